Source: an optimization exercise on an open RTL-to-GDS flow (aim: small area and a short achievable clock period). Production flows keep margins and buffers that such runs may drop. At most, simulation tests tie the RTL to the original design; equivalence was not proved. Runs are listed by start time; runs that overlapped did not see each other's results, and the first one shown may already differ from the original design. Some runs may be left out. An edit can pass the tests and still lose a function that they never use. No functional check of the RTL was part of runs 1 and 2. Power is estimated from default activity; no workload was simulated.

File: flow/run.sh
#!/bin/bash
# synth_recipe.tcl (not shown) runs the flow's synth.tcl, then flattens the netlist and writes it again
# the make line also repeats each setting of config.mk as NAME=value (left out here)
make -C /OpenROAD-flow-scripts/flow DESIGN_CONFIG=/design/flow/config.mk WORK_HOME=/design/flow/orfs CLKGATE_MAP_FILE= SYNTH_SCRIPT=/design/flow/synth_recipe.tcl finish
File: flow/config.mk
export PLATFORM = sky130hd
export DESIGN_NAME = circle_gen
export DESIGN_NICKNAME = circle_gen
export VERILOG_FILES = /design/flow/design.v
export SDC_FILE = /design/flow/constraint.sdc
export NUM_CORES = 4
export LEC_CHECK = 0
export CAP_MARGIN = 20
export CORE_MARGIN = 2
export CORE_UTILIZATION = 40
export SLEW_MARGIN = 20
File: flow/constraint.sdc
create_clock -name core_clock -period 20.0 [get_ports {clk_d}]
set_input_delay 4.0000 -clock core_clock [delete_from_list [all_inputs] [get_ports {clk_d}]]
set_output_delay 4.0000 -clock core_clock [all_outputs]
set_load 0.01 [all_outputs]
File: flow/design.v
module circle_gen(
  input clk_d,
  input [9:0] pixel_x,
  input [9:0] pixel_y,
  input video_on,
  input [9:0] x, 
  input [9:0] y, 
  input [5:0] r,
  input [9:0] E1x, 
  input [9:0] E1y,
  input [9:0] E2x, 
  input [9:0] E2y,
  input [9:0] E3x, 
  input [9:0] E3y,
  input [9:0] E4x, 
  input [9:0] E4y,
  input [9:0] F1x, 
  input [9:0] F1y,
  input gamemenu,
  input gamerun,
  input gamepause,
  output reg [3:0] red,
  output reg [3:0] green,
  output reg [3:0] blue
  );
  always @(posedge clk_d) 
  begin
          if ((pixel_x<=14 && pixel_x >=0)||(pixel_x >=626 && pixel_x <=640)||(pixel_y<=14&&pixel_y >=0)||(pixel_y>=466 && pixel_y <= 480)) 
        begin
          red <= gamepause?(((pixel_x<=14 && pixel_x >=0)||(pixel_x >=626 && pixel_x <=640)||(pixel_y<=14&&pixel_y >=0)||(pixel_y>=466 && pixel_y <= 480))?(4'hF):(4'h0)):(4'h0);
          green <= gamemenu?(((pixel_x<=14 && pixel_x >=0)||(pixel_x >=626 && pixel_x <=640)||(pixel_y<=14&&pixel_y >=0)||(pixel_y>=466 && pixel_y <= 480))?(4'hF):(4'h0)):(4'h0);
          blue <= gamerun?(((pixel_x<=14 && pixel_x >=0)||(pixel_x >=626 && pixel_x <=640)||(pixel_y<=14&&pixel_y >=0)||(pixel_y>=466 && pixel_y <= 480))?(4'hF):(4'h0)):(4'h0);
          end  
          else
          begin
              if (r == 20)
              begin
                  red <= video_on?((pixel_x - x)*(pixel_x - x) + (pixel_y - y) * (pixel_y - y) <= 20 * 20 ? 4'hF:4'h0):(4'h0);
                  green <= (video_on?((pixel_x - E1x)*(pixel_x - E1x) + (pixel_y - E1y) * (pixel_y - E1y) <= 10 * 10 ? 4'hF:4'h0):(4'h0)) | (video_on?((pixel_x - E2x)*(pixel_x - E2x) + (pixel_y - E2y) * (pixel_y - E2y) <= 10 * 10 ? 4'hF:4'h0):(4'h0))|(video_on?((pixel_x - E3x)*(pixel_x - E3x) + (pixel_y - E3y) * (pixel_y - E3y) <= 10 * 10 ? 4'hF:4'h0) | (video_on?((pixel_x - E4x)*(pixel_x - E4x) + (pixel_y - E4y) * (pixel_y - E4y) <= 10 * 10 ? 4'hF:4'h0):(4'h0)):(4'h0));
                  blue <= video_on?((pixel_x - F1x)*(pixel_x - F1x) + (pixel_y - F1y) * (pixel_y - F1y) <= 10 * 10 ? 4'hF:4'h0):(4'h0);
              end
              else if (r == 18)
              begin 
                  red <= video_on?((pixel_x - x)*(pixel_x - x) + (pixel_y - y) * (pixel_y - y) <= 18 * 18 ? 4'hF:4'h0):(4'h0);
                  green <= (video_on?((pixel_x - E1x)*(pixel_x - E1x) + (pixel_y - E1y) * (pixel_y - E1y) <= 10 * 10 ? 4'hF:4'h0):(4'h0)) | (video_on?((pixel_x - E2x)*(pixel_x - E2x) + (pixel_y - E2y) * (pixel_y - E2y) <= 10 * 10 ? 4'hF:4'h0):(4'h0))|(video_on?((pixel_x - E3x)*(pixel_x - E3x) + (pixel_y - E3y) * (pixel_y - E3y) <= 10 * 10 ? 4'hF:4'h0) | (video_on?((pixel_x - E4x)*(pixel_x - E4x) + (pixel_y - E4y) * (pixel_y - E4y) <= 10 * 10 ? 4'hF:4'h0):(4'h0)):(4'h0));
                  blue <= video_on?((pixel_x - F1x)*(pixel_x - F1x) + (pixel_y - F1y) * (pixel_y - F1y) <= 10 * 10 ? 4'hF:4'h0):(4'h0);
              end
              else if (r == 16)
              begin 
                  red <= video_on?((pixel_x - x)*(pixel_x - x) + (pixel_y - y) * (pixel_y - y) <= 16 * 16 ? 4'hF:4'h0):(4'h0);
                  green <= (video_on?((pixel_x - E1x)*(pixel_x - E1x) + (pixel_y - E1y) * (pixel_y - E1y) <= 10 * 10 ? 4'hF:4'h0):(4'h0)) | (video_on?((pixel_x - E2x)*(pixel_x - E2x) + (pixel_y - E2y) * (pixel_y - E2y) <= 10 * 10 ? 4'hF:4'h0):(4'h0))|(video_on?((pixel_x - E3x)*(pixel_x - E3x) + (pixel_y - E3y) * (pixel_y - E3y) <= 10 * 10 ? 4'hF:4'h0) | (video_on?((pixel_x - E4x)*(pixel_x - E4x) + (pixel_y - E4y) * (pixel_y - E4y) <= 10 * 10 ? 4'hF:4'h0):(4'h0)):(4'h0));
                  blue <= video_on?((pixel_x - F1x)*(pixel_x - F1x) + (pixel_y - F1y) * (pixel_y - F1y) <= 10 * 10 ? 4'hF:4'h0):(4'h0);
              end
              else if (r == 14)
              begin 
                  red <= video_on?((pixel_x - x)*(pixel_x - x) + (pixel_y - y) * (pixel_y - y) <= 14 * 14 ? 4'hF:4'h0):(4'h0);
                  green <= (video_on?((pixel_x - E1x)*(pixel_x - E1x) + (pixel_y - E1y) * (pixel_y - E1y) <= 10 * 10 ? 4'hF:4'h0):(4'h0)) | (video_on?((pixel_x - E2x)*(pixel_x - E2x) + (pixel_y - E2y) * (pixel_y - E2y) <= 10 * 10 ? 4'hF:4'h0):(4'h0))|(video_on?((pixel_x - E3x)*(pixel_x - E3x) + (pixel_y - E3y) * (pixel_y - E3y) <= 10 * 10 ? 4'hF:4'h0) | (video_on?((pixel_x - E4x)*(pixel_x - E4x) + (pixel_y - E4y) * (pixel_y - E4y) <= 10 * 10 ? 4'hF:4'h0):(4'h0)):(4'h0));
                  blue <= video_on?((pixel_x - F1x)*(pixel_x - F1x) + (pixel_y - F1y) * (pixel_y - F1y) <= 10 * 10 ? 4'hF:4'h0):(4'h0);
              end
              else if (r == 12)
              begin 
                  red <= video_on?((pixel_x - x)*(pixel_x - x) + (pixel_y - y) * (pixel_y - y) <= 12 * 12 ? 4'hF:4'h0):(4'h0);
                  green <= (video_on?((pixel_x - E1x)*(pixel_x - E1x) + (pixel_y - E1y) * (pixel_y - E1y) <= 10 * 10 ? 4'hF:4'h0):(4'h0)) | (video_on?((pixel_x - E2x)*(pixel_x - E2x) + (pixel_y - E2y) * (pixel_y - E2y) <= 10 * 10 ? 4'hF:4'h0):(4'h0))|(video_on?((pixel_x - E3x)*(pixel_x - E3x) + (pixel_y - E3y) * (pixel_y - E3y) <= 10 * 10 ? 4'hF:4'h0) | (video_on?((pixel_x - E4x)*(pixel_x - E4x) + (pixel_y - E4y) * (pixel_y - E4y) <= 10 * 10 ? 4'hF:4'h0):(4'h0)):(4'h0));
                  blue <= video_on?((pixel_x - F1x)*(pixel_x - F1x) + (pixel_y - F1y) * (pixel_y - F1y) <= 10 * 10 ? 4'hF:4'h0):(4'h0);
              end
              else if (r == 10)
              begin 
                  red <= 4'h0;
                  green <= (video_on?((pixel_x - E1x)*(pixel_x - E1x) + (pixel_y - E1y) * (pixel_y - E1y) <= 10 * 10 ? 4'hF:4'h0):(4'h0)) | (video_on?((pixel_x - E2x)*(pixel_x - E2x) + (pixel_y - E2y) * (pixel_y - E2y) <= 10 * 10 ? 4'hF:4'h0):(4'h0))|(video_on?((pixel_x - E3x)*(pixel_x - E3x) + (pixel_y - E3y) * (pixel_y - E3y) <= 10 * 10 ? 4'hF:4'h0) | (video_on?((pixel_x - E4x)*(pixel_x - E4x) + (pixel_y - E4y) * (pixel_y - E4y) <= 10 * 10 ? 4'hF:4'h0):(4'h0)):(4'h0));
                  blue <= video_on?((pixel_x - F1x)*(pixel_x - F1x) + (pixel_y - F1y) * (pixel_y - F1y) <= 10 * 10 ? 4'hF:4'h0):(4'h0);
              end
          end
   end
endmodule 
==> impl_metrics.ini, run 1 <==
[run_status]
status = complete, no violations

[floorplan]
fp.dieH_um = 529
die_width_um = 529
ios = 163
core_area_um2 = 274000
die_area_um2 = 280000
floorplan.initialDensity_pct = 40.3
row_count = 192

[route]
ant_nets = 0
vias = 71300
drt_iter0_drc = 4062
wl_per_cell_um = 19.2
first_pass_iters = 6
drc = 0
via_per_inst = 4.76
wl_um = 287000

[sta]
rsz0062_at_grt = no
fin_tns_setup_ns = 0
min_period_over_period_pct = 88.6
setup_violations = 0
fmax_mhz = 56.5
worst_pin_slew_ns = 1.10
finalCriticalPeriod_ns = 17.71
maxSlewViolCount = 0
slew_headroom_pct = 26.5
finalHoldViolCount = 0
fin_ws_ns = 2.29

[worst_setup_path]
crit_path_frequent_cell = fa_1
cp-startpoint = pixel_x[1]
slowest_stage = fa_1
crit_family = adder cells
end_kind = flip-flop
crit_type = input port to flip-flop
slowest_delay_ns = 0.85
worstPathRequired_ns = 20.10
path_max_fanout = 17
worst_ep_arrival_time_ns = 17.82
critical_path.startpoint_type = input port
worst-path-buf-inv = 8

[cells_and_area]
syn_to_final_growth_pct = 5.65
nets = 15900
fill_cells = 26900
final_cells = 15000
layout-drive-gt1-share_pct = 2.31

[clocking]
cts_tree = done
postCtsSetupBuffers = 0
hold_buffers = 0
cts_sinks = 3
root_buffer = clkbuf_16
cts_buffer_depth = 2
htree_levels = 1
clk_pin_slew_worst_paths_ns = 0.06
ctsResizeCount = 0
cts_buffers = 3

[placed_design]
port_buffers = 162
dp_hpwl_um = 265000
dp_slack_ns = 1.96
gp_congestion = 0.931
placedCellCount = 15000

[logic_synthesis]
async_reset_ff_share_pct = 0
syn_inst = 11200
synth_ff_type = edfxtp_1
synth_common_cells = inv_1 (3782), fa_1 (3046), ha_1 (1421)
netlist-cell-type-count = 95
synth_edf_count = 3
yosys_warnings = 1
synth_top_area_share_pct = 55.2
netlist_area_um2 = 110000
synth_nets = 15800
synth.area.top_cells = fa_1 (55%), ha_1 (16%), inv_1 (13%)
ys_ff_latch = 3
yosys.area.top_type = fa_1
synth-seq-area-share_pct = 0.0816
syn_area_per_cell_um2 = 9.88
yosysMostFrequentCell = inv_1

[global_routing]
overflow = 0
grt_pass1_wl_um = 461000
grt_pass1_vias = 79700
grt_max_degree = 30
track_usage_pct = 21.5
antenna_found_initial = 25

[hold_path]
min_from = gamerun
hold_depth = 3
hp-class = input port to flip-flop
holdPathEnd = blue[2]$_DFFE_PP_

[job]
maxCapViolCount = 0
[area by class of cell]
type                    instances  area, um^2  share of cell area (%)
diodes                          3        7.51                 0.00644
clock buffers                   4        78.8                  0.0676
multi-input cells            7222       95400                    81.8
inverters                    3805       14300                    12.2
well taps                    3686        4610                    3.96
repair buffers                238        2100                    1.80
flip-flops and latches          3        90.1                  0.0773
[logic make-up (layout without fill, tap and decap cells)]
family | count (synthesis) | after routing | share of synthesized area, %
compound gates | 818 | 818 | 4.93
xor+xnor | 492 | 492 | 3.94
simple gates | 1419 | 1419 | 5.98
fa+ha+maj | 4467 | 4467 | 71.4
buf+inv | 3947 | 4047 | 13.5
mux | 26 | 26 | 0.243
other cells | 0 | 3 | 0
flops | 3 | 3 | 0.0816
[metal layers]
| metal | wire (um) | vias to the layer above | part of all wire (%) | GRT usage (%) |
|---|---|---|---|---|
| li1 | - | 32800 | - | - |
| met1 | 124000 | 36700 | 43 | 29.3 |
| met5 | 91 | - | 0.032 | 0 |
| met4 | 9030 | 14 | 3.2 | 5.46 |
| met3 | 15000 | 252 | 5.2 | 2.65 |
| met2 | 139000 | 1505 | 48 | 36.1 |
[worst max-delay path by stage]
| stage | slack, ns | depth (start not counted) | to |
|---|---|---|---|
| 2_1_floorplan | 4.47 | 39 | blue[2]$_DFFE_PP_ |
| 3_3_place_gp | 2.11 | 44 | green[2]$_DFFE_PP_ |
| 3_5_place_dp | 1.96 | 41 | green[2]$_DFFE_PP_ |
| 4_1_cts | 2.23 | 41 | green[2]$_DFFE_PP_ |
| 5_1_grt | 1.15 | 41 | green[2]$_DFFE_PP_ |
| 6_report | 2.29 | 39 | green[2]$_DFFE_PP_ |
[registers in the layout, indices dropped and copies added, names as in the netlist]
register,count
green,1
red,1
blue,1
[through the flow]
stage | hold slack [ns] | utilization [%] | instance area (um^2)
floorplan | 4.18 | - | 110000
CTS | 4.58 | 42.5 | 117000
detailed placement | 4.86 | 42.5 | 117000
finish | 4.59 | 42.5 | 117000
global route | 4.59 | 42.5 | 117000
global placement | 4.87 | 42.5 | 117000
[layout by cell type (no fill, tap or decap), types with 37 or more instances in the layout]
cell type        synthesis  routed
nand2b_1               105     105
inv_1                 3782    3781
clkdlybuf4s50_1          0     144
a21o_1                 104     104
xnor2_1                383     383
nor3_1                  69      69
nor2b_1                 60      60
o21ai_0                184     182
or2_2                  107     107
nand3_1                 49      49
a21oi_1                183     183
buf_4                    9      76
ha_1                  1421    1421
nand2_1                308     308
xor2_1                 105     105
nor2_1                 586     583
o21a_1                  37      37
fa_1                  3046    3046
Power of run 1 is left out: the tool's default activity adds up to more than one toggle a clock period on the data nets, which glitch-free logic cannot reach.
==> run 2: changes to the inputs <==
==> flow/design.v (replaced) <==
module circle_gen(
  input clk_d,
  input [9:0] pixel_x,
  input [9:0] pixel_y,
  input video_on,
  input [9:0] x,
  input [9:0] y,
  input [5:0] r,
  input [9:0] E1x,
  input [9:0] E1y,
  input [9:0] E2x,
  input [9:0] E2y,
  input [9:0] E3x,
  input [9:0] E3y,
  input [9:0] E4x,
  input [9:0] E4y,
  input [9:0] F1x,
  input [9:0] F1y,
  input gamemenu,
  input gamerun,
  input gamepause,
  output [3:0] red,
  output [3:0] green,
  output [3:0] blue
  );
  wire bx = (pixel_x <= 10'd14) || (pixel_x >= 10'd626 && pixel_x <= 10'd640);
  wire by = (pixel_y <= 10'd14) || (pixel_y >= 10'd466 && pixel_y <= 10'd480);
  wire border = bx | by;
  wire rok = (r == 6'd10) | (r == 6'd12) | (r == 6'd14) | (r == 6'd16) | (r == 6'd18) | (r == 6'd20);
  wire [10:0] ux16 = {1'b0, pixel_x} + 11'd16;
  wire [10:0] uy16 = {1'b0, pixel_y} + 11'd16;
  wire [10:0] ux32 = {1'b0, pixel_x} + 11'd32;
  wire [10:0] uy32 = {1'b0, pixel_y} + 11'd32;
  wire e1, e2, e3, e4, f1, p1;
  circ10 c_e1(.ux(ux16), .uy(uy16), .cx(E1x), .cy(E1y), .o(e1));
  circ10 c_e2(.ux(ux16), .uy(uy16), .cx(E2x), .cy(E2y), .o(e2));
  circ10 c_e3(.ux(ux16), .uy(uy16), .cx(E3x), .cy(E3y), .o(e3));
  circ10 c_e4(.ux(ux16), .uy(uy16), .cx(E4x), .cy(E4y), .o(e4));
  circ10 c_f1(.ux(ux16), .uy(uy16), .cx(F1x), .cy(F1y), .o(f1));
  circp  c_p1(.ux(ux32), .uy(uy32), .cx(x), .cy(y), .k(r[3:1]), .o(p1));
  reg red_q, green_q, blue_q;
  always @(posedge clk_d) begin
    if (border) begin
      red_q <= gamepause;
      green_q <= gamemenu;
      blue_q <= gamerun;
    end else if (rok) begin
      red_q <= video_on & p1;
      green_q <= video_on & (e1 | e2 | e3 | e4);
      blue_q <= video_on & f1;
    end
  end
  assign red = {4{red_q}};
  assign green = {4{green_q}};
  assign blue = {4{blue_q}};
endmodule
module win #(parameter W = 5) (
  input [10:0] u,
  input [9:0] c,
  output [W-1:0] e,
  output ok
  );
  wire [W:0] lo = {1'b0, u[W-1:0]} - {1'b0, c[W-1:0]};
  wire [10-W:0] uh = u[10:W];
  wire [10-W:0] uhm = uh - 1'b1;
  wire [10-W:0] ch = {1'b0, c[9:W]};
  assign e = {~lo[W-1], lo[W-2:0]};
  assign ok = lo[W] ? (uhm == ch) : (uh == ch);
endmodule
module circ10(
  input [10:0] ux,
  input [10:0] uy,
  input [9:0] cx,
  input [9:0] cy,
  output o
  );
  wire [4:0] ex, ey;
  wire okx, oky;
  win #(.W(5)) wx(.u(ux), .c(cx), .e(ex), .ok(okx));
  win #(.W(5)) wy(.u(uy), .c(cy), .e(ey), .ok(oky));
  reg t;
  always @* begin
    case ({ex, ey})
      10'd0, 10'd1, 10'd2, 10'd3, 10'd4, 10'd5, 10'd6, 10'd7, 10'd8, 10'd9, 10'd10, 10'd22,
      10'd23, 10'd24, 10'd25, 10'd26, 10'd27, 10'd28, 10'd29, 10'd30, 10'd31, 10'd32, 10'd33, 10'd34,
      10'd35, 10'd36, 10'd37, 10'd38, 10'd39, 10'd40, 10'd41, 10'd55, 10'd56, 10'd57, 10'd58, 10'd59,
      10'd60, 10'd61, 10'd62, 10'd63, 10'd64, 10'd65, 10'd66, 10'd67, 10'd68, 10'd69, 10'd70, 10'd71,
      10'd72, 10'd73, 10'd87, 10'd88, 10'd89, 10'd90, 10'd91, 10'd92, 10'd93, 10'd94, 10'd95, 10'd96,
      10'd97, 10'd98, 10'd99, 10'd100, 10'd101, 10'd102, 10'd103, 10'd104, 10'd105, 10'd119, 10'd120, 10'd121,
      10'd122, 10'd123, 10'd124, 10'd125, 10'd126, 10'd127, 10'd128, 10'd129, 10'd130, 10'd131, 10'd132, 10'd133,
      10'd134, 10'd135, 10'd136, 10'd137, 10'd151, 10'd152, 10'd153, 10'd154, 10'd155, 10'd156, 10'd157, 10'd158,
      10'd159, 10'd160, 10'd161, 10'd162, 10'd163, 10'd164, 10'd165, 10'd166, 10'd167, 10'd168, 10'd184, 10'd185,
      10'd186, 10'd187, 10'd188, 10'd189, 10'd190, 10'd191, 10'd192, 10'd193, 10'd194, 10'd195, 10'd196, 10'd197,
      10'd198, 10'd199, 10'd200, 10'd216, 10'd217, 10'd218, 10'd219, 10'd220, 10'd221, 10'd222, 10'd223, 10'd224,
      10'd225, 10'd226, 10'd227, 10'd228, 10'd229, 10'd230, 10'd231, 10'd249, 10'd250, 10'd251, 10'd252, 10'd253,
      10'd254, 10'd255, 10'd256, 10'd257, 10'd258, 10'd259, 10'd260, 10'd261, 10'd262, 10'd282, 10'd283, 10'd284,
      10'd285, 10'd286, 10'd287, 10'd288, 10'd289, 10'd290, 10'd291, 10'd292, 10'd316, 10'd317, 10'd318, 10'd319,
      10'd320, 10'd704, 10'd736, 10'd737, 10'd738, 10'd739, 10'd740, 10'd764, 10'd765, 10'd766, 10'd767, 10'd768,
      10'd769, 10'd770, 10'd771, 10'd772, 10'd773, 10'd774, 10'd794, 10'd795, 10'd796, 10'd797, 10'd798, 10'd799,
      10'd800, 10'd801, 10'd802, 10'd803, 10'd804, 10'd805, 10'd806, 10'd807, 10'd825, 10'd826, 10'd827, 10'd828,
      10'd829, 10'd830, 10'd831, 10'd832, 10'd833, 10'd834, 10'd835, 10'd836, 10'd837, 10'd838, 10'd839, 10'd840,
      10'd856, 10'd857, 10'd858, 10'd859, 10'd860, 10'd861, 10'd862, 10'd863, 10'd864, 10'd865, 10'd866, 10'd867,
      10'd868, 10'd869, 10'd870, 10'd871, 10'd872, 10'd888, 10'd889, 10'd890, 10'd891, 10'd892, 10'd893, 10'd894,
      10'd895, 10'd896, 10'd897, 10'd898, 10'd899, 10'd900, 10'd901, 10'd902, 10'd903, 10'd904, 10'd905, 10'd919,
      10'd920, 10'd921, 10'd922, 10'd923, 10'd924, 10'd925, 10'd926, 10'd927, 10'd928, 10'd929, 10'd930, 10'd931,
      10'd932, 10'd933, 10'd934, 10'd935, 10'd936, 10'd937, 10'd951, 10'd952, 10'd953, 10'd954, 10'd955, 10'd956,
      10'd957, 10'd958, 10'd959, 10'd960, 10'd961, 10'd962, 10'd963, 10'd964, 10'd965, 10'd966, 10'd967, 10'd968,
      10'd969, 10'd983, 10'd984, 10'd985, 10'd986, 10'd987, 10'd988, 10'd989, 10'd990, 10'd991, 10'd992, 10'd993,
      10'd994, 10'd995, 10'd996, 10'd997, 10'd998, 10'd999, 10'd1000, 10'd1001, 10'd1015, 10'd1016, 10'd1017, 10'd1018,
      10'd1019, 10'd1020, 10'd1021, 10'd1022, 10'd1023: t = 1'b1;
      default: t = 1'b0;
    endcase
  end
  assign o = okx & oky & t;
endmodule
module circp(
  input [10:0] ux,
  input [10:0] uy,
  input [9:0] cx,
  input [9:0] cy,
  input [2:0] k,
  output o
  );
  wire [5:0] ex, ey;
  wire okx, oky;
  win #(.W(6)) wx(.u(ux), .c(cx), .e(ex), .ok(okx));
  win #(.W(6)) wy(.u(uy), .c(cy), .e(ey), .ok(oky));
  wire [4:0] ax = ex[5] ? -ex[4:0] : ex[4:0];
  wire [4:0] ay = ey[5] ? -ey[4:0] : ey[4:0];
  reg [4:0] lim;
  reg lv;
  always @* begin
    lv = 1'b1;
    lim = 5'd0;
    case (k)
      3'd0:  
        case (ax)
          5'd0: lim = 5'd16;
          5'd1: lim = 5'd15;
          5'd2: lim = 5'd15;
          5'd3: lim = 5'd15;
          5'd4: lim = 5'd15;
          5'd5: lim = 5'd15;
          5'd6: lim = 5'd14;
          5'd7: lim = 5'd14;
          5'd8: lim = 5'd13;
          5'd9: lim = 5'd13;
          5'd10: lim = 5'd12;
          5'd11: lim = 5'd11;
          5'd12: lim = 5'd10;
          5'd13: lim = 5'd9;
          5'd14: lim = 5'd7;
          5'd15: lim = 5'd5;
          5'd16: lim = 5'd0;
          default: lv = 1'b0;
        endcase
      3'd1:  
        case (ax)
          5'd0: lim = 5'd18;
          5'd1: lim = 5'd17;
          5'd2: lim = 5'd17;
          5'd3: lim = 5'd17;
          5'd4: lim = 5'd17;
          5'd5: lim = 5'd17;
          5'd6: lim = 5'd16;
          5'd7: lim = 5'd16;
          5'd8: lim = 5'd16;
          5'd9: lim = 5'd15;
          5'd10: lim = 5'd14;
          5'd11: lim = 5'd14;
          5'd12: lim = 5'd13;
          5'd13: lim = 5'd12;
          5'd14: lim = 5'd11;
          5'd15: lim = 5'd9;
          5'd16: lim = 5'd8;
          5'd17: lim = 5'd5;
          5'd18: lim = 5'd0;
          default: lv = 1'b0;
        endcase
      3'd2:  
        case (ax)
          5'd0: lim = 5'd20;
          5'd1: lim = 5'd19;
          5'd2: lim = 5'd19;
          5'd3: lim = 5'd19;
          5'd4: lim = 5'd19;
          5'd5: lim = 5'd19;
          5'd6: lim = 5'd19;
          5'd7: lim = 5'd18;
          5'd8: lim = 5'd18;
          5'd9: lim = 5'd17;
          5'd10: lim = 5'd17;
          5'd11: lim = 5'd16;
          5'd12: lim = 5'd16;
          5'd13: lim = 5'd15;
          5'd14: lim = 5'd14;
          5'd15: lim = 5'd13;
          5'd16: lim = 5'd12;
          5'd17: lim = 5'd10;
          5'd18: lim = 5'd8;
          5'd19: lim = 5'd6;
          5'd20: lim = 5'd0;
          default: lv = 1'b0;
        endcase
      3'd6:  
        case (ax)
          5'd0: lim = 5'd12;
          5'd1: lim = 5'd11;
          5'd2: lim = 5'd11;
          5'd3: lim = 5'd11;
          5'd4: lim = 5'd11;
          5'd5: lim = 5'd10;
          5'd6: lim = 5'd10;
          5'd7: lim = 5'd9;
          5'd8: lim = 5'd8;
          5'd9: lim = 5'd7;
          5'd10: lim = 5'd6;
          5'd11: lim = 5'd4;
          5'd12: lim = 5'd0;
          default: lv = 1'b0;
        endcase
      3'd7:  
        case (ax)
          5'd0: lim = 5'd14;
          5'd1: lim = 5'd13;
          5'd2: lim = 5'd13;
          5'd3: lim = 5'd13;
          5'd4: lim = 5'd13;
          5'd5: lim = 5'd13;
          5'd6: lim = 5'd12;
          5'd7: lim = 5'd12;
          5'd8: lim = 5'd11;
          5'd9: lim = 5'd10;
          5'd10: lim = 5'd9;
          5'd11: lim = 5'd8;
          5'd12: lim = 5'd7;
          5'd13: lim = 5'd5;
          5'd14: lim = 5'd0;
          default: lv = 1'b0;
        endcase
      default: lv = 1'b0;
    endcase
  end
  assign o = okx & oky & lv & (ay <= lim) & ~(ex[5] & ex[4:0] == 5'd0) & ~(ey[5] & ey[4:0] == 5'd0);
endmodule
==> impl_metrics.ini, run 2 <==
[placed_design]
dp_slack_ns = 9.53
port_buffers = 162
gp_congestion = 0.901
placed_area_um2 = 9450
dp_hpwl_um = 21200

[worst_setup_path]
worst_ep_arrival_time_ns = 10.27
slowest_delay_ns = 0.58
crit_path_end = red_q$_DFFE_PP_
path_max_fanout = 10
slowest_stage = fa_1
crit_type = input port to flip-flop
critical_path.startpoint_type = input port
cp-startpoint = pixel_x[0]
worstPathRequired_ns = 20.03
end_kind = flip-flop
crit_path_frequent_cell = ha_1

[global_routing]
track_usage_pct = 24.9
grt_pass1_wl_um = 40900
antenna_found_initial = 0
grt_max_degree = 22
overflow = 0
grt_pass1_vias = 7944

[logic_synthesis]
synth_edf_count = 3
syn_inst = 1094
synth_common_cells = inv_1 (104), ha_1 (93), xnor2_1 (86)
synth-simple-area-share_pct = 23.0
synthMuxAreaShare_pct = 3.83
netlist-cell-type-count = 84
synth_ff_type = edfxtp_1
synth.area.top_cells = ha_1 (15%), xnor2_1 (9.7%), xor2_1 (5.9%)
synth_fa_ha_area_share_pct = 18.5
synth_top_family_by_area = compound AO/OA/AOI/OAI gates
synth-seq-area-share_pct = 1.16
yosys.area.top_type = ha_1
syn_area_per_cell_um2 = 7.08
synth_xor_xnor_area_share_pct = 17.2
yosysMostFrequentCell = inv_1
synth_compound_area_share_pct = 27.8
synth_nets = 1350
synth_top_area_share_pct = 15.0
async_reset_ff_share_pct = 0
netlist_area_um2 = 7740
ys_ff_latch = 3
yosys_warnings = 3

[hold_path]
hp-class = input port to flip-flop

[route]
ant_nets = 0
via_per_inst = 5.73
first_pass_iters = 5
wl_per_cell_um = 17.6
vias = 8434
drc = 0
drt_iter0_drc = 642
wl_um = 25900

[cells_and_area]
register_area_um2 = 90.1
layout-drive-gt1-share_pct = 3.55
reg_top3 = blue_q: 1 flops, green_q: 1 flops, red_q: 1 flops
syn_to_final_growth_pct = 23.2
final_common_cell = clkdlybuf4s50_1
nets = 1468
fill_cells = 1879
layout_common_cells = clkdlybuf4s50_1 (162), inv_1 (104), ha_1 (93)
multiInputGateArea_um2 = 6990
design_area_um2 = 9540
postLayoutCoreUtil_pct = 50.6

[floorplan]
row_count = 50
die_width_um = 143
fp.dieH_um = 143
floorplan.initialDensity_pct = 41.1
die_area_um2 = 20500
ios = 163
core_area_um2 = 18800

[pwr]
leakage_nw = 3.87
ir_drop_v = 0.0000258
pwr_density_cell_nw_per_um2 = 45.6
finalPower_w = 0.000435

[sta]
worst_pin_slew_ns = 1.04
min_period_over_period_pct = 51.2
maxSlewViolCount = 0
fmax_mhz = 97.6
setup_violations = 0
finalCriticalPeriod_ns = 10.25
finalHoldViolCount = 0
slew_headroom_pct = 30.4
fin_tns_setup_ns = 0
rsz0062_at_grt = no
fin_ws_ns = 9.75

[clocking]
ctsResizeCount = 0
postCtsSetupBuffers = 0
cts_sinks = 3
hold_buffers = 0
cts_buffers = 3
root_buffer = clkbuf_16
cts_buffer_depth = 2
cts_tree = done
clk_pin_slew_worst_paths_ns = 0.03
htree_levels = 1

[run_status]
status = complete, no violations

[job]
maxCapViolCount = 0
[run 2: cell types whose count changed after synthesis, moves of 53 or more]
cell / delta
fa_1: -3034
ha_1: -1328
xnor2_1: -297
a21o_1: -87
clkbuf_1: -96
nand2_1: -234
or2_2: -98
nand2b_1: -87
xor2_1: -53
o21ai_0: -132
a21oi_1: -111
nor2_1: -521
inv_1: -3678
[run 2: kinds of logic (layout without fill, tap and decap cells)]
logic type / count (synthesis) / after routing
adders and majority gates: 108 / 108
AOI/OAI and AO/OA: 316 / 316
muxes: 29 / 29
DFF: 3 / 3
and+or+nand+nor: 336 / 336
other: 0 / 1
xor gates and xnor gates: 144 / 144
buffers and inverters: 158 / 275
[run 2: cell type report]
type | instances | share of cell area, %
diodes | 1 | 0.0262
clock buffers | 4 | 0.827
inverters | 104 | 4.09
multi-input cells | 933 | 73.3
flip-flops and latches | 3 | 0.945
well taps | 260 | 3.41
repair buffers | 167 | 17.4
[run 2: worst max-delay path: cells and delay by family]
| family | cells | cell delay [ns] |
|---|---|---|
| adder cells (fa/ha/maj) | 5 | 1.93 |
| AO/OA/AOI/OAI | 11 | 2.21 |
| buffers and inverters | 4 | 0.99 |
| multiplexers | 2 | 0.38 |
| AND/OR/NAND/NOR | 3 | 0.72 |
[run 2: per-layer routing]
layer	routed length (um)	global-route usage, %	vias up
met2	12000	42.2	311
li1	-	-	4236
met5	0	0	-
met3	1420	2.21	41
met1	11800	33.9	3846
met4	646	5.84	0
[run 2: per-stage QoR]
stage	hold WS (ns)	instances
2_1_floorplan	4.18	1094
5_1_grt	4.57	1471
3_5_place_dp	4.76	1467
4_1_cts	4.53	1471
6_report	4.52	1472
3_3_place_gp	4.76	1467
[run 2: where the power goes]
group | internal [W] | total, W | switching [W]
clock network | 0.0000264 | 0.0000323 | 0.00000590
registers | 0.00000765 | 0.00000826 | 0.000000609
logic | 0.000172 | 0.000395 | 0.000223
total | 0.000206 | 0.000435 | 0.000229
[run 2: worst min-delay path by stage]
stage / startpoint / endpoint / slack [ns] / depth (start not counted)
final: gamepause / red_q$_DFFE_PP_ / 4.52 / 3
after global routing: gamerun / blue_q$_DFFE_PP_ / 4.57 / 3
after CTS: gamepause / red_q$_DFFE_PP_ / 4.53 / 3
after detailed placement: gamerun / blue_q$_DFFE_PP_ / 4.76 / 3
after global placement: gamerun / blue_q$_DFFE_PP_ / 4.76 / 3
after floorplan: gamepause / red_q$_DFFE_PP_ / 4.18 / 2
==> run 3: changes to the inputs <==
==> flow/design.v (replaced) <==
module circle_gen(
  input clk_d,
  input [9:0] pixel_x,
  input [9:0] pixel_y,
  input video_on,
  input [9:0] x,
  input [9:0] y,
  input [5:0] r,
  input [9:0] E1x,
  input [9:0] E1y,
  input [9:0] E2x,
  input [9:0] E2y,
  input [9:0] E3x,
  input [9:0] E3y,
  input [9:0] E4x,
  input [9:0] E4y,
  input [9:0] F1x,
  input [9:0] F1y,
  input gamemenu,
  input gamerun,
  input gamepause,
  output [3:0] red,
  output [3:0] green,
  output [3:0] blue
  );
  wire bx = (pixel_x <= 10'd14) || (pixel_x >= 10'd626 && pixel_x <= 10'd640);
  wire by = (pixel_y <= 10'd14) || (pixel_y >= 10'd466 && pixel_y <= 10'd480);
  wire border = bx | by;
  wire rok = ~r[0] & ((r[5:1] == 5'd5) | (r[5:1] == 5'd6) | (r[5:1] == 5'd7) |
                      (r[5:1] == 5'd8) | (r[5:1] == 5'd9) | (r[5:1] == 5'd10));
  wire [10:0] vx10 = 11'd20 - {1'b0, pixel_x};
  wire [10:0] vy10 = 11'd20 - {1'b0, pixel_y};
  wire [10:0] vxp = 11'd40 - {1'b0, pixel_x};
  wire [10:0] vyp = 11'd40 - {1'b0, pixel_y};
  wire e1, e2, e3, e4, f1, p1;
  circ10 c_e1(.vx(vx10), .vy(vy10), .cx(E1x), .cy(E1y), .o(e1));
  circ10 c_e2(.vx(vx10), .vy(vy10), .cx(E2x), .cy(E2y), .o(e2));
  circ10 c_e3(.vx(vx10), .vy(vy10), .cx(E3x), .cy(E3y), .o(e3));
  circ10 c_e4(.vx(vx10), .vy(vy10), .cx(E4x), .cy(E4y), .o(e4));
  circ10 c_f1(.vx(vx10), .vy(vy10), .cx(F1x), .cy(F1y), .o(f1));
  circp  c_p1(.vx(vxp), .vy(vyp), .cx(x), .cy(y), .k(r[3:1]), .o(p1));
  reg red_q, green_q, blue_q;
  always @(posedge clk_d) begin
    if (border) begin
      red_q <= gamepause;
      green_q <= gamemenu;
      blue_q <= gamerun;
    end else if (rok) begin
      red_q <= video_on & p1;
      green_q <= video_on & (e1 | e2 | e3 | e4);
      blue_q <= video_on & f1;
    end
  end
  assign red = {4{red_q}};
  assign green = {4{green_q}};
  assign blue = {4{blue_q}};
endmodule
module near #(parameter W = 5) (
  input [10:0] v,
  input [9:0] c,
  output [W-1:0] t,
  output ok
  );
  assign t = v[W-1:0] + c[W-1:0];
  wire k = (v[W-1] & c[W-1]) | ((v[W-1] | c[W-1]) & v[W-2] & c[W-2]);
  wire [10-W:0] a = -v[10:W];
  wire [10-W:0] b = ~v[10:W];
  wire [10-W:0] ch = {1'b0, c[9:W]};
  assign ok = k ? (b == ch) : (a == ch);
endmodule
module circ10(
  input [10:0] vx,
  input [10:0] vy,
  input [9:0] cx,
  input [9:0] cy,
  output o
  );
  wire [4:0] tx, ty;
  wire okx, oky;
  near #(.W(5)) nx(.v(vx), .c(cx), .t(tx), .ok(okx));
  near #(.W(5)) ny(.v(vy), .c(cy), .t(ty), .ok(oky));
  reg in;
  always @* begin
    case ({tx, ty})
      10'd340, 10'd368, 10'd369, 10'd370, 10'd371, 10'd372, 10'd373, 10'd374, 10'd375, 10'd376, 10'd398, 10'd399,
      10'd400, 10'd401, 10'd402, 10'd403, 10'd404, 10'd405, 10'd406, 10'd407, 10'd408, 10'd409, 10'd410, 10'd429,
      10'd430, 10'd431, 10'd432, 10'd433, 10'd434, 10'd435, 10'd436, 10'd437, 10'd438, 10'd439, 10'd440, 10'd441,
      10'd442, 10'd443, 10'd460, 10'd461, 10'd462, 10'd463, 10'd464, 10'd465, 10'd466, 10'd467, 10'd468, 10'd469,
      10'd470, 10'd471, 10'd472, 10'd473, 10'd474, 10'd475, 10'd476, 10'd492, 10'd493, 10'd494, 10'd495, 10'd496,
      10'd497, 10'd498, 10'd499, 10'd500, 10'd501, 10'd502, 10'd503, 10'd504, 10'd505, 10'd506, 10'd507, 10'd508,
      10'd523, 10'd524, 10'd525, 10'd526, 10'd527, 10'd528, 10'd529, 10'd530, 10'd531, 10'd532, 10'd533, 10'd534,
      10'd535, 10'd536, 10'd537, 10'd538, 10'd539, 10'd540, 10'd541, 10'd555, 10'd556, 10'd557, 10'd558, 10'd559,
      10'd560, 10'd561, 10'd562, 10'd563, 10'd564, 10'd565, 10'd566, 10'd567, 10'd568, 10'd569, 10'd570, 10'd571,
      10'd572, 10'd573, 10'd587, 10'd588, 10'd589, 10'd590, 10'd591, 10'd592, 10'd593, 10'd594, 10'd595, 10'd596,
      10'd597, 10'd598, 10'd599, 10'd600, 10'd601, 10'd602, 10'd603, 10'd604, 10'd605, 10'd619, 10'd620, 10'd621,
      10'd622, 10'd623, 10'd624, 10'd625, 10'd626, 10'd627, 10'd628, 10'd629, 10'd630, 10'd631, 10'd632, 10'd633,
      10'd634, 10'd635, 10'd636, 10'd637, 10'd650, 10'd651, 10'd652, 10'd653, 10'd654, 10'd655, 10'd656, 10'd657,
      10'd658, 10'd659, 10'd660, 10'd661, 10'd662, 10'd663, 10'd664, 10'd665, 10'd666, 10'd667, 10'd668, 10'd669,
      10'd670, 10'd683, 10'd684, 10'd685, 10'd686, 10'd687, 10'd688, 10'd689, 10'd690, 10'd691, 10'd692, 10'd693,
      10'd694, 10'd695, 10'd696, 10'd697, 10'd698, 10'd699, 10'd700, 10'd701, 10'd715, 10'd716, 10'd717, 10'd718,
      10'd719, 10'd720, 10'd721, 10'd722, 10'd723, 10'd724, 10'd725, 10'd726, 10'd727, 10'd728, 10'd729, 10'd730,
      10'd731, 10'd732, 10'd733, 10'd747, 10'd748, 10'd749, 10'd750, 10'd751, 10'd752, 10'd753, 10'd754, 10'd755,
      10'd756, 10'd757, 10'd758, 10'd759, 10'd760, 10'd761, 10'd762, 10'd763, 10'd764, 10'd765, 10'd779, 10'd780,
      10'd781, 10'd782, 10'd783, 10'd784, 10'd785, 10'd786, 10'd787, 10'd788, 10'd789, 10'd790, 10'd791, 10'd792,
      10'd793, 10'd794, 10'd795, 10'd796, 10'd797, 10'd812, 10'd813, 10'd814, 10'd815, 10'd816, 10'd817, 10'd818,
      10'd819, 10'd820, 10'd821, 10'd822, 10'd823, 10'd824, 10'd825, 10'd826, 10'd827, 10'd828, 10'd844, 10'd845,
      10'd846, 10'd847, 10'd848, 10'd849, 10'd850, 10'd851, 10'd852, 10'd853, 10'd854, 10'd855, 10'd856, 10'd857,
      10'd858, 10'd859, 10'd860, 10'd877, 10'd878, 10'd879, 10'd880, 10'd881, 10'd882, 10'd883, 10'd884, 10'd885,
      10'd886, 10'd887, 10'd888, 10'd889, 10'd890, 10'd891, 10'd910, 10'd911, 10'd912, 10'd913, 10'd914, 10'd915,
      10'd916, 10'd917, 10'd918, 10'd919, 10'd920, 10'd921, 10'd922, 10'd944, 10'd945, 10'd946, 10'd947, 10'd948,
      10'd949, 10'd950, 10'd951, 10'd952, 10'd980: in = 1'b1;
      default: in = 1'b0;
    endcase
  end
  assign o = okx & oky & in;
endmodule
module circp(
  input [10:0] vx,
  input [10:0] vy,
  input [9:0] cx,
  input [9:0] cy,
  input [2:0] k,
  output o
  );
  wire [5:0] tx, ty;
  wire okx, oky;
  near #(.W(6)) nx(.v(vx), .c(cx), .t(tx), .ok(okx));
  near #(.W(6)) ny(.v(vy), .c(cy), .t(ty), .ok(oky));
  wire [5:0] dx = 6'd40 - tx;
  wire [5:0] dy = 6'd40 - ty;
  wire [5:0] ax = dx[5] ? -dx : dx;
  wire [5:0] ay = dy[5] ? -dy : dy;
  reg [4:0] lim;
  reg lv;
  always @* begin
    lv = 1'b1;
    lim = 5'd0;
    case (k)
      3'd0:  
        case (ax)
          6'd0: lim = 5'd16;
          6'd1: lim = 5'd15;
          6'd2: lim = 5'd15;
          6'd3: lim = 5'd15;
          6'd4: lim = 5'd15;
          6'd5: lim = 5'd15;
          6'd6: lim = 5'd14;
          6'd7: lim = 5'd14;
          6'd8: lim = 5'd13;
          6'd9: lim = 5'd13;
          6'd10: lim = 5'd12;
          6'd11: lim = 5'd11;
          6'd12: lim = 5'd10;
          6'd13: lim = 5'd9;
          6'd14: lim = 5'd7;
          6'd15: lim = 5'd5;
          6'd16: lim = 5'd0;
          default: lv = 1'b0;
        endcase
      3'd1:  
        case (ax)
          6'd0: lim = 5'd18;
          6'd1: lim = 5'd17;
          6'd2: lim = 5'd17;
          6'd3: lim = 5'd17;
          6'd4: lim = 5'd17;
          6'd5: lim = 5'd17;
          6'd6: lim = 5'd16;
          6'd7: lim = 5'd16;
          6'd8: lim = 5'd16;
          6'd9: lim = 5'd15;
          6'd10: lim = 5'd14;
          6'd11: lim = 5'd14;
          6'd12: lim = 5'd13;
          6'd13: lim = 5'd12;
          6'd14: lim = 5'd11;
          6'd15: lim = 5'd9;
          6'd16: lim = 5'd8;
          6'd17: lim = 5'd5;
          6'd18: lim = 5'd0;
          default: lv = 1'b0;
        endcase
      3'd2:  
        case (ax)
          6'd0: lim = 5'd20;
          6'd1: lim = 5'd19;
          6'd2: lim = 5'd19;
          6'd3: lim = 5'd19;
          6'd4: lim = 5'd19;
          6'd5: lim = 5'd19;
          6'd6: lim = 5'd19;
          6'd7: lim = 5'd18;
          6'd8: lim = 5'd18;
          6'd9: lim = 5'd17;
          6'd10: lim = 5'd17;
          6'd11: lim = 5'd16;
          6'd12: lim = 5'd16;
          6'd13: lim = 5'd15;
          6'd14: lim = 5'd14;
          6'd15: lim = 5'd13;
          6'd16: lim = 5'd12;
          6'd17: lim = 5'd10;
          6'd18: lim = 5'd8;
          6'd19: lim = 5'd6;
          6'd20: lim = 5'd0;
          default: lv = 1'b0;
        endcase
      3'd6:  
        case (ax)
          6'd0: lim = 5'd12;
          6'd1: lim = 5'd11;
          6'd2: lim = 5'd11;
          6'd3: lim = 5'd11;
          6'd4: lim = 5'd11;
          6'd5: lim = 5'd10;
          6'd6: lim = 5'd10;
          6'd7: lim = 5'd9;
          6'd8: lim = 5'd8;
          6'd9: lim = 5'd7;
          6'd10: lim = 5'd6;
          6'd11: lim = 5'd4;
          6'd12: lim = 5'd0;
          default: lv = 1'b0;
        endcase
      3'd7:  
        case (ax)
          6'd0: lim = 5'd14;
          6'd1: lim = 5'd13;
          6'd2: lim = 5'd13;
          6'd3: lim = 5'd13;
          6'd4: lim = 5'd13;
          6'd5: lim = 5'd13;
          6'd6: lim = 5'd12;
          6'd7: lim = 5'd12;
          6'd8: lim = 5'd11;
          6'd9: lim = 5'd10;
          6'd10: lim = 5'd9;
          6'd11: lim = 5'd8;
          6'd12: lim = 5'd7;
          6'd13: lim = 5'd5;
          6'd14: lim = 5'd0;
          default: lv = 1'b0;
        endcase
      default: lv = 1'b0;
    endcase
  end
  assign o = okx & oky & lv & (ay <= {1'b0, lim});
endmodule
==> flow/flow/run.sh (new file) <==
#!/bin/bash
# Standard ORFS layout, except:
#  - synthesis maps the logic with flow/abc.script (deep AIG optimisation, then
#    mapping) and without the full/half-adder cell extraction;
#  - the port buffers are sky130_fd_sc_hd__buf_1.
# Each tool's output is in the ORFS logs under orfs/logs; make's output in flow_make.log.
set -euo pipefail
here=$(pwd)
export OWN_ABC_SCRIPT=$here/flow/abc.script
bash standard.sh SYNTH_SCRIPT=$here/flow/synth.tcl ADDER_MAP_FILE= SYNTH_OPERATIONS_ARGS=-noshare \
  "BUFFER_PORTS_ARGS=-buffer_cell sky130_fd_sc_hd__buf_1" finish > flow_make.log 2>&1
==> flow/flow/abc.script (new file) <==
strash
&get -n
&deepsyn -T 60
&put
dch -f
map -D 2000
topo
stime -c
buffer -c
upsize -c
dnsize -c
==> flow/flow/synth.tcl (new file) <==
proc synth {args} { yosys synth -nofsm -noshare {*}$args }
proc abc {args} {
  set out {}
  set skip 0
  foreach a $args {
    if {$skip} { set skip 0; continue }
    if {$a eq "-script" || $a eq "-D"} { set skip 1; continue }
    lappend out $a
  }
  yosys abc -script $::env(OWN_ABC_SCRIPT) {*}$out
}
source $::env(SCRIPTS_DIR)/synth.tcl
# left out here: clear keep_hierarchy, flatten, clean up, hide names made inside functions, write 1_2_yosys.v
==> flow/standard.sh (new file) <==
#!/bin/bash
# synth_recipe.tcl (not shown) runs the flow's synth.tcl, then flattens the netlist and writes it again
# the make line also repeats each setting of config.mk as NAME=value (left out here)
make -C /OpenROAD-flow-scripts/flow DESIGN_CONFIG=/design/flow/config.mk WORK_HOME=/design/flow/orfs CLKGATE_MAP_FILE= SYNTH_SCRIPT=/design/flow/synth_recipe.tcl "${@:-finish}"
--- a/flow/config.mk
+++ b/flow/config.mk
@@ -9,3 +9,4 @@
 export CORE_MARGIN = 2
-export CORE_UTILIZATION = 40
-export SLEW_MARGIN = 20
+export CORE_UTILIZATION = 60
+export CTS_BUF_LIST = sky130_fd_sc_hd__clkbuf_4
+export SLEW_MARGIN = 60
removed: flow/run.sh
==> impl_metrics.ini, run 3 <==
[run_status]
status = complete, no violations

[logic_synthesis]
yosys_warnings = 3
yosysMostFrequentCell = nand2_1
netlist_area_um2 = 6020
synth_ff_type = edfxtp_1
synth.area.top_cells = nand2_1 (16%), inv_1 (11%), nor2_1 (11%)
synth_edf_count = 3
synth-seq-area-share_pct = 1.50
yosys.area.top_type = nand2_1
synth_top_area_share_pct = 16.3
syn_inst = 1157
netlist-cell-type-count = 64
ys_ff_latch = 3
synth_common_cells = nand2_1 (262), inv_1 (178), nor2_1 (171)
synth_nets = 1308
async_reset_ff_share_pct = 0
syn_area_per_cell_um2 = 5.21

[sta]
fmax_mhz = 140
worst_pin_slew_ns = 0.534
rsz0062_at_grt = no
whs_ns = 4.10
min_period_over_period_pct = 35.7
slew_headroom_pct = 64.4
finalHoldViolCount = 0
fin_tns_setup_ns = 0
finalCriticalPeriod_ns = 7.13
setup_violations = 0
maxSlewViolCount = 0

[route]
wl_um = 20000
vias = 8057
via_per_inst = 5.60
drc = 0
ant_nets = 0
drt_iter0_drc = 731
first_pass_iters = 5
wl_per_cell_um = 13.9

[clocking]
cts_tree = done
root_buffer = clkbuf_4
ctsResizeCount = 0
clk_pin_slew_worst_paths_ns = 0.05
postCtsSetupBuffers = 0
hold_buffers = 0
htree_levels = 1
cts_buffers = 3
cts_sinks = 3
cts_buffer_depth = 2

[worst_setup_path]
worst_ep_arrival_time_ns = 7.25
worstPathRequired_ns = 20.12
crit_type = input port to flip-flop
end_kind = flip-flop
critical_path.startpoint_type = input port
path_max_fanout = 8

[global_routing]
track_usage_pct = 35.5
antenna_found_initial = 0
grt_pass1_wl_um = 32300
grt_pass1_vias = 6989
grt_max_degree = 17
overflow = 0

[cells_and_area]
reg_top3 = blue_q: 1 flops, green_q: 1 flops, red_q: 1 flops
design_area_um2 = 6740
nets = 1457
final_common_cell = nand2_1
antennaDiodeCount = 0
layout_common_cells = nand2_1 (262), inv_1 (178), nor2_1 (171)
syn_to_final_growth_pct = 11.8
postLayoutCoreUtil_pct = 68.9
layout-drive-gt1-share_pct = 5.98

[floorplan]
die_width_um = 104
fp.dieH_um = 104
ios = 163
row_count = 36
core_area_um2 = 9770
die_area_um2 = 10900
floorplan.initialDensity_pct = 61.6

[pwr]
leakage_nw = 3.31
pwr_density_cell_nw_per_um2 = 38.6
ir_drop_v = 0.0000188

[hold_path]
holdPathEnd = red_q$_DFFE_PP_
hold_depth = 3
min_from = gamepause
hp-class = input port to flip-flop

[placed_design]
port_buffers = 162
gp_congestion = 1.07
placed_area_um2 = 6700
dp_hpwl_um = 17000

[job]
maxCapViolCount = 0
-- run 3: changes by cell type after synthesis, moves of 24 or more --
cell,delta
inv_1,+74
mux2i_1,-24
nand3_1,+29
nor2_1,+106
o21ai_0,+30
ha_1,-93
nand2_1,+188
xnor2_1,-48
-- run 3: metrics by stage --
step | power, W | instances | setup WS, ns
2_1_floorplan | 0.000183 | 1157 | 13.62
3_3_place_gp | 0.000238 | 1433 | 12.36
3_5_place_dp | 0.000239 | 1434 | 12.75
4_1_cts | 0.000254 | 1438 | 13.00
5_1_grt | 0.000287 | 1438 | 12.64
6_report | 0.000260 | 1438 | 12.87
-- run 3: worst max-delay path: stages --
cell and delay [ns]:
buf_1 0.34, nor2_4 0.09, nor2_1 0.43, inv_1 0.25, nor2_1 0.21, o21ai_0 0.11, nand2_1 0.17, inv_1 0.12
nand2_1 0.09, o22ai_1 0.09, a31oi_1 0.16, o2111ai_1 0.12, nor4_1 0.43, nand4_1 0.15, o21bai_1 0.21, o2111ai_1 0.12
nand2_1 0.08, nand2_1 0.06
-- run 3: kinds of logic after synthesis --
family	Yosys count	share of synthesized area, %
flops	3	1.50
compound gates	258	26.4
xor+xnor	98	14.7
buf+inv	209	14.2
simple gates	589	43.2
-- run 3: final cells by class --
type / instances / area, um^2
Multi-Input combinational cell: 945 / 5110
Inverter: 189 / 717
Tap cell: 133 / 166
Sequential cell: 3 / 90.1
Timing Repair Buffer: 164 / 624
Fill cell: 999 / 3040
Clock buffer: 4 / 30.0
-- run 3: power breakdown --
part / switching [W] / total, W / internal (W)
clock network: 0.00000466 / 0.0000136 / 0.00000893
logic: 0.000156 / 0.000238 / 0.0000820
registers: 0.000000698 / 0.00000842 / 0.00000772
total: 0.000162 / 0.000260 / 0.0000986
-- run 3: worst max path at each step --
stage	startpoint	end	cells after the start
floorplan	pixel_x[2]	red_q$_DFFE_PP_	19
global placement	pixel_x[2]	green_q$_DFFE_PP_	17
detailed placement	pixel_x[3]	green_q$_DFFE_PP_	18
CTS	pixel_x[3]	green_q$_DFFE_PP_	18
global route	pixel_x[3]	green_q$_DFFE_PP_	18
finish	pixel_x[3]	green_q$_DFFE_PP_	18
-- run 3: metal layers --
| layer | vias up | part of all wire, % | GRT usage, % |
|---|---|---|---|
| li1 | 4095 | - | - |
| met1 | 3483 | 43 | 47.1 |
| met2 | 439 | 45 | 61.2 |
| met3 | 40 | 9.4 | 4.51 |
| met4 | 0 | 2.4 | 8.01 |
| met5 | - | 0 | 0 |
==> run 4: changes to the inputs <==
==> flow/flow/run.sh (replaced) <==
#!/bin/bash
# Standard ORFS layout, except:
#  - synthesis maps the logic with flow/abc.script (deep AIG optimisation with
#    several seeds, keeping the smallest, then mapping) and without the
#    full/half-adder cell extraction (see flow/synth.tcl);
#  - the port buffers are sky130_fd_sc_hd__buf_1.
# Each tool's log is under orfs/logs; make's output is in flow_make.log.
set -euo pipefail
here=$(pwd)
mkdir -p $here/abc_tmp
export OWN_ABC_SCRIPT=$here/flow/abc.script OWN_ABC_DIR=$here/abc_tmp OWN_ABC_SEEDS="1 2 3 4 5 6"
bash standard.sh SYNTH_SCRIPT=$here/flow/synth.tcl ADDER_MAP_FILE= SYNTH_OPERATIONS_ARGS=-noshare \
  "BUFFER_PORTS_ARGS=-buffer_cell sky130_fd_sc_hd__buf_1" finish > flow_make.log 2>&1
==> flow/flow/abc.script (replaced) <==
strash
&get -n
&deepsyn -T 40 -S @SEED@
&put
dch -f
map -D 2000
topo
stime -c
buffer -c
upsize -c
dnsize -c
--- a/flow/flow/synth.tcl
+++ b/flow/flow/synth.tcl
@@ -9,3 +9,24 @@
   }
-  yosys abc -script $::env(OWN_ABC_SCRIPT) {*}$out
+  set f [open $::env(OWN_ABC_SCRIPT) r]
+  set template [read $f]
+  close $f
+  yosys design -save own_pre
+  set best_area 1e30
+  foreach seed $::env(OWN_ABC_SEEDS) {
+    yosys design -load own_pre
+    set script $::env(OWN_ABC_DIR)/abc_$seed.script
+    set f [open $script w]
+    puts $f [string map [list @SEED@ $seed] $template]
+    close $f
+    yosys abc -script $script {*}$out
+    set st [tee -q -s result.string stat {*}$::lib_args]
+    regexp {Chip area for module[^:]*: *([0-9.]+)} $st -> area
+    puts "own abc seed $seed: area $area"
+    if {$area < $best_area} {
+      set best_area $area
+      yosys design -save own_best
+    }
+  }
+  yosys design -load own_best
+  puts "own abc: kept area $best_area"
 }
==> impl_metrics.ini, run 4 <==
[run_status]
status = complete, no violations

[pwr]
power_frac_seq_pct = 3.5
swShare_pct = 60.7
p_clk_share_pct = 5.6
leakage_nw = 3.05
finalPower_w = 0.000222
power.switching_w = 0.000135
combinationalPowerShare_pct = 90.9
internal-power_w = 0.0000872
ir_drop_v = 0.0000191
pwr_density_cell_nw_per_um2 = 34.4

[sta]
fmax_mhz = 136
fin_ws_ns = 12.64
worst_pin_slew_ns = 0.577
whs_ns = 4.08
finalHoldViolCount = 0
finalCriticalPeriod_ns = 7.36
fin_tns_setup_ns = 0
min_period_over_period_pct = 36.8
setup_violations = 0
slew_headroom_pct = 61.5
maxSlewViolCount = 0
rsz0062_at_grt = no

[route]
first_pass_iters = 7
wl_per_cell_um = 13.6
drc = 0
drt_iter0_drc = 562
ant_nets = 0
vias = 8045
wl_um = 19200
via_per_inst = 5.68

[logic_synthesis]
syn_inst = 1143
synth_top_area_share_pct = 14.9
synth_edf_count = 3
syn_area_per_cell_um2 = 5.06
synth_top_family_by_area = simple AND/OR/NAND/NOR gates
synth_compound_area_share_pct = 30.2
netlist-cell-type-count = 64
synth_fa_ha_area_share_pct = 0.195
synth_common_cells = nor2_1 (229), nand2_1 (220), inv_1 (176)
ys_ff_latch = 3
synth-seq-area-share_pct = 1.56
synth_xor_xnor_area_share_pct = 10.9
yosys_warnings = 3
synthMuxAreaShare_pct = 0
synth.area.top_cells = nor2_1 (15%), nand2_1 (14%), inv_1 (11%)
yosysMostFrequentCell = nor2_1
yosys.area.top_type = nor2_1
synth-simple-area-share_pct = 42.6
async_reset_ff_share_pct = 0
netlist_area_um2 = 5780
synth_nets = 1294
synth_ff_type = edfxtp_1

[global_routing]
track_usage_pct = 35.9
grt_pass1_wl_um = 30300
grtUsageMet1_pct = 46.5
met3_usage_pct = 3.90
overflow = 0
met2_usage_pct = 61.3
busiest_layer = met2
grt_pass1_vias = 6839
grt_max_degree = 16
antenna_found_initial = 0

[worst_setup_path]
worstPathRequired_ns = 20.09
cp-startpoint = pixel_x[2]
critical_path.startpoint_type = input port
end_kind = flip-flop
worst_ep_arrival_time_ns = 7.45
path_max_fanout = 9
crit_type = input port to flip-flop

[floorplan]
core_area_um2 = 9280
ios = 163
die_area_um2 = 10400
fp.dieH_um = 102
floorplan.initialDensity_pct = 62.2
die_width_um = 102
row_count = 35

[cells_and_area]
postLayoutCoreUtil_pct = 69.5
layout_common_cells = nor2_1 (229), nand2_1 (220), inv_1 (176)
final_common_cell = nor2_1
reg_top3 = blue_q: 1 flops, green_q: 1 flops, red_q: 1 flops
syn_to_final_growth_pct = 11.6
antennaDiodeCount = 0
layout-drive-gt1-share_pct = 3.89
nets = 1439

[hold_path]
min_from = gamemenu
hp-class = input port to flip-flop

[clocking]
postCtsSetupBuffers = 0
hold_buffers = 0
clk_pin_slew_worst_paths_ns = 0.04
root_buffer = clkbuf_4
ctsResizeCount = 0
cts_tree = done
cts_buffer_depth = 2
cts_buffers = 3
htree_levels = 1
cts_sinks = 3

[placed_design]
dp_hpwl_um = 16300
gp_congestion = 1.05
port_buffers = 162
dp_slack_ns = 12.52

[job]
maxCapViolCount = 0
[run 4: cell types whose count changed in the layout (fill, tap and decap cells not counted), sizes merged, moves of 9 or more]
cell   delta
a21oi     +9
xor2     -27
nand3    -10
nor2     +41
nand2    -45
o21ai    +13
inv      -10
[run 4: logic make-up after synthesis]
kind of cell	after synthesis
and+or+nand+nor	578
AOI/OAI and AO/OA	281
buffers and inverters	208
xor gates and xnor gates	72
DFF	3
adders and majority gates	1
[run 4: power by group through the flow]
stage	logic (W)	clock network (W)	registers (W)
2_1_floorplan	0.000148	0	0.00000789
3_3_place_gp	0.000195	0	0.00000795
3_5_place_dp	0.000196	0	0.00000795
4_1_cts	0.000197	0.0000122	0.00000786
5_1_grt	0.000226	0.0000136	0.00000798
6_report	0.000202	0.0000124	0.00000786
[run 4: worst paths after layout]
| path | end | slack [ns] | cells past startpoint |
|---|---|---|---|
| setup / recovery | green_q$_DFFE_PP_ | 12.64 | 17 |
| hold / removal | green_q$_DFFE_PP_ | 4.08 | 3 |
[run 4: final cells by class]
class,instances,area (um^2)
Clock buffer,4,30.0
Fill cell,972,2830
Inverter,183,687
Multi-Input combinational cell,932,4850
Sequential cell,3,90.1
Tap cell,129,161
Timing Repair Buffer,165,628
[run 4: critical path, cell delays in order]
cell     delay [ns]
buf_1          0.33
nor2_1         0.16
nor2_1         0.28
inv_1          0.13
nand2_1        0.11
nor2_1         0.08
nor2_2         0.45
nor2_1         0.17
nand2_1        0.11
xnor2_1        0.27
a21oi_1        0.18
xor2_1         0.18
nor3_1         0.33
nand4_1        0.25
nand3_1        0.15
a21oi_1        0.09
o21ai_1        0.16
[run 4: per-layer routing]
layer	wire length [um]	share of wire [%]
met1	8120	42
met2	8620	45
met3	1820	9.5
met4	653	3.4
met5	0	0
[run 4: through the flow]
stage / cells / area, um^2
floorplan: 1143 / 5780
global placement: 1409 / 6390
detailed placement: 1410 / 6400
CTS: 1414 / 6430
global route: 1416 / 6450
finish: 1416 / 6450
==> run 5: changes to the inputs <==
--- a/flow/design.v
+++ b/flow/design.v
@@ -32,4 +32,4 @@
   wire [10:0] vy10 = 11'd20 - {1'b0, pixel_y};
-  wire [10:0] vxp = 11'd40 - {1'b0, pixel_x};
-  wire [10:0] vyp = 11'd40 - {1'b0, pixel_y};
+  wire [10:0] vxp = 11'd32 - {1'b0, pixel_x};
+  wire [10:0] vyp = 11'd32 - {1'b0, pixel_y};
   wire e1, e2, e3, e4, f1, p1;
@@ -57,3 +57,3 @@
 endmodule
-module near #(parameter W = 5) (
+module near #(parameter W = 5, parameter G = 2) (
   input [10:0] v,
@@ -64,3 +64,4 @@
   assign t = v[W-1:0] + c[W-1:0];
-  wire k = (v[W-1] & c[W-1]) | ((v[W-1] | c[W-1]) & v[W-2] & c[W-2]);
+  wire [G:0] top = {1'b0, v[W-1:W-G]} + {1'b0, c[W-1:W-G]};
+  wire k = top[G];
   wire [10-W:0] a = -v[10:W];
@@ -126,8 +127,4 @@
   wire okx, oky;
-  near #(.W(6)) nx(.v(vx), .c(cx), .t(tx), .ok(okx));
-  near #(.W(6)) ny(.v(vy), .c(cy), .t(ty), .ok(oky));
-  wire [5:0] dx = 6'd40 - tx;
-  wire [5:0] dy = 6'd40 - ty;
-  wire [5:0] ax = dx[5] ? -dx : dx;
-  wire [5:0] ay = dy[5] ? -dy : dy;
+  near #(.W(6), .G(3)) nx(.v(vx), .c(cx), .t(tx), .ok(okx));
+  near #(.W(6), .G(3)) ny(.v(vy), .c(cy), .t(ty), .ok(oky));
   reg [4:0] lim;
@@ -139,104 +136,184 @@
       3'd0:  
-        case (ax)
-          6'd0: lim = 5'd16;
-          6'd1: lim = 5'd15;
-          6'd2: lim = 5'd15;
-          6'd3: lim = 5'd15;
-          6'd4: lim = 5'd15;
-          6'd5: lim = 5'd15;
-          6'd6: lim = 5'd14;
-          6'd7: lim = 5'd14;
-          6'd8: lim = 5'd13;
-          6'd9: lim = 5'd13;
-          6'd10: lim = 5'd12;
-          6'd11: lim = 5'd11;
-          6'd12: lim = 5'd10;
-          6'd13: lim = 5'd9;
-          6'd14: lim = 5'd7;
+        case (tx)
+          6'd16: lim = 5'd0;
+          6'd17: lim = 5'd5;
+          6'd18: lim = 5'd7;
+          6'd19: lim = 5'd9;
+          6'd20: lim = 5'd10;
+          6'd21: lim = 5'd11;
+          6'd22: lim = 5'd12;
+          6'd23: lim = 5'd13;
+          6'd24: lim = 5'd13;
+          6'd25: lim = 5'd14;
+          6'd26: lim = 5'd14;
+          6'd27: lim = 5'd15;
+          6'd28: lim = 5'd15;
+          6'd29: lim = 5'd15;
+          6'd30: lim = 5'd15;
+          6'd31: lim = 5'd15;
+          6'd32: lim = 5'd16;
+          6'd33: lim = 5'd15;
+          6'd34: lim = 5'd15;
+          6'd35: lim = 5'd15;
+          6'd36: lim = 5'd15;
+          6'd37: lim = 5'd15;
+          6'd38: lim = 5'd14;
+          6'd39: lim = 5'd14;
+          6'd40: lim = 5'd13;
+          6'd41: lim = 5'd13;
+          6'd42: lim = 5'd12;
+          6'd43: lim = 5'd11;
+          6'd44: lim = 5'd10;
+          6'd45: lim = 5'd9;
+          6'd46: lim = 5'd7;
+          6'd47: lim = 5'd5;
+          6'd48: lim = 5'd0;
+          default: lv = 1'b0;
+        endcase
+      3'd1:  
+        case (tx)
+          6'd14: lim = 5'd0;
           6'd15: lim = 5'd5;
-          6'd16: lim = 5'd0;
-          default: lv = 1'b0;
-        endcase
-      3'd1:  
-        case (ax)
-          6'd0: lim = 5'd18;
-          6'd1: lim = 5'd17;
-          6'd2: lim = 5'd17;
-          6'd3: lim = 5'd17;
-          6'd4: lim = 5'd17;
-          6'd5: lim = 5'd17;
-          6'd6: lim = 5'd16;
-          6'd7: lim = 5'd16;
-          6'd8: lim = 5'd16;
-          6'd9: lim = 5'd15;
-          6'd10: lim = 5'd14;
-          6'd11: lim = 5'd14;
-          6'd12: lim = 5'd13;
-          6'd13: lim = 5'd12;
-          6'd14: lim = 5'd11;
-          6'd15: lim = 5'd9;
           6'd16: lim = 5'd8;
-          6'd17: lim = 5'd5;
+          6'd17: lim = 5'd9;
+          6'd18: lim = 5'd11;
+          6'd19: lim = 5'd12;
+          6'd20: lim = 5'd13;
+          6'd21: lim = 5'd14;
+          6'd22: lim = 5'd14;
+          6'd23: lim = 5'd15;
+          6'd24: lim = 5'd16;
+          6'd25: lim = 5'd16;
+          6'd26: lim = 5'd16;
+          6'd27: lim = 5'd17;
+          6'd28: lim = 5'd17;
+          6'd29: lim = 5'd17;
+          6'd30: lim = 5'd17;
+          6'd31: lim = 5'd17;
+          6'd32: lim = 5'd18;
+          6'd33: lim = 5'd17;
+          6'd34: lim = 5'd17;
+          6'd35: lim = 5'd17;
+          6'd36: lim = 5'd17;
+          6'd37: lim = 5'd17;
+          6'd38: lim = 5'd16;
+          6'd39: lim = 5'd16;
+          6'd40: lim = 5'd16;
+          6'd41: lim = 5'd15;
+          6'd42: lim = 5'd14;
+          6'd43: lim = 5'd14;
+          6'd44: lim = 5'd13;
+          6'd45: lim = 5'd12;
+          6'd46: lim = 5'd11;
+          6'd47: lim = 5'd9;
+          6'd48: lim = 5'd8;
+          6'd49: lim = 5'd5;
+          6'd50: lim = 5'd0;
+          default: lv = 1'b0;
+        endcase
+      3'd2:  
+        case (tx)
+          6'd12: lim = 5'd0;
+          6'd13: lim = 5'd6;
+          6'd14: lim = 5'd8;
+          6'd15: lim = 5'd10;
+          6'd16: lim = 5'd12;
+          6'd17: lim = 5'd13;
+          6'd18: lim = 5'd14;
+          6'd19: lim = 5'd15;
+          6'd20: lim = 5'd16;
+          6'd21: lim = 5'd16;
+          6'd22: lim = 5'd17;
+          6'd23: lim = 5'd17;
+          6'd24: lim = 5'd18;
+          6'd25: lim = 5'd18;
+          6'd26: lim = 5'd19;
+          6'd27: lim = 5'd19;
+          6'd28: lim = 5'd19;
+          6'd29: lim = 5'd19;
+          6'd30: lim = 5'd19;
+          6'd31: lim = 5'd19;
+          6'd32: lim = 5'd20;
+          6'd33: lim = 5'd19;
+          6'd34: lim = 5'd19;
+          6'd35: lim = 5'd19;
+          6'd36: lim = 5'd19;
+          6'd37: lim = 5'd19;
+          6'd38: lim = 5'd19;
+          6'd39: lim = 5'd18;
+          6'd40: lim = 5'd18;
+          6'd41: lim = 5'd17;
+          6'd42: lim = 5'd17;
+          6'd43: lim = 5'd16;
+          6'd44: lim = 5'd16;
+          6'd45: lim = 5'd15;
+          6'd46: lim = 5'd14;
+          6'd47: lim = 5'd13;
+          6'd48: lim = 5'd12;
+          6'd49: lim = 5'd10;
+          6'd50: lim = 5'd8;
+          6'd51: lim = 5'd6;
+          6'd52: lim = 5'd0;
+          default: lv = 1'b0;
+        endcase
+      3'd6:  
+        case (tx)
+          6'd20: lim = 5'd0;
+          6'd21: lim = 5'd4;
+          6'd22: lim = 5'd6;
+          6'd23: lim = 5'd7;
+          6'd24: lim = 5'd8;
+          6'd25: lim = 5'd9;
+          6'd26: lim = 5'd10;
+          6'd27: lim = 5'd10;
+          6'd28: lim = 5'd11;
+          6'd29: lim = 5'd11;
+          6'd30: lim = 5'd11;
+          6'd31: lim = 5'd11;
+          6'd32: lim = 5'd12;
+          6'd33: lim = 5'd11;
+          6'd34: lim = 5'd11;
+          6'd35: lim = 5'd11;
+          6'd36: lim = 5'd11;
+          6'd37: lim = 5'd10;
+          6'd38: lim = 5'd10;
+          6'd39: lim = 5'd9;
+          6'd40: lim = 5'd8;
+          6'd41: lim = 5'd7;
+          6'd42: lim = 5'd6;
+          6'd43: lim = 5'd4;
+          6'd44: lim = 5'd0;
+          default: lv = 1'b0;
+        endcase
+      3'd7:  
+        case (tx)
           6'd18: lim = 5'd0;
-          default: lv = 1'b0;
-        endcase
-      3'd2:  
-        case (ax)
-          6'd0: lim = 5'd20;
-          6'd1: lim = 5'd19;
-          6'd2: lim = 5'd19;
-          6'd3: lim = 5'd19;
-          6'd4: lim = 5'd19;
-          6'd5: lim = 5'd19;
-          6'd6: lim = 5'd19;
-          6'd7: lim = 5'd18;
-          6'd8: lim = 5'd18;
-          6'd9: lim = 5'd17;
-          6'd10: lim = 5'd17;
-          6'd11: lim = 5'd16;
-          6'd12: lim = 5'd16;
-          6'd13: lim = 5'd15;
-          6'd14: lim = 5'd14;
-          6'd15: lim = 5'd13;
-          6'd16: lim = 5'd12;
-          6'd17: lim = 5'd10;
-          6'd18: lim = 5'd8;
-          6'd19: lim = 5'd6;
-          6'd20: lim = 5'd0;
-          default: lv = 1'b0;
-        endcase
-      3'd6:  
-        case (ax)
-          6'd0: lim = 5'd12;
-          6'd1: lim = 5'd11;
-          6'd2: lim = 5'd11;
-          6'd3: lim = 5'd11;
-          6'd4: lim = 5'd11;
-          6'd5: lim = 5'd10;
-          6'd6: lim = 5'd10;
-          6'd7: lim = 5'd9;
-          6'd8: lim = 5'd8;
-          6'd9: lim = 5'd7;
-          6'd10: lim = 5'd6;
-          6'd11: lim = 5'd4;
-          6'd12: lim = 5'd0;
-          default: lv = 1'b0;
-        endcase
-      3'd7:  
-        case (ax)
-          6'd0: lim = 5'd14;
-          6'd1: lim = 5'd13;
-          6'd2: lim = 5'd13;
-          6'd3: lim = 5'd13;
-          6'd4: lim = 5'd13;
-          6'd5: lim = 5'd13;
-          6'd6: lim = 5'd12;
-          6'd7: lim = 5'd12;
-          6'd8: lim = 5'd11;
-          6'd9: lim = 5'd10;
-          6'd10: lim = 5'd9;
-          6'd11: lim = 5'd8;
-          6'd12: lim = 5'd7;
-          6'd13: lim = 5'd5;
-          6'd14: lim = 5'd0;
+          6'd19: lim = 5'd5;
+          6'd20: lim = 5'd7;
+          6'd21: lim = 5'd8;
+          6'd22: lim = 5'd9;
+          6'd23: lim = 5'd10;
+          6'd24: lim = 5'd11;
+          6'd25: lim = 5'd12;
+          6'd26: lim = 5'd12;
+          6'd27: lim = 5'd13;
+          6'd28: lim = 5'd13;
+          6'd29: lim = 5'd13;
+          6'd30: lim = 5'd13;
+          6'd31: lim = 5'd13;
+          6'd32: lim = 5'd14;
+          6'd33: lim = 5'd13;
+          6'd34: lim = 5'd13;
+          6'd35: lim = 5'd13;
+          6'd36: lim = 5'd13;
+          6'd37: lim = 5'd13;
+          6'd38: lim = 5'd12;
+          6'd39: lim = 5'd12;
+          6'd40: lim = 5'd11;
+          6'd41: lim = 5'd10;
+          6'd42: lim = 5'd9;
+          6'd43: lim = 5'd8;
+          6'd44: lim = 5'd7;
+          6'd45: lim = 5'd5;
+          6'd46: lim = 5'd0;
           default: lv = 1'b0;
@@ -246,3 +323,4 @@
   end
-  assign o = okx & oky & lv & (ay <= {1'b0, lim});
+  wire [4:0] fy = ty[4:0] ^ {5{~ty[5]}};
+  assign o = okx & oky & lv & ({1'b0, fy} < {1'b0, lim} + ty[5]);
 endmodule
==> flow/flow/run.sh (replaced) <==
#!/bin/bash
# Standard ORFS layout, except:
#  - the port buffers are sky130_fd_sc_hd__buf_1.
# Each tool's log is under orfs/logs; make's output is in flow_make.log.
set -euo pipefail
here=$(pwd)
mkdir -p $here/abc_tmp
export OWN_ABC_SCRIPT=$here/flow/abc.script OWN_STA_SCRIPT=$here/flow/sta.tcl OWN_ABC_DIR=$here/abc_tmp
export OWN_ABC_CANDS="1:2000 2:2000 3:2000 4:2000 5:2000 6:2000 1:1500 2:1500" OWN_AREA_PAD=800 OWN_CLOCK_PORT=clk_d
export OWN_PERIOD=${FLOW_PERIOD_NS:-20}
# OpenSTA, installed beside openroad
export OWN_STA=$(dirname $(command -v openroad))/sta
bash standard.sh SYNTH_SCRIPT=$here/flow/synth.tcl ADDER_MAP_FILE= SYNTH_OPERATIONS_ARGS=-noshare \
  "BUFFER_PORTS_ARGS=-buffer_cell sky130_fd_sc_hd__buf_1" finish > flow_make.log 2>&1
==> flow/flow/abc.script (replaced) <==
strash
&get -n
&deepsyn -I 1 -J 40 -S @SEED@
&put
dch -f
map -D @D@
topo
stime -c
buffer -c
upsize -c
dnsize -c
==> flow/flow/sta.tcl (new file) <==
read_liberty $::env(OWN_LIB)
read_verilog $::env(OWN_NET)
link_design $::env(OWN_TOP)
read_sdc $::env(OWN_SDC)
set_driving_cell -lib_cell sky130_fd_sc_hd__buf_1 [delete_from_list [all_inputs] [get_ports $::env(OWN_CLK)]]
set_load 0.002 [get_nets *]
puts "OWN_WS [sta::worst_slack_cmd max]"
--- a/flow/flow/synth.tcl
+++ b/flow/flow/synth.tcl
@@ -12,9 +12,12 @@
   close $f
+  set dir $::env(OWN_ABC_DIR)
+  set period $::env(OWN_PERIOD)
   yosys design -save own_pre
-  set best_area 1e30
-  foreach seed $::env(OWN_ABC_SEEDS) {
+  set best 1e30
+  foreach cand $::env(OWN_ABC_CANDS) {
+    lassign [split $cand :] seed d
     yosys design -load own_pre
-    set script $::env(OWN_ABC_DIR)/abc_$seed.script
+    set script $dir/abc_${seed}_$d.script
     set f [open $script w]
-    puts $f [string map [list @SEED@ $seed] $template]
+    puts $f [string map [list @SEED@ $seed @D@ $d] $template]
     close $f
@@ -23,5 +26,13 @@
     regexp {Chip area for module[^:]*: *([0-9.]+)} $st -> area
-    puts "own abc seed $seed: area $area"
-    if {$area < $best_area} {
-      set best_area $area
+    set net $dir/cand_${seed}_$d.v
+    yosys write_verilog -noattr -noexpr $net
+    set sta [exec env OWN_NET=$net OWN_LIB=[lindex $::env(LIB_FILES) 0] OWN_TOP=$::env(DESIGN_NAME) \
+      OWN_SDC=$::env(SDC_FILE) OWN_CLK=$::env(OWN_CLOCK_PORT) \
+      $::env(OWN_STA) -no_init -exit $::env(OWN_STA_SCRIPT) 2>@1]
+    regexp {OWN_WS ([-0-9.eE+]+)} $sta -> ws
+    set p [expr {$period - $ws * 1e9}]
+    set est [expr {($area + $::env(OWN_AREA_PAD)) * $p}]
+    puts "own abc seed $seed D $d: area $area period $p estimate $est"
+    if {$est < $best} {
+      set best $est
       yosys design -save own_best
@@ -30,3 +41,3 @@
   yosys design -load own_best
-  puts "own abc: kept area $best_area"
+  puts "own abc: kept estimate $best"
 }
==> impl_metrics.ini, run 5 <==
[clocking]
cts_buffers = 3
cts_sinks = 3
hold_buffers = 0
cts_tree = done
htree_levels = 1
clk_pin_slew_worst_paths_ns = 0.04
cts_buffer_depth = 2
root_buffer = clkbuf_4
ctsResizeCount = 0
postCtsSetupBuffers = 0

[logic_synthesis]
netlist_area_um2 = 5660
yosys_warnings = 3
synth_common_cells = nand2_1 (218), nor2_1 (202), inv_1 (166)
syn_inst = 1096
syn_area_per_cell_um2 = 5.16
synth_nets = 1247
synth_edf_count = 3
yosysMostFrequentCell = nand2_1
synth_top_area_share_pct = 14.5
yosys.area.top_type = nand2_1
synth-seq-area-share_pct = 1.59
ys_ff_latch = 3
netlist-cell-type-count = 61
async_reset_ff_share_pct = 0
synth_ff_type = edfxtp_1
synth.area.top_cells = nand2_1 (14%), nor2_1 (13%), inv_1 (11%)

[cells_and_area]
fill_cells = 928
final_cells = 1349
layout_common_cells = nand2_1 (218), nor2_1 (200), inv_1 (166)
reg_top3 = blue_q: 1 flops, green_q: 1 flops, red_q: 1 flops
antennaDiodeCount = 0
nets = 1390
layout-drive-gt1-share_pct = 7.43
multiInputGateArea_um2 = 4740
register_area_um2 = 90.1
final_common_cell = nand2_1
syn_to_final_growth_pct = 11.3

[global_routing]
busiest_layer = met2
overflow = 0
grt_pass1_vias = 6754
track_usage_pct = 36.6
grt_max_degree = 14
grtUsageMet1_pct = 45.8
grt_pass1_wl_um = 30000
met3_usage_pct = 3.05
met2_usage_pct = 62.5
antenna_found_initial = 0

[route]
first_pass_iters = 8
via_per_inst = 5.74
drc = 0
wl_um = 19500
vias = 7745
ant_nets = 0
drt_iter0_drc = 509
wl_per_cell_um = 14.4

[sta]
fin_tns_setup_ns = 0
finalHoldViolCount = 0
fmax_mhz = 143
setup_violations = 0
worst_pin_slew_ns = 0.622
slew_headroom_pct = 58.6
maxSlewViolCount = 0
finalCriticalPeriod_ns = 7.00
rsz0062_at_grt = no
min_period_over_period_pct = 35.0

[placed_design]
dp_hpwl_um = 16200
port_buffers = 162
placedCellCount = 1345
gp_congestion = 1.04

[worst_setup_path]
crit_type = input port to flip-flop
critical_path.startpoint_type = input port
worstPathRequired_ns = 20.00
end_kind = flip-flop
cp-startpoint = pixel_y[3]
worst_ep_arrival_time_ns = 7.00
path_max_fanout = 10

[floorplan]
floorplan.initialDensity_pct = 61.5
die_area_um2 = 10200
row_count = 35
core_area_um2 = 9200
die_width_um = 101
fp.dieH_um = 101
ios = 163

[pwr]
leakage_nw = 3.04
ir_drop_v = 0.0000161
pwr_density_cell_nw_per_um2 = 34.4

[hold_path]
min_from = gamemenu
hp-class = input port to flip-flop

[job]
maxCapViolCount = 0

[run_status]
status = complete, no violations
[run 5: stage by stage]
| step | worst slack [ns] | util [%] | hold WS [ns] | instance area (um^2) | power (W) |
|---|---|---|---|---|---|
| after floorplan | 13.68 | - | 4.19 | 5660 | 0.000150 |
| after detailed placement | 12.90 | 68.1 | 4.30 | 6260 | 0.000197 |
| after CTS | 13.15 | 68.4 | 4.05 | 6290 | 0.000211 |
| after global routing | 12.79 | 68.5 | 4.05 | 6300 | 0.000238 |
| after global placement | 12.74 | 68.0 | 4.31 | 6250 | 0.000196 |
| final | 13.00 | 68.5 | 4.06 | 6300 | 0.000217 |
[run 5: power by group]
part | switching, W | total (W) | leakage (nW) | internal (W)
logic | 0.000128 | 0.000195 | 3.00 | 0.0000671
clock network | 0.00000467 | 0.0000136 | 0.0184 | 0.00000893
registers | 0.000000684 | 0.00000844 | 0.0242 | 0.00000775
total | 0.000133 | 0.000217 | 3.04 | 0.0000837
[run 5: cell families (layout without fill, tap and decap cells)]
logic type             after synthesis  in the layout  synth area share (%)
AO/OA/AOI/OAI                      256            256                  29.0
AND/OR/NAND/NOR                    554            554                  42.7
multiplexers                         1              1                 0.177
flip-flops                           3              3                  1.59
buffers and inverters              206            348                  14.8
XOR/XNOR                            76             76                  11.8
[run 5: worst max-delay path: stages]
cell	delay, ns
buf_1	0.46
nor2_4	0.11
inv_2	0.10
nand2_1	0.05
nand2_1	0.11
and2_1	0.39
inv_1	0.16
nand2_1	0.16
nor2_1	0.10
nand2_1	0.12
xor2_1	0.25
inv_2	0.09
o211ai_1	0.23
a22oi_1	0.10
o2111ai_1	0.09
o221ai_1	0.19
o21ai_1	0.22
nand2_1	0.07
[run 5: worst paths after layout]
path                           endpoint  slack [ns]  cells past startpoint
worst min-delay path  green_q$_DFFE_PP_        4.06                      3
worst max-delay path  green_q$_DFFE_PP_       13.00                     18
[run 5: final cells by class]
cell class,instances,area share [%]
clock buffers,4,0.477
inverters,182,10.8
multi-input cells,887,75.3
flip-flops and latches,3,1.43
well taps,111,2.20
repair buffers,162,9.75
[run 5: metal layers]
metal | share of wire (%) | vias to the layer above
li1 | - | 3902
met2 | 46 | 384
met5 | 0 | -
met3 | 8.6 | 62
met1 | 41 | 3397
met4 | 4.7 | 0
==> run 6: changes to the inputs <==
--- a/flow/flow/run.sh
+++ b/flow/flow/run.sh
@@ -8,3 +8,3 @@
 export OWN_ABC_SCRIPT=$here/flow/abc.script OWN_STA_SCRIPT=$here/flow/sta.tcl OWN_ABC_DIR=$here/abc_tmp
-export OWN_ABC_CANDS="1:2000 2:2000 3:2000 4:2000 5:2000 6:2000 1:1500 2:1500" OWN_AREA_PAD=800 OWN_CLOCK_PORT=clk_d
+export OWN_ABC_CANDS="2:2000:40 1:2000:100 2:2000:100 3:2000:100 4:2000:100 5:2000:100" OWN_AREA_PAD=800 OWN_CLOCK_PORT=clk_d
 export OWN_PERIOD=${FLOW_PERIOD_NS:-20}
==> flow/flow/abc.script (replaced) <==
strash
&get -n
&deepsyn -I 1 -J @J@ -S @SEED@
&put
dch -f
map -D @D@
topo
stime -c
buffer -c
upsize -c
dnsize -c
--- a/flow/flow/synth.tcl
+++ b/flow/flow/synth.tcl
@@ -17,7 +17,7 @@
   foreach cand $::env(OWN_ABC_CANDS) {
-    lassign [split $cand :] seed d
+    lassign [split $cand :] seed d j
     yosys design -load own_pre
-    set script $dir/abc_${seed}_$d.script
+    set script $dir/abc_${seed}_${d}_$j.script
     set f [open $script w]
-    puts $f [string map [list @SEED@ $seed @D@ $d] $template]
+    puts $f [string map [list @SEED@ $seed @D@ $d @J@ $j] $template]
     close $f
@@ -26,3 +26,3 @@
     regexp {Chip area for module[^:]*: *([0-9.]+)} $st -> area
-    set net $dir/cand_${seed}_$d.v
+    set net $dir/cand_${seed}_${d}_$j.v
     yosys write_verilog -noattr -noexpr $net
@@ -34,3 +34,3 @@
     set est [expr {($area + $::env(OWN_AREA_PAD)) * $p}]
-    puts "own abc seed $seed D $d: area $area period $p estimate $est"
+    puts "own abc seed $seed D $d J $j: area $area period $p estimate $est"
     if {$est < $best} {
==> impl_metrics.ini, run 6 <==
[sta]
fin_tns_setup_ns = 0
fmax_mhz = 140
min_period_over_period_pct = 35.7
worst_pin_slew_ns = 0.594
finalHoldViolCount = 0
setup_violations = 0
maxSlewViolCount = 0
rsz0062_at_grt = no
slew_headroom_pct = 60.2
whs_ns = 4.11
finalCriticalPeriod_ns = 7.14

[pwr]
leakage_nw = 2.90
pwr_density_cell_nw_per_um2 = 34.4
ir_drop_v = 0.0000156
finalPower_w = 0.000209

[clocking]
root_buffer = clkbuf_4
cts_sinks = 3
ctsResizeCount = 0
postCtsSetupBuffers = 0
clk_pin_slew_worst_paths_ns = 0.04
hold_buffers = 0
htree_levels = 1
cts_buffer_depth = 2
cts_tree = done
cts_buffers = 3

[cells_and_area]
fill_cells = 917
layout_common_cells = nor2_1 (225), nand2_1 (192), inv_1 (163)
antennaDiodeCount = 0
nets = 1351
layout-drive-gt1-share_pct = 5.00
syn_to_final_growth_pct = 11.6
multiInputGateArea_um2 = 4530
register_area_um2 = 90.1
final_common_cell = nor2_1
reg_top3 = blue_q: 1 flops, green_q: 1 flops, red_q: 1 flops

[worst_setup_path]
slowest_delay_ns = 0.39
path_max_fanout = 10
slowest_stage = a2111oi_2
critical_path.startpoint_type = input port
crit_path_frequent_cell = nor2_2
worstPathRequired_ns = 20.10
end_kind = flip-flop
path_cells = clkbuf_2, nor2_2, inv_2, nor2_2, inv_2, nor2_1, inv_2, nor2_2, nor2_1, nor2_2, a21oi_1, a31oi_1, inv_1, nor2_1, nand3_1, a2111oi_2, o2111ai_1, o21ai_1
crit_family = simple AND/OR/NAND/NOR gates
worst_ep_arrival_time_ns = 7.23
worst-path-buf-inv = 5
crit_type = input port to flip-flop

[global_routing]
antenna_found_initial = 0
grt_max_degree = 13
overflow = 0
grt_pass1_vias = 6518
grt_pass1_wl_um = 29700
track_usage_pct = 36.7

[hold_path]
hp-class = input port to flip-flop
holdPathEnd = blue_q$_DFFE_PP_
hold_depth = 3
min_from = gamerun

[route]
drt_iter0_drc = 658
top_layer = met4
wl_met2_um = 8420
wl_per_cell_um = 14.3
wl_met3_um = 2130
wl_um = 18700
first_pass_iters = 7
met1Wirelength_um = 7510
via_per_inst = 5.74
drc = 0
ant_nets = 0
vias = 7508

[placed_design]
port_buffers = 162
gp_congestion = 1.03
dp_hpwl_um = 15600

[logic_synthesis]
yosysMostFrequentCell = nor2_1
netlist_area_um2 = 5430
syn_inst = 1057
netlist-cell-type-count = 63
synth_nets = 1208
synth_top_area_share_pct = 15.6
async_reset_ff_share_pct = 0
synth-seq-area-share_pct = 1.66
yosys_warnings = 3
ys_ff_latch = 3
synth_edf_count = 3
synth.area.top_cells = nor2_1 (16%), nand2_1 (13%), inv_1 (11%)
synth_common_cells = nor2_1 (226), nand2_1 (192), inv_1 (163)
synth_ff_type = edfxtp_1
yosys.area.top_type = nor2_1
syn_area_per_cell_um2 = 5.14

[floorplan]
ios = 163
die_area_um2 = 9830
fp.dieH_um = 99.2
row_count = 34
core_area_um2 = 8760
die_width_um = 99.2
floorplan.initialDensity_pct = 62.0

[run_status]
status = complete, no violations

[job]
maxCapViolCount = 0
-- run 6: cell count changes after synthesis, moves of 5 or more --
cell / previous run / this run
a21oi_1: 71 / 66
inv_2: 15 / 7
nand2_1: 218 / 192
nand2_2: 8 / 1
nand3_1: 36 / 29
nand3_2: 6 / 1
nand4_1: 13 / 8
nor2_1: 202 / 226
o211ai_1: 15 / 10
o21ai_1: 7 / 13
o31ai_1: 7 / 13
o32ai_1: 0 / 7
-- run 6: per-stage QoR --
step | setup slack (ns) | utilization (%) | std cells | instance area [um^2]
floorplan | 13.62 | - | 1057 | 5430
global placement | 12.70 | 68.7 | 1303 | 6020
detailed placement | 12.68 | 68.7 | 1303 | 6020
CTS | 12.94 | 69.1 | 1307 | 6050
global route | 12.61 | 69.2 | 1307 | 6060
finish | 12.86 | 69.2 | 1307 | 6060
-- run 6: cell families after synthesis --
kind of cell,share of synthesized area (%)
AND/OR/NAND/NOR,39.8
multiplexers,0.369
flip-flops,1.66
buffers and inverters,15.0
XOR/XNOR,11.7
AO/OA/AOI/OAI,31.4
-- run 6: layout make-up --
cell class | instances | share of cell area [%]
clock buffers | 4 | 0.495
inverters | 174 | 10.9
multi-input cells | 856 | 74.8
flip-flops and latches | 3 | 1.49
well taps | 108 | 2.23
repair buffers | 162 | 10.1
-- run 6: where the power goes --
part	switching [W]	internal, W
Combinational	0.000122	0.0000647
Sequential	0.000000890	0.00000777
Clock	0.00000419	0.00000890
-- run 6: worst max path at each step --
stage / from / end / depth (start not counted)
after floorplan: pixel_x[1] / red_q$_DFFE_PP_ / 19
after global placement: pixel_x[4] / blue_q$_DFFE_PP_ / 18
after detailed placement: pixel_x[4] / blue_q$_DFFE_PP_ / 18
after CTS: pixel_x[4] / blue_q$_DFFE_PP_ / 18
after global routing: pixel_x[4] / blue_q$_DFFE_PP_ / 18
final: pixel_x[4] / blue_q$_DFFE_PP_ / 18
-- run 6: per-layer routing --
metal | global-route usage, % | vias up
met4 | 13.1 | 0
met1 | 48.6 | 3204
met2 | 61.3 | 458
met5 | 0 | -
met3 | 4.50 | 61
li1 | - | 3785
==> run 7: changes to the inputs <==
--- a/flow/design.v
+++ b/flow/design.v
@@ -41,13 +41,9 @@
   circp  c_p1(.vx(vxp), .vy(vyp), .cx(x), .cy(y), .k(r[3:1]), .o(p1));
+  wire hold = ~border & ~rok;
+  wire draw = ~border & rok & video_on;
   reg red_q, green_q, blue_q;
   always @(posedge clk_d) begin
-    if (border) begin
-      red_q <= gamepause;
-      green_q <= gamemenu;
-      blue_q <= gamerun;
-    end else if (rok) begin
-      red_q <= video_on & p1;
-      green_q <= video_on & (e1 | e2 | e3 | e4);
-      blue_q <= video_on & f1;
-    end
+    red_q <= (border & gamepause) | (draw & p1) | (hold & red_q);
+    green_q <= (border & gamemenu) | (draw & (e1 | e2 | e3 | e4)) | (hold & green_q);
+    blue_q <= (border & gamerun) | (draw & f1) | (hold & blue_q);
   end
--- a/flow/flow/run.sh
+++ b/flow/flow/run.sh
@@ -8,3 +8,3 @@
 export OWN_ABC_SCRIPT=$here/flow/abc.script OWN_STA_SCRIPT=$here/flow/sta.tcl OWN_ABC_DIR=$here/abc_tmp
-export OWN_ABC_CANDS="2:2000:40 1:2000:100 2:2000:100 3:2000:100 4:2000:100 5:2000:100" OWN_AREA_PAD=800 OWN_CLOCK_PORT=clk_d
+export OWN_ABC_CANDS="5:2000:40 1:2000:100 2:2000:100 3:2000:100 4:2000:100 5:2000:100" OWN_AREA_PAD=800 OWN_CLOCK_PORT=clk_d
 export OWN_PERIOD=${FLOW_PERIOD_NS:-20}
==> impl_metrics.ini, run 7 <==
[run_status]
status = complete, no violations

[pwr]
p_clk_share_pct = 6.0
swShare_pct = 61.5
pwr_density_cell_nw_per_um2 = 35.5
power_frac_seq_pct = 4.0
leakage_nw = 2.96
internal-power_w = 0.0000841
combinationalPowerShare_pct = 90.0
power.switching_w = 0.000134
ir_drop_v = 0.0000234

[route]
drt_iter0_drc = 514
ant_nets = 0
via_per_inst = 5.75
vias = 7575
wl_um = 18400
drc = 0
wl_per_cell_um = 13.9
first_pass_iters = 6

[logic_synthesis]
synth.area.top_cells = nand2_1 (14%), nor2_1 (13%), inv_1 (11%)
synth_edf_count = 0
synth_ff_type = dfxtp_1
yosysMostFrequentCell = nand2_1
synth_common_cells = nand2_1 (202), nor2_1 (193), inv_1 (159)
netlist-cell-type-count = 60
async_reset_ff_share_pct = 0
netlist_area_um2 = 5500
synth_nets = 1219
ys_ff_latch = 3
yosys.area.top_type = nand2_1
yosys_warnings = 3
synth-seq-area-share_pct = 1.09
synth_top_area_share_pct = 13.8
syn_area_per_cell_um2 = 5.15
syn_inst = 1068

[clocking]
cts_buffers = 3
cts_sinks = 3
ctsResizeCount = 0
cts_buffer_depth = 2
root_buffer = clkbuf_4
postCtsSetupBuffers = 0
htree_levels = 1
hold_buffers = 0
clk_pin_slew_worst_paths_ns = 0.05
clk_latency_ns = 0.23
cts_tree = done

[cells_and_area]
final_cells = 1318
fill_cells = 915
reg_top3 = blue_q: 1 flops, green_q: 1 flops, red_q: 1 flops
layout_common_cells = nand2_1 (202), nor2_1 (191), buf_1 (160)
nets = 1362
final_common_cell = nand2_1
layout-drive-gt1-share_pct = 5.62
antennaDiodeCount = 0
syn_to_final_growth_pct = 11.7
postLayoutCoreUtil_pct = 69.8

[placed_design]
port_buffers = 162
placedCellCount = 1314
dp_hpwl_um = 15700
gp_congestion = 0.979

[sta]
min_period_over_period_pct = 34.5
setup_violations = 0
finClkSkew_ns = 0
rsz0062_at_grt = no
finalHoldViolCount = 0
fin_tns_setup_ns = 0
worst_pin_slew_ns = 0.535
fmax_mhz = 145
maxSlewViolCount = 0
slew_headroom_pct = 63.4
finalCriticalPeriod_ns = 6.89

[floorplan]
fp.dieH_um = 99.8
core_area_um2 = 8810
die_area_um2 = 9950
ios = 163
die_width_um = 99.8
floorplan.initialDensity_pct = 62.5
row_count = 34

[global_routing]
grt_pass1_wl_um = 29400
grtUsageMet1_pct = 48.8
met3_usage_pct = 5.69
antenna_found_initial = 1
grt_pass1_vias = 6357
overflow = 0
met2_usage_pct = 59.8
grt_max_degree = 13
busiest_layer = met2
track_usage_pct = 35.7

[hold_path]
min_from = blue_q$_DFF_P_
hold_depth = 2
holdPathEnd = blue_q$_DFF_P_
hp-class = flip-flop to flip-flop

[worst_setup_path]
worst-r2r-cell-count = 2
worstPathRequired_ns = 20.19
path_cells = buf_1, nor2_1, inv_1, nor2_1, nand2_1, nand2_1, inv_1, a2111oi_0, nand3_1, a21oi_1, o311ai_0, a211oi_1, o21ai_1, nand2_1
crit_type = input port to flip-flop
worst-path-buf-inv = 3
crit_path_frequent_cell = nand2_1
end_kind = flip-flop
crit_family = compound AO/OA/AOI/OAI gates
worst_ep_arrival_time_ns = 7.08
timing.reg2reg.setup_slack_ns = 19.13
path_max_fanout = 9
r2r-end = green_q$_DFF_P_
critical_path.startpoint_type = input port
slowest_delay_ns = 0.56
slowest_stage = a2111oi_0
worstReg2RegStart = green_q$_DFF_P_

[job]
maxCapViolCount = 0
==> run 7: layer usage <==
metal,part of all wire [%],vias up
li1,-,3840
met1,43,3286
met2,44,418
met3,11,29
met4,1.7,2
met5,0.071,-
==> run 7: through the flow <==
| step | power, W | setup slack, ns | cell area, um^2 | hold WS [ns] |
|---|---|---|---|---|
| 6_report | 0.000218 | 13.11 | 6140 | 0.548 |
| 2_1_floorplan | 0.000153 | 13.79 | 5500 | 0.516 |
| 4_1_cts | 0.000214 | 13.22 | 6140 | 0.552 |
| 5_1_grt | 0.000242 | 12.87 | 6140 | 0.583 |
| 3_5_place_dp | 0.000200 | 12.99 | 6110 | 0.539 |
| 3_3_place_gp | 0.000198 | 12.69 | 6090 | 0.529 |
==> run 7: worst max path at each step <==
stage / slack [ns] / from / cells after the start / endpoint
after floorplan: 13.79 / pixel_x[2] / 19 / red_q$_DFF_P_
after global placement: 12.69 / pixel_x[2] / 14 / green_q$_DFF_P_
after detailed placement: 12.99 / pixel_y[4] / 14 / green_q$_DFF_P_
after CTS: 13.22 / pixel_y[4] / 14 / green_q$_DFF_P_
after global routing: 12.87 / pixel_x[3] / 22 / red_q$_DFF_P_
final: 13.11 / pixel_y[4] / 14 / green_q$_DFF_P_
==> run 7: worst min-delay path: cells and delay by family, from the launching register on <==
family,cells,cell delay (ns)
AO/OA/AOI/OAI,2,0.14
flip-flops,1,0.37
==> run 7: final cells by class <==
class                           instances  area [um^2]  area share [%]
Tap cell                              108          135            2.20
Multi-Input combinational cell        873         4680            76.1
Timing Repair Buffer                  163          616            10.0
Clock buffer                            4         30.0           0.489
Inverter                              167          627            10.2
Sequential cell                         3         60.1           0.978
==> run 7: logic make-up (layout without fill, tap and decap cells) <==
family,count (synthesis),after routing,share of synthesized area [%]
AO/OA/AOI/OAI,276,276,31.0
XOR/XNOR,78,78,12.8
buffers and inverters,192,334,14.2
flip-flops,3,3,1.09
AND/OR/NAND/NOR,519,519,40.8
==> run 7: power groups by stage <==
stage | Sequential (W) | Combinational, W | Clock [W]
after floorplan | 0.00000833 | 0.000145 | 0
after global placement | 0.00000876 | 0.000189 | 0
after detailed placement | 0.00000884 | 0.000191 | 0
after CTS | 0.00000874 | 0.000192 | 0.0000131
after global routing | 0.00000892 | 0.000219 | 0.0000140
final | 0.00000877 | 0.000196 | 0.0000130
==> run 8: changes to the inputs <==
--- a/flow/design.v
+++ b/flow/design.v
@@ -35,8 +35,8 @@
   wire e1, e2, e3, e4, f1, p1;
-  circ10 c_e1(.vx(vx10), .vy(vy10), .cx(E1x), .cy(E1y), .o(e1));
-  circ10 c_e2(.vx(vx10), .vy(vy10), .cx(E2x), .cy(E2y), .o(e2));
-  circ10 c_e3(.vx(vx10), .vy(vy10), .cx(E3x), .cy(E3y), .o(e3));
-  circ10 c_e4(.vx(vx10), .vy(vy10), .cx(E4x), .cy(E4y), .o(e4));
-  circ10 c_f1(.vx(vx10), .vy(vy10), .cx(F1x), .cy(F1y), .o(f1));
-  circp  c_p1(.vx(vxp), .vy(vyp), .cx(x), .cy(y), .k(r[3:1]), .o(p1));
+  circ10 c_e1(.px(pixel_x), .py(pixel_y), .vx(vx10), .vy(vy10), .cx(E1x), .cy(E1y), .o(e1));
+  circ10 c_e2(.px(pixel_x), .py(pixel_y), .vx(vx10), .vy(vy10), .cx(E2x), .cy(E2y), .o(e2));
+  circ10 c_e3(.px(pixel_x), .py(pixel_y), .vx(vx10), .vy(vy10), .cx(E3x), .cy(E3y), .o(e3));
+  circ10 c_e4(.px(pixel_x), .py(pixel_y), .vx(vx10), .vy(vy10), .cx(E4x), .cy(E4y), .o(e4));
+  circ10 c_f1(.px(pixel_x), .py(pixel_y), .vx(vx10), .vy(vy10), .cx(F1x), .cy(F1y), .o(f1));
+  circp  c_p1(.px(pixel_x), .py(pixel_y), .vx(vxp), .vy(vyp), .cx(x), .cy(y), .k(r[3:1]), .o(p1));
   wire hold = ~border & ~rok;
@@ -53,3 +53,4 @@
 endmodule
-module near #(parameter W = 5, parameter G = 2) (
+module near #(parameter W = 5, parameter G = 2, parameter OFF = 0) (
+  input [9:0] p,
   input [10:0] v,
@@ -59,3 +60,3 @@
   );
-  assign t = v[W-1:0] + c[W-1:0];
+  assign t = c[W-1:0] - p[W-1:0] + OFF;
   wire [G:0] top = {1'b0, v[W-1:W-G]} + {1'b0, c[W-1:W-G]};
@@ -68,2 +69,4 @@
 module circ10(
+  input [9:0] px,
+  input [9:0] py,
   input [10:0] vx,
@@ -76,4 +79,4 @@
   wire okx, oky;
-  near #(.W(5)) nx(.v(vx), .c(cx), .t(tx), .ok(okx));
-  near #(.W(5)) ny(.v(vy), .c(cy), .t(ty), .ok(oky));
+  near #(.W(5), .OFF(20)) nx(.p(px), .v(vx), .c(cx), .t(tx), .ok(okx));
+  near #(.W(5), .OFF(20)) ny(.p(py), .v(vy), .c(cy), .t(ty), .ok(oky));
   reg in;
@@ -114,2 +117,4 @@
 module circp(
+  input [9:0] px,
+  input [9:0] py,
   input [10:0] vx,
@@ -123,4 +128,4 @@
   wire okx, oky;
-  near #(.W(6), .G(3)) nx(.v(vx), .c(cx), .t(tx), .ok(okx));
-  near #(.W(6), .G(3)) ny(.v(vy), .c(cy), .t(ty), .ok(oky));
+  near #(.W(6), .G(3), .OFF(32)) nx(.p(px), .v(vx), .c(cx), .t(tx), .ok(okx));
+  near #(.W(6), .G(3), .OFF(32)) ny(.p(py), .v(vy), .c(cy), .t(ty), .ok(oky));
   reg [4:0] lim;
--- a/flow/flow/run.sh
+++ b/flow/flow/run.sh
@@ -8,3 +8,3 @@
 export OWN_ABC_SCRIPT=$here/flow/abc.script OWN_STA_SCRIPT=$here/flow/sta.tcl OWN_ABC_DIR=$here/abc_tmp
-export OWN_ABC_CANDS="5:2000:40 1:2000:100 2:2000:100 3:2000:100 4:2000:100 5:2000:100" OWN_AREA_PAD=800 OWN_CLOCK_PORT=clk_d
+export OWN_ABC_CANDS="3:2000:40 1:2000:100 2:2000:100 3:2000:100 4:2000:100 5:2000:100" OWN_AREA_PAD=800 OWN_CLOCK_PORT=clk_d
 export OWN_PERIOD=${FLOW_PERIOD_NS:-20}
==> impl_metrics.ini, run 8 <==
[run_status]
status = complete, no violations

[global_routing]
grt_pass1_wl_um = 30800
grt_max_degree = 13
busiest_layer = met2
met3_usage_pct = 4.36
grtUsageMet1_pct = 51.5
overflow = 0
grt_pass1_vias = 6637
track_usage_pct = 37.8
met2_usage_pct = 63.0
antenna_found_initial = 0

[floorplan]
die_width_um = 99.3
row_count = 34
core_area_um2 = 8760
ios = 163
fp.dieH_um = 99.3
floorplan.initialDensity_pct = 62.2
die_area_um2 = 9860

[clocking]
cts_sinks = 3
ctsResizeCount = 0
cts_buffers = 3
postCtsSetupBuffers = 0
htree_levels = 1
clk_pin_slew_worst_paths_ns = 0.04
clk_latency_ns = 0.25
root_buffer = clkbuf_4
cts_buffer_depth = 2
cts_tree = done
hold_buffers = 0

[logic_synthesis]
yosysMostFrequentCell = nor2_1
synth_common_cells = nor2_1 (206), nand2_1 (187), inv_1 (160)
yosys.area.top_type = nor2_1
yosys_warnings = 3
syn_area_per_cell_um2 = 5.20
synth_xor_xnor_area_share_pct = 12.7
ys_ff_latch = 3
synth_edf_count = 0
synth-simple-area-share_pct = 39.6
netlist_area_um2 = 5450
syn_inst = 1048
synth_compound_area_share_pct = 32.2
synth_top_family_by_area = simple AND/OR/NAND/NOR gates
synth_ff_type = dfxtp_1
synth_nets = 1199
async_reset_ff_share_pct = 0
synth_top_area_share_pct = 14.2
synth-seq-area-share_pct = 1.10
synth_fa_ha_area_share_pct = 0.184
netlist-cell-type-count = 64
synthMuxAreaShare_pct = 0
synth.area.top_cells = nor2_1 (14%), nand2_1 (13%), inv_1 (11%)

[placed_design]
placed_area_um2 = 6080
dp_hpwl_um = 16100
port_buffers = 162
gp_congestion = 1.06

[pwr]
p_clk_share_pct = 6.0
swShare_pct = 61.1
leakage_nw = 2.86
ir_drop_v = 0.0000145
pwr_density_cell_nw_per_um2 = 35.9
power.switching_w = 0.000134
combinationalPowerShare_pct = 89.9
finalPower_w = 0.000220
internal-power_w = 0.0000855
power_frac_seq_pct = 4.1

[sta]
setup_violations = 0
finalCriticalPeriod_ns = 6.89
fin_tns_setup_ns = 0
slew_headroom_pct = 62.1
maxSlewViolCount = 0
finalHoldViolCount = 0
rsz0062_at_grt = no
worst_pin_slew_ns = 0.568
fmax_mhz = 145
finClkSkew_ns = 0
min_period_over_period_pct = 34.4

[cells_and_area]
nets = 1345
final_common_cell = nor2_1
fill_cells = 887
register_area_um2 = 60.1
design_area_um2 = 6120
syn_to_final_growth_pct = 12.3
postLayoutCoreUtil_pct = 69.8
layout_common_cells = nor2_1 (205), nand2_1 (187), inv_1 (160)
multiInputGateArea_um2 = 4640
antennaDiodeCount = 0
layout-drive-gt1-share_pct = 5.45
reg_top3 = blue_q: 1 flops, green_q: 1 flops, red_q: 1 flops

[route]
first_pass_iters = 9
via_per_inst = 5.83
wl_per_cell_um = 14.8
wl_um = 19200
drc = 0
drt_iter0_drc = 631
ant_nets = 0
vias = 7581

[worst_setup_path]
crit_type = input port to flip-flop
critical_path.startpoint_type = input port
worst_ep_arrival_time_ns = 7.01
path_max_fanout = 10
end_kind = flip-flop
worstPathRequired_ns = 20.13

[job]
maxCapViolCount = 0

[hold_path]
hp-class = flip-flop to flip-flop
run 8: cell types whose count changed in the layout (fill, tap and decap cells not counted), sizes merged, moves of 10 or more:
cell   change
nand2     -19
nor2      +14
xnor2     +12
xor2      -12
a21oi     -10
nand3     -10
run 8: final cells by class:
cell class | instances | area share, %
clock buffers | 4 | 0.491
repair buffers | 164 | 10.2
flip-flops and latches | 3 | 0.982
multi-input cells | 854 | 75.8
well taps | 108 | 2.21
inverters | 168 | 10.3
run 8: layer usage:
layer	share of wire (%)	up-vias
li1	-	3783
met1	42	3267
met2	44	469
met3	10	62
met4	3.0	0
met5	0	-
run 8: cell families after synthesis:
| logic type | count (synthesis) |
|---|---|
| fa+ha+maj | 1 |
| flops | 3 |
| compound gates | 273 |
| buf+inv | 191 |
| xor+xnor | 78 |
| simple gates | 502 |
run 8: stage by stage:
step | hold WS, ns | worst slack (ns) | cells
after floorplan | 0.517 | 13.71 | 1048
after global placement | 0.581 | 12.93 | 1296
after detailed placement | 0.556 | 12.92 | 1296
after CTS | 0.578 | 13.17 | 1300
after global routing | 0.659 | 12.91 | 1301
final | 0.590 | 13.11 | 1301
run 8: critical path: stages:
cell     delay, ns
buf_1         0.37
inv_2         0.25
nand2_1       0.15
nand2_2       0.14
nor2_4        0.18
inv_2         0.08
nor2_4        0.19
inv_2         0.11
o21ai_4       0.27
inv_2         0.09
nand2_1       0.08
o21ai_0       0.14
a31o_2        0.30
nand3_2       0.06
nand4_2       0.08
a32oi_1       0.18
o21ai_1       0.09
a21oi_1       0.16
o21ai_1       0.07
run 8: worst paths after layout:
path                  start              to  slack (ns)  cells after the start
min          blue_q$_DFF_P_  blue_q$_DFF_P_        0.59                      2
max reg2reg   red_q$_DFF_P_   red_q$_DFF_P_       19.16                      2
min reg2reg  blue_q$_DFF_P_  blue_q$_DFF_P_        0.59                      2
max              pixel_x[0]   red_q$_DFF_P_       13.11                     19
run 8: power by group through the flow:
| stage | clock network [W] | logic, W | registers (W) |
|---|---|---|---|
| after floorplan | 0 | 0.000144 | 0.00000847 |
| final | 0.0000132 | 0.000197 | 0.00000907 |
| after global routing | 0.0000130 | 0.000218 | 0.00000925 |
| after global placement | 0 | 0.000189 | 0.00000911 |
| after detailed placement | 0 | 0.000190 | 0.00000909 |
| after CTS | 0.0000130 | 0.000192 | 0.00000904 |

[separate check: timing with driven ports]
In the flow no input, the clock included, has a driving cell. The finished layouts below were timed again as built, in two steps.
Step 1: set_driving_cell puts a clkbuf_16 on clk_d and a buf_2 on each other input, an assumption about the parent block.
Step 2, shift: input delay + t, output delay - t, t = (earliest + latest rising clock arrival at the registers) / 2. This alone moves slack from input paths to output paths.
Slacks: ideal ports / drivers / drivers and shift; pairs: ideal ports / drivers.
| run | t (ns) | setup slack, ns | clock arrival spread, ns | slew at the worst register clock pin (ns) | worst slew at a driven data input, ns |
|---|---|---|---|---|---|
| run 1 | 0.317 | 2.289 / 2.326 / 2.009 | 0.020 / 0.020 | 0.06 / 0.06 | 0.15 |
| run 2 | 0.252 | 9.753 / 9.757 / 9.505 | 0.003 / 0.002 | 0.03 / 0.03 | 0.08 |
| run 3 | 0.271 | 12.866 / 12.860 / 12.589 | 0.010 / 0.010 | 0.05 / 0.05 | 0.06 |
| run 4 | 0.257 | 12.637 / 12.634 / 12.377 | 0.004 / 0.004 | 0.04 / 0.04 | 0.05 |
| run 5 | 0.276 | 13.001 / 12.999 / 12.724 | 0.001 / 0.001 | 0.04 / 0.04 | 0.06 |
| run 6 | 0.278 | 12.863 / 12.872 / 12.595 | 0.005 / 0.005 | 0.04 / 0.04 | 0.05 |
| run 7 | 0.262 | 13.109 / 13.112 / 12.850 | 0.012 / 0.012 | 0.05 / 0.05 | 0.05 |
| run 8 | 0.269 | 13.114 / 13.114 / 12.845 | 0.004 / 0.004 | 0.04 / 0.04 | 0.05 |
After both steps every run listed still meets setup and hold. For run 1, which loses most, drivers alone change the setup slack by +0.037 ns; drivers and shift together by -0.280 ns.
